What follows belongs to an exercise in optimizing a design on an open flow for small area and a short achievable clock period; a production flow would make more cautious choices.
Function was checked by simulation only, so behaviour that the tests miss may differ from the original.
The runs stand in the order in which they began. Some may have run side by side, so a run need not build on the results above it, and the first need not be the original design.
The series may have gaps, and a smaller design here may also do less where the tests do not look.
Power and IR drop assume default switching activity.

==> design.v <==
module mips32_pipeline #(parameter WIDTH = 32, REGBITS = 5) (
	input			clk, reset,
	input [WIDTH-1:0] 	imem_data,
	input			imem_ready,
	output [WIDTH-1:0] 	imem_addr,
	input [WIDTH-1:0] 	dmem_rdata,
	output			dmem_we,
	output [WIDTH-1:0] 	dmem_addr,
	output [WIDTH-1:0] 	dmem_wdata,
	output [31:0]		cycle_count,
	output [31:0]		inst_count,
	output [31:0]		branch_predict_correct,
	output [31:0]		branch_predict_total
);
reg [31:0] pc;
reg [31:0] ifid_pc;
reg [31:0] ifid_instr;
reg        ifid_valid;
reg        ifid_pt;           
reg [1:0]  ifid_cnt;          
reg [31:0] idex_pc;
reg [31:0] idex_rd1, idex_rd2;
reg [25:0] idex_ins;          
reg        idex_sx;           
reg        idex_regwrite, idex_memtoreg, idex_memwrite, idex_memread;
reg        idex_alusrc, idex_regdst;
reg [3:0]  idex_alucont;
reg        idex_branch, idex_jump, idex_jr, idex_jal;
reg        idex_valid;
reg        idex_pt;
reg [1:0]  idex_cnt;
reg        idex_multiply, idex_divide;
reg        idex_bne;
reg        idex_lui;
reg [31:0] exmem_aluresult;
reg [31:0] exmem_writedata;
reg [4:0]  exmem_writereg;
reg        exmem_rw;          
reg        exmem_memtoreg;
reg        exmem_we;          
reg        exmem_valid;
reg        exmem_isbr;        
reg        exmem_tk;          
reg        exmem_pt;
reg [9:0]  exmem_idx;
reg [1:0]  exmem_cnt;
reg [31:0] memwb_wdata;
reg [4:0]  memwb_writereg;
reg        memwb_rw;
reg        memwb_valid;
reg [31:0] cycle_counter;
reg [31:0] instruction_counter;
reg [31:0] branch_correct_counter;
reg [31:0] branch_total_counter;
reg [31:0] hi_reg, lo_reg;
reg [31:0] md_op;             
reg        md_x;              
reg        mult_busy, div_busy;
reg [3:0]  md_cnt;
reg [31:0] rf [1:31];
wire [2047:0] bp;
wire [5:0] op = ifid_instr[31:26];
wire [5:0] fn = ifid_instr[5:0];
wire [4:0] ra1 = ifid_instr[25:21];
wire [4:0] ra2 = ifid_instr[20:16];
reg        regwrite, memtoreg, memwrite, memread, alusrc, regdst;
reg [3:0]  alucont;
reg        branch, jump, jr, jal, multiply, divide, mfhi, mflo, bne, lui;
always @(*) begin
	regwrite = 0; memtoreg = 0; memwrite = 0; memread = 0;
	alucont = 4'b0000; alusrc = 0; regdst = 0;
	branch = 0; jump = 0; jr = 0; jal = 0;
	multiply = 0; divide = 0; mfhi = 0; mflo = 0; bne = 0; lui = 0;
	case (op)
		6'b000000: begin
			regdst = 1;
			case (fn)
				6'b100000: begin regwrite = 1; alucont = 4'b0010; end
				6'b100010: begin regwrite = 1; alucont = 4'b0110; end
				6'b100100: begin regwrite = 1; alucont = 4'b0000; end
				6'b100101: begin regwrite = 1; alucont = 4'b0001; end
				6'b100110: begin regwrite = 1; alucont = 4'b0011; end
				6'b100111: begin regwrite = 1; alucont = 4'b0100; end
				6'b101010: begin regwrite = 1; alucont = 4'b0111; end
				6'b000000: begin regwrite = 1; alucont = 4'b1000; end
				6'b000010: begin regwrite = 1; alucont = 4'b1001; end
				6'b000011: begin regwrite = 1; alucont = 4'b1010; end
				6'b001000: jr = 1;
				6'b011000: multiply = 1;
				6'b011010: divide = 1;
				6'b010000: begin regwrite = 1; mfhi = 1; alucont = 4'b1100; end
				6'b010010: begin regwrite = 1; mflo = 1; alucont = 4'b1101; end
				default: ;
			endcase
		end
		6'b100011: begin regwrite = 1; memtoreg = 1; memread = 1; alusrc = 1; alucont = 4'b0010; end
		6'b101011: begin memwrite = 1; alusrc = 1; alucont = 4'b0010; end
		6'b000100: begin branch = 1; alucont = 4'b0110; end
		6'b000101: begin branch = 1; alucont = 4'b0110; bne = 1; end
		6'b001000: begin regwrite = 1; alusrc = 1; alucont = 4'b0010; end
		6'b001100: begin regwrite = 1; alusrc = 1; alucont = 4'b0000; end
		6'b001101: begin regwrite = 1; alusrc = 1; alucont = 4'b0001; end
		6'b001110: begin regwrite = 1; alusrc = 1; alucont = 4'b0011; end
		6'b001111: begin regwrite = 1; lui = 1; alucont = 4'b1111; end
		6'b000010: jump = 1;
		6'b000011: begin jump = 1; jal = 1; regwrite = 1; end
		default: ;
	endcase
end
wire zero_extend = (op == 6'b001101) || (op == 6'b001100) || (op == 6'b001110);
wire [31:0] write_data = memwb_wdata;
wire [31:0] rf_rd1 = (ra1 != 0) ? rf[ra1] : 32'd0;
wire [31:0] rf_rd2 = (ra2 != 0) ? rf[ra2] : 32'd0;
wire [31:0] rd1 = (memwb_rw && memwb_writereg == ra1) ? write_data : rf_rd1;
wire [31:0] rd2 = (memwb_rw && memwb_writereg == ra2) ? write_data : rf_rd2;
always @(posedge clk)
	if (memwb_rw) rf[memwb_writereg] <= write_data;
wire [4:0]  idex_rs_w  = idex_ins[25:21];
wire [4:0]  idex_rt_w  = idex_ins[20:16];
wire [4:0]  idex_rd_w  = idex_ins[15:11];
wire [4:0]  idex_sh_w  = idex_ins[10:6];
wire [31:0] idex_imm   = {{16{idex_sx}}, idex_ins[15:0]};
wire load_use = idex_memread && (idex_rt_w != 0) &&
                ((idex_rt_w == ra1) || (idex_rt_w == ra2));
wire id_uses_hilo = mfhi || mflo || multiply || divide;
wire stall = load_use ||
             (((idex_multiply || idex_divide) || mult_busy || div_busy) && id_uses_hilo);
wire fa_ex = exmem_rw && (exmem_writereg == idex_rs_w);
wire fa_wb = memwb_rw && (memwb_writereg == idex_rs_w);
wire fb_ex = exmem_rw && (exmem_writereg == idex_rt_w);
wire fb_wb = memwb_rw && (memwb_writereg == idex_rt_w);
wire [31:0] fwd1 = fa_ex ? exmem_aluresult : fa_wb ? write_data : idex_rd1;
wire [31:0] fwd2 = fb_ex ? exmem_aluresult : fb_wb ? write_data : idex_rd2;
wire [31:0] a = fwd1;
wire [31:0] b = idex_alusrc ? idex_imm : fwd2;
wire        sub = idex_alucont[2];
wire [31:0] sum = a + (sub ? ~b : b) + {31'd0, sub};
wire        sh_left = (idex_alucont[1:0] == 2'b00);
wire        sh_fill = (idex_alucont[1:0] == 2'b10) & b[31];
reg  [31:0] b_rev, sh_out_rev;
integer k;
always @(*)
	for (k = 0; k < 32; k = k + 1) b_rev[k] = b[31-k];
wire [31:0] sh_in  = sh_left ? b_rev : b;
wire [31:0] sh_r   = $signed({sh_fill, sh_in}) >>> idex_sh_w;
always @(*)
	for (k = 0; k < 32; k = k + 1) sh_out_rev[k] = sh_r[31-k];
wire [31:0] sh_out = sh_left ? sh_out_rev : sh_r;
reg [31:0] alu_result;
always @(*)
	if (idex_lui)
		alu_result = {idex_ins[15:0], 16'h0000};
	else
		case (idex_alucont)
			4'b0000: alu_result = a & b;
			4'b0001: alu_result = a | b;
			4'b0010: alu_result = sum;
			4'b0011: alu_result = a ^ b;
			4'b0100: alu_result = ~(a | b);
			4'b0110: alu_result = sum;
			4'b0111: alu_result = {31'b0, sum[31]};
			4'b1000: alu_result = sh_out;
			4'b1001: alu_result = sh_out;
			4'b1010: alu_result = sh_out;
			4'b1100: alu_result = hi_reg;
			4'b1101: alu_result = lo_reg;
			default: alu_result = 32'd0;
		endcase
wire zero = (alu_result == 0);
wire br_cond = idex_bne ? !zero : zero;
wire branch_taken_ex = idex_branch & idex_valid & br_cond;
wire [31:0] idex_pc4 = idex_pc + 32'd4;
wire [31:0] branch_target = idex_pc4 + {idex_imm[29:0], 2'b00};
wire [31:0] jump_target = {idex_pc4[31:28], idex_ins, 2'b00};
wire jal_v = idex_jal && idex_valid;
wire [4:0]  write_reg = jal_v ? 5'd31 : (idex_regdst ? idex_rd_w : idex_rt_w);
wire [31:0] alu_result_final = jal_v ? idex_pc4 : alu_result;
wire jump_flush = (idex_jump || idex_jr) && idex_valid;
wire flush = branch_taken_ex || jump_flush;
wire [9:0] pidx = pc[11:2];
wire [9:0] ifid_idx = ifid_pc[11:2];
wire [9:0] idex_idx = idex_pc[11:2];
wire [1:0] bp_rd = bp[{pidx, 1'b0} +: 2];
wire       bp_upd = exmem_isbr;
wire [1:0] bp_new = exmem_tk ? ((exmem_cnt == 2'b11) ? 2'b11 : exmem_cnt + 2'd1)
                             : ((exmem_cnt == 2'b00) ? 2'b00 : exmem_cnt - 2'd1);
wire [1:0] fetch_cnt = (bp_upd && exmem_idx == pidx) ? bp_new : bp_rd;
wire [1:0] ifid_cnt_c = (bp_upd && exmem_idx == ifid_idx) ? bp_new : ifid_cnt;
wire [1:0] idex_cnt_c = (bp_upd && exmem_idx == idex_idx) ? bp_new : idex_cnt;
genvar g;
generate
	for (g = 0; g < 1024; g = g + 1) begin : bpe
		reg [1:0] c;
		always @(posedge clk)
			if (reset || (bp_upd && exmem_idx == g))
				c <= reset ? 2'b10 : bp_new;
		assign bp[2*g +: 2] = c;
	end
endgenerate
wire [31:0] pc_plus4 = pc + 32'd4;
wire        fetch_br = (imem_data[31:26] == 6'b000100) || (imem_data[31:26] == 6'b000101);
always @(posedge clk) begin
	if (reset)
		pc <= 0;
	else if (branch_taken_ex)
		pc <= branch_target;
	else if (idex_jr && idex_valid)
		pc <= fwd1;
	else if (idex_jump && idex_valid)
		pc <= jump_target;
	else if (!stall && imem_ready)
		pc <= pc_plus4;
end
always @(posedge clk) begin
	if (reset || flush) begin
		ifid_instr <= 0;
		ifid_valid <= 0;
		ifid_pt <= 0;
	end else if (!stall) begin
		ifid_instr <= imem_ready ? imem_data : 32'd0;
		ifid_valid <= imem_ready;
		ifid_pt <= imem_ready & fetch_br & bp_rd[1];
	end
	if (!stall) begin
		ifid_pc <= pc;
		ifid_cnt <= fetch_cnt;
	end else
		ifid_cnt <= ifid_cnt_c;
end
always @(posedge clk) begin
	idex_pc <= ifid_pc;
	idex_cnt <= ifid_cnt_c;
	if (reset || flush) begin
		idex_rd1 <= 0;
		idex_rd2 <= 0;
		idex_ins <= 0;
		idex_sx <= 0;
		idex_regwrite <= 0;
		idex_memtoreg <= 0;
		idex_memwrite <= 0;
		idex_memread <= 0;
		idex_alusrc <= 0;
		idex_regdst <= 0;
		idex_alucont <= 0;
		idex_branch <= 0;
		idex_jump <= 0;
		idex_jr <= 0;
		idex_jal <= 0;
		idex_valid <= 0;
		idex_pt <= 0;
		idex_multiply <= 0;
		idex_divide <= 0;
		idex_bne <= 0;
		idex_lui <= 0;
	end else if (stall) begin
		idex_regwrite <= 0;
		idex_memtoreg <= 0;
		idex_memwrite <= 0;
		idex_memread <= 0;
		idex_branch <= 0;
		idex_jump <= 0;
		idex_jr <= 0;
		idex_jal <= 0;
		idex_valid <= 0;
		idex_multiply <= 0;
		idex_divide <= 0;
		idex_lui <= 0;
	end else begin
		idex_rd1 <= rd1;
		idex_rd2 <= rd2;
		idex_ins <= ifid_instr[25:0];
		idex_sx <= ~zero_extend & ifid_instr[15];
		idex_regwrite <= regwrite;
		idex_memtoreg <= memtoreg;
		idex_memwrite <= memwrite;
		idex_memread <= memread;
		idex_alusrc <= alusrc;
		idex_regdst <= regdst;
		idex_alucont <= alucont;
		idex_branch <= branch;
		idex_jump <= jump;
		idex_jr <= jr;
		idex_jal <= jal;
		idex_valid <= ifid_valid;
		idex_pt <= ifid_pt;
		idex_multiply <= multiply;
		idex_divide <= divide;
		idex_bne <= bne;
		idex_lui <= lui;
	end
end
always @(posedge clk) begin
	exmem_writereg <= write_reg;
	exmem_memtoreg <= idex_memtoreg;
	exmem_tk <= br_cond;
	exmem_pt <= idex_pt;
	exmem_idx <= idex_idx;
	exmem_cnt <= idex_cnt_c;
	if (reset) begin
		exmem_aluresult <= 0;
		exmem_writedata <= 0;
		exmem_rw <= 0;
		exmem_we <= 0;
		exmem_valid <= 0;
		exmem_isbr <= 0;
	end else begin
		exmem_aluresult <= alu_result_final;
		exmem_writedata <= fwd2;
		exmem_rw <= idex_regwrite && idex_valid && (write_reg != 0);
		exmem_we <= idex_memwrite && idex_valid;
		exmem_valid <= idex_valid;
		exmem_isbr <= idex_branch && idex_valid;
	end
end
assign dmem_we = exmem_we;
assign dmem_addr = exmem_aluresult;
assign dmem_wdata = exmem_writedata;
always @(posedge clk) begin
	memwb_wdata <= exmem_memtoreg ? dmem_rdata : exmem_aluresult;
	memwb_writereg <= exmem_writereg;
	if (reset) begin
		memwb_rw <= 0;
		memwb_valid <= 0;
	end else begin
		memwb_rw <= exmem_rw;
		memwb_valid <= exmem_valid;
	end
end
always @(posedge clk) begin
	if (reset) begin
		cycle_counter <= 0;
		instruction_counter <= 0;
		branch_correct_counter <= 0;
		branch_total_counter <= 0;
	end else begin
		cycle_counter <= cycle_counter + 1;
		if (memwb_valid)
			instruction_counter <= instruction_counter + 1;
		if (exmem_isbr) begin
			branch_total_counter <= branch_total_counter + 1;
			if (exmem_tk == exmem_pt)
				branch_correct_counter <= branch_correct_counter + 1;
		end
	end
end
assign cycle_count = cycle_counter;
assign inst_count = instruction_counter;
assign branch_predict_correct = branch_correct_counter;
assign branch_predict_total = branch_total_counter;
assign imem_addr = pc;
wire        m_last = (md_cnt == 4'd0);
wire [5:0]  m_dig  = m_last ? {{4{lo_reg[1]}}, lo_reg[1:0]} : {1'b0, lo_reg[4:0]};
wire [37:0] m_sum  = $signed(hi_reg) + $signed(md_op) * $signed(m_dig);
reg [31:0] d_r;
reg [32:0] d_q;
reg [33:0] d_t;
integer j;
always @(*) begin
	d_r = hi_reg;
	d_q = {md_x, lo_reg};
	for (j = 0; j < 3; j = j + 1) begin
		d_t = {1'b0, d_r, d_q[32]} - {2'b00, md_op};
		if (!d_t[33])
			d_r = d_t[31:0];
		else
			d_r = {d_r[30:0], d_q[32]};
		d_q = {d_q[31:0], !d_t[33]};
	end
end
wire d_zero = (md_op == 0);
always @(posedge clk) begin
	if (reset) begin
		hi_reg <= 0;
		lo_reg <= 0;
		mult_busy <= 0;
		div_busy <= 0;
	end else begin
		if (idex_multiply && !mult_busy && !div_busy && idex_valid) begin
			mult_busy <= 1;
			md_cnt <= 4'd6;
			md_op <= fwd1;
			hi_reg <= 0;
			lo_reg <= fwd2;
		end else if (mult_busy) begin
			md_cnt <= md_cnt - 4'd1;
			if (m_last) begin
				hi_reg <= m_sum[33:2];
				lo_reg <= {m_sum[1:0], lo_reg[31:2]};
				mult_busy <= 0;
			end else begin
				hi_reg <= m_sum[36:5];
				lo_reg <= {m_sum[4:0], lo_reg[31:5]};
			end
		end
		if (idex_divide && !div_busy && !mult_busy && idex_valid) begin
			div_busy <= 1;
			md_cnt <= 4'd12;
			md_op <= fwd2;
			md_x <= 0;
			hi_reg <= 0;
			lo_reg <= fwd1;
		end else if (div_busy) begin
			md_cnt <= md_cnt - 4'd1;
			if (md_cnt <= 4'd10) begin
				if (m_last && d_zero) begin
					hi_reg <= 32'hDEADBEEF;
					lo_reg <= 32'hDEADBEEF;
				end else begin
					hi_reg <= d_r;
					lo_reg <= d_q[31:0];
				end
				md_x <= d_q[32];
			end
			if (m_last)
				div_busy <= 0;
		end
	end
end
endmodule
==> run.sh <==
#!/bin/bash
# synth_recipe.tcl (not shown) runs the flow's synth.tcl, then flattens the netlist and writes it again
# the make line also repeats each setting of config.mk as NAME=value (left out here)
make -C /OpenROAD-flow-scripts/flow DESIGN_CONFIG=/design/flow/config.mk WORK_HOME=/design/flow/orfs CLKGATE_MAP_FILE= SYNTH_SCRIPT=/design/flow/synth_recipe.tcl finish
==> config.mk <==
export PLATFORM = sky130hd
export DESIGN_NAME = mips32_pipeline
export DESIGN_NICKNAME = mips32_pipeline
export VERILOG_FILES = /design/flow/design.v
export SDC_FILE = /design/flow/constraint.sdc
export NUM_CORES = 4
export LEC_CHECK = 0
export CAP_MARGIN = 20
export CORE_MARGIN = 2
export CORE_UTILIZATION = 30
export SLEW_MARGIN = 20
==> constraint.sdc <==
create_clock -name core_clock -period 95.0 [get_ports {clk}]
set_input_delay 19.0000 -clock core_clock [delete_from_list [all_inputs] [get_ports {clk}]]
set_output_delay 19.0000 -clock core_clock [all_outputs]
set_load 0.01 [all_outputs]
==> results by group, run 1 <==
Critical path
  – Critical Path Fanout Max: about 90
  – CP startpoint: reset
  – Critical R2R Capture: hi_reg[19]
  – Critical Path Source Type: input pin
  – Reg-to-reg setup timing slack: 80.92 ns
  – Crit path capture type: flop
  – Critical path capture point: bpe[393].c[1]
  – CP required: approximately 96 ns
  – Crit Reg-Reg Startpoint: md_op[1]
  – Critical path class: in -> reg
  – Worst Reg2Reg Path Length in Cells: 50
  – CP arrival: around 23 ns

Route
  – DR iter-0 viols: 15000
  – Detail Route Antenna Nets: 0
  – Vias per cell: 5.56
  – Post-DR wirelength/cell: about 28 µm
  – Via count: 120000
  – DRC: 0
  – Pre-antenna DRT Iters: 7
  – Total wire length: ~610000 µm

Global routing
  – Largest net degree at the start of global routing: 238
  – First-pass GRT wire length: 861000 µm
  – Grt total ovfl: 0
  – Initial antenna violation count: 48
  – Vias in the first global route: 118000
  – Total GRT Usage: 0.189

Floorplanning
  – I/O pin total: 292
  – Die Area: 619000 µm²
  – # rows: ~290
  – Die Ht: about 790 µm
  – Core Area: around 610000 µm²
  – Die Wd: a little under 800 µm
  – Starting Density: 0.301

Timing
  – Crit share post-route: 0.233
  – Measured slew at the worst slew-check pin: 1.43 ns
  – Setup repair after global routing missed its margin: no
  – Post-Route Setup TNS: 0 ns
  – # setup viols final: 0
  – Slew Limit Fails: 0
  – Endpoints failing hold: 0
  – Fin crit period: approximately 22 ns
  – Slew HR: 0.0421
  – Max Clock Freq: between 0.04 and 0.05 GHz
  – Setup Skew: 0.136 ns
  – Setup ws final: 72.91 ns

Layout
  – Area grow syn2layout: 13.9%
  – Fillers: 58700
  – Most frequent cells in the layout: edfxtp_1 (3109), mux4_2 (1243), nand2_1 (937)
  – Layout Nets: approximately 14000
  – Regs by FF count: bpe.c (2048), rf (992)
  – Largest register FFs: 2048
  – Util after Layout: 0.343
  – Biggest register: bpe.c
  – Commonest non-fill, non-tap cell in the layout: edfxtp_1
  – Layout cell share with drive strength beyond 1: 0.187

Clock tree
  – Clock Pin Slew Worst Setup and Hold Paths: 0.06 ns
  – CTS hold repair buffers: 0
  – CTS tree: done
  – Cells resized by post-CTS repair: 0
  – CTS H-tree depth: 5
  – Clk root buf: clkbuf_16
  – CTS Buf Count: between 300 and 400
  – Clock latency on the worst-skew pair: 1.03 ns
  – CTS sink cnt: 3662
  – Post-CTS Setup Bufs: 0
  – Max clock buf depth: 4

Placement
  – Post-DP HPWL: between 300000 and 400000 µm
  – DP Worst Slack: slightly above 70 ns
  – Port bufs: 291
  – Final Wtd Congestion: around 1.0

Yosys
  – Ys async rst share: 0
  – Main synth FF type: edfxtp_1
  – Cells after Synth: 13000
  – Register area share after synthesis: 0.569
  – Synth cell types: around 110
  – Yosys warning count: 1
  – #FFs+latches synth: between 3000 and 4000
  – Number of synthesized flops with an enable pin: between 3000 and 4000
  – Yosys top cell area share: 0.508
  – Largest area contributor in the netlist: edfxtp_1
  – Post-Syn Area: approximately 180000 µm²
  – Largest cells by area after synthesis: edfxtp_1 (51%), mux4_2 (15%), dfxtp_1 (6.0%)
  – Syn_area_per_cell: 14.1 µm²
  – Syn Nets: around 14000

Worst hold path
  – Hold Crit Start: ifid_pc[15]
  – Hold Crit Class: reg -> reg

Power
  – Internal power: slightly above 3 mW
  – Leakage: slightly below 70 nW
  – Power per cell area: approximately 20 nW/µm²
  – Max VDD drop: 0.0000161 V
  – Clock power share: 0.368
  – Switching Fraction: 0.257
  – Register share of total power: 0.496
  – Sw power: 1.07 mW
  – Combinational power share: 0.136

Flow run
  – Max cap viols: 0

Status
  – Status: no timing/DRC/antenna violations
==> power by group through the flow <==
| stage | registers (mW) | logic (mW) | clock network, mW |
|---|---|---|---|
| after floorplan | 2.16 | 0.337 | 0 |
| after global placement | 2.10 | 0.559 | 0 |
| after detailed placement | 2.10 | 0.561 | 0 |
| after CTS | 2.07 | 0.562 | 1.56 |
| after global routing | 2.09 | 0.592 | 1.62 |
| final | 2.07 | 0.566 | 1.54 |
==> cells by family after synthesis <==
logic type / count (synthesis) / synth area share
mux: 1494 / 0.166
fa+ha+maj: 474 / 0.0390
buf+inv: 1319 / 0.0276
flops: 3662 / 0.569
compound gates: 2869 / 0.110
xor+xnor: 430 / 0.0205
simple gates: 2789 / 0.0681
==> metal layers <==
metal / vias up / track usage / share of wire
li1: 51000 / - / -
met1: 61900 / 0.248 / 0.40
met2: 5670 / 0.297 / 0.46
met3: 1073 / 0.0465 / 0.096
met4: 14 / 0.0829 / 0.051
met5: - / 0 / 0.00015
==> critical path, stage by stage <==
cell and delay, ns:
buf_8 0.31, or2_4 0.86, buf_4 0.83, buf_4 0.83
buf_4 0.77
==> metrics by stage <==
step	std cells	power (mW)	hold WS [ns]	instance area (µm²)
6_report	21500	4.17	0.255	209000
5_1_grt	21500	4.30	0.265	209000
4_1_cts	21500	4.19	0.232	209000
3_5_place_dp	20800	2.66	0.328	196000
3_3_place_gp	20800	2.66	0.324	196000
2_1_floorplan	13000	2.49	0.323	184000
==> layout make-up <==
type / instances / area, µm² / share of cell area
repair buffers: 620 / 5620 / 0.0269
multi-input cells: 8056 / 74800 / 0.358
well taps: 8092 / 10100 / 0.0484
inverters: 336 / 1270 / 0.00606
flip-flops and latches: 3662 / 105000 / 0.499
clock inverters: 241 / 2610 / 0.0125
clock buffers: 472 / 10200 / 0.0489
diodes: 23 / 57.6 / 0.000275
==> worst min path at each step <==
stage,to,cells past startpoint,slack (ns)
6_report,idex_pc[15],0,0.26
5_1_grt,idex_pc[15],0,0.26
4_1_cts,idex_pc[15],0,0.23
3_5_place_dp,idex_pc[20],0,0.33
3_3_place_gp,idex_pc[20],0,0.32
2_1_floorplan,idex_pc[0],0,0.32
==> Yosys cell counts, drive strengths merged (227+ instances only) <==
cell and number:
dfxtp 553, mux4 1243, a21oi 495, xnor2 232, nand3 227, nand2 943, a21o 252, clkbuf 745
o21ai 322, nor2 922, ha 306, buf 238, inv 333, o21bai 858, edfxtp 3109
==> run 2, diff against run 1 <==
--- a/design.v
+++ b/design.v
@@ -58,4 +58,6 @@
 reg        mult_busy, div_busy;
 reg [3:0]  md_cnt;
+reg        reset_q;
+always @(posedge clk) reset_q <= reset;
 reg [31:0] rf [1:31];
 wire [2047:0] bp;
@@ -110,6 +112,14 @@
 wire zero_extend = (op == 6'b001101) || (op == 6'b001100) || (op == 6'b001110);
 wire [31:0] write_data = memwb_wdata;
-wire [31:0] rf_rd1 = (ra1 != 0) ? rf[ra1] : 32'd0;
-wire [31:0] rf_rd2 = (ra2 != 0) ? rf[ra2] : 32'd0;
+reg  [31:0] rf_rd1, rf_rd2;
+integer r;
+always @(*) begin
+	rf_rd1 = 0;
+	rf_rd2 = 0;
+	for (r = 1; r < 32; r = r + 1) begin
+		rf_rd1 = rf_rd1 | ({32{ra1 == r}} & rf[r]);
+		rf_rd2 = rf_rd2 | ({32{ra2 == r}} & rf[r]);
+	end
+end
 wire [31:0] rd1 = (memwb_rw && memwb_writereg == ra1) ? write_data : rf_rd1;
 wire [31:0] rd2 = (memwb_rw && memwb_writereg == ra2) ? write_data : rf_rd2;
@@ -135,5 +145,6 @@
 wire [31:0] b = idex_alusrc ? idex_imm : fwd2;
 wire        sub = idex_alucont[2];
-wire [31:0] sum = a + (sub ? ~b : b) + {31'd0, sub};
+wire [31:0] sum;
+rca #(32) alu_add(.a(a), .b(sub ? ~b : b), .ci(sub), .s(sum));
 wire        sh_left = (idex_alucont[1:0] == 2'b00);
 wire        sh_fill = (idex_alucont[1:0] == 2'b10) & b[31];
@@ -170,6 +181,10 @@
 wire br_cond = idex_bne ? !zero : zero;
 wire branch_taken_ex = idex_branch & idex_valid & br_cond;
-wire [31:0] idex_pc4 = idex_pc + 32'd4;
-wire [31:0] branch_target = idex_pc4 + {idex_imm[29:0], 2'b00};
+wire [31:0] idex_pc4;
+wire [31:0] branch_target;
+inc #(30) idex_pc_inc(.a(idex_pc[31:2]), .s(idex_pc4[31:2]));
+assign idex_pc4[1:0] = idex_pc[1:0];
+rca #(30) bt_add(.a(idex_pc4[31:2]), .b(idex_imm[29:0]), .ci(1'b0), .s(branch_target[31:2]));
+assign branch_target[1:0] = idex_pc[1:0];
 wire [31:0] jump_target = {idex_pc4[31:28], idex_ins, 2'b00};
 wire jal_v = idex_jal && idex_valid;
@@ -181,11 +196,28 @@
 wire [9:0] ifid_idx = ifid_pc[11:2];
 wire [9:0] idex_idx = idex_pc[11:2];
-wire [1:0] bp_rd = bp[{pidx, 1'b0} +: 2];
+wire [31:0] bp_csel = 32'd1 << pidx[4:0];
+wire [31:0] bp_rsel = 32'd1 << pidx[9:5];
+reg  [63:0] bp_row;
+reg  [1:0]  bp_rd;
+integer q, q2;
+always @(*) begin
+	bp_row = 0;
+	for (q = 0; q < 32; q = q + 1)
+		for (q2 = 0; q2 < 32; q2 = q2 + 1)
+			bp_row[2*q +: 2] = bp_row[2*q +: 2] | ({2{bp_csel[q2]}} & bp[2*(32*q+q2) +: 2]);
+	bp_rd = 0;
+	for (q = 0; q < 32; q = q + 1)
+		bp_rd = bp_rd | ({2{bp_rsel[q]}} & bp_row[2*q +: 2]);
+end
 wire       bp_upd = exmem_isbr;
 wire [1:0] bp_new = exmem_tk ? ((exmem_cnt == 2'b11) ? 2'b11 : exmem_cnt + 2'd1)
                              : ((exmem_cnt == 2'b00) ? 2'b00 : exmem_cnt - 2'd1);
-wire [1:0] fetch_cnt = (bp_upd && exmem_idx == pidx) ? bp_new : bp_rd;
+wire [1:0] bp_rd_e = reset_q ? 2'b10 : bp_rd;
+wire [1:0] fetch_cnt = (bp_upd && exmem_idx == pidx) ? bp_new : bp_rd_e;
 wire [1:0] ifid_cnt_c = (bp_upd && exmem_idx == ifid_idx) ? bp_new : ifid_cnt;
 wire [1:0] idex_cnt_c = (bp_upd && exmem_idx == idex_idx) ? bp_new : idex_cnt;
+wire [31:0] bp_wa = reset_q ? 32'hffffffff : (bp_upd ? (32'd1 << exmem_idx[4:0]) : 32'd0);
+wire [31:0] bp_wb = reset_q ? 32'hffffffff : (32'd1 << exmem_idx[9:5]);
+wire [1:0]  bp_wd = reset_q ? 2'b10 : bp_new;
 genvar g;
 generate
@@ -193,10 +225,12 @@
 		reg [1:0] c;
 		always @(posedge clk)
-			if (reset || (bp_upd && exmem_idx == g))
-				c <= reset ? 2'b10 : bp_new;
+			if (bp_wa[g % 32] & bp_wb[g / 32])
+				c <= bp_wd;
 		assign bp[2*g +: 2] = c;
 	end
 endgenerate
-wire [31:0] pc_plus4 = pc + 32'd4;
+wire [31:0] pc_plus4;
+inc #(30) pc_inc(.a(pc[31:2]), .s(pc_plus4[31:2]));
+assign pc_plus4[1:0] = pc[1:0];
 wire        fetch_br = (imem_data[31:26] == 6'b000100) || (imem_data[31:26] == 6'b000101);
 always @(posedge clk) begin
@@ -220,5 +254,5 @@
 		ifid_instr <= imem_ready ? imem_data : 32'd0;
 		ifid_valid <= imem_ready;
-		ifid_pt <= imem_ready & fetch_br & bp_rd[1];
+		ifid_pt <= imem_ready & fetch_br & bp_rd_e[1];
 	end
 	if (!stall) begin
@@ -232,8 +266,6 @@
 	idex_cnt <= ifid_cnt_c;
 	if (reset || flush) begin
-		idex_rd1 <= 0;
 		idex_rd2 <= 0;
-		idex_ins <= 0;
-		idex_sx <= 0;
+		idex_ins[20:16] <= 0;
 		idex_regwrite <= 0;
 		idex_memtoreg <= 0;
@@ -327,4 +359,9 @@
 	end
 end
+wire [31:0] cycle_inc, inst_inc, bc_inc, bt_inc;
+inc #(32) cyc_i(.a(cycle_counter), .s(cycle_inc));
+inc #(32) ins_i(.a(instruction_counter), .s(inst_inc));
+inc #(32) bc_i(.a(branch_correct_counter), .s(bc_inc));
+inc #(32) bt_i(.a(branch_total_counter), .s(bt_inc));
 always @(posedge clk) begin
 	if (reset) begin
@@ -334,11 +371,11 @@
 		branch_total_counter <= 0;
 	end else begin
-		cycle_counter <= cycle_counter + 1;
+		cycle_counter <= cycle_inc;
 		if (memwb_valid)
-			instruction_counter <= instruction_counter + 1;
+			instruction_counter <= inst_inc;
 		if (exmem_isbr) begin
-			branch_total_counter <= branch_total_counter + 1;
+			branch_total_counter <= bt_inc;
 			if (exmem_tk == exmem_pt)
-				branch_correct_counter <= branch_correct_counter + 1;
+				branch_correct_counter <= bc_inc;
 		end
 	end
@@ -350,10 +387,32 @@
 assign imem_addr = pc;
 wire        m_last = (md_cnt == 4'd0);
-wire [5:0]  m_dig  = m_last ? {{4{lo_reg[1]}}, lo_reg[1:0]} : {1'b0, lo_reg[4:0]};
-wire [37:0] m_sum  = $signed(hi_reg) + $signed(md_op) * $signed(m_dig);
+reg [4:0]  m_d;
+reg [36:0] m_op [0:6];
+reg [36:0] cs_s, cs_c, t_s;
+integer j;
+always @(*) begin
+	m_d = m_last ? {3'b000, lo_reg[1:0]} : lo_reg[4:0];
+	m_op[0] = {5'b00000, ~hi_reg[31], hi_reg[30:0]};
+	for (j = 0; j < 5; j = j + 1) begin
+		m_op[j+1] = 0;
+		if (j == 1)
+			m_op[j+1][j +: 32] = {~(m_d[j] & (md_op[31] ^ m_last)), {31{m_d[j]}} & (md_op[30:0] ^ {31{m_last}})};
+		else
+			m_op[j+1][j +: 32] = {~(m_d[j] & md_op[31]), {31{m_d[j]}} & md_op[30:0]};
+	end
+	m_op[6] = {1'b1, 34'd0, m_last & m_d[1], 1'b0};
+	cs_s = m_op[0];
+	cs_c = m_op[1];
+	for (j = 2; j < 7; j = j + 1) begin
+		t_s  = cs_s ^ cs_c ^ m_op[j];
+		cs_c = ((cs_s & cs_c) | (cs_s & m_op[j]) | (cs_c & m_op[j])) << 1;
+		cs_s = t_s;
+	end
+end
+wire [36:0] m_sum;
+rca #(37) m_add(.a(cs_s), .b(cs_c), .ci(1'b0), .s(m_sum));
 reg [31:0] d_r;
 reg [32:0] d_q;
 reg [33:0] d_t;
-integer j;
 always @(*) begin
 	d_r = hi_reg;
@@ -370,5 +429,10 @@
 wire d_zero = (md_op == 0);
 always @(posedge clk) begin
-	if (reset) begin
+	if (((idex_multiply && idex_valid) || (idex_divide && idex_valid)) && !mult_busy && !div_busy) begin
+		md_op <= fwd2;
+		md_x <= 0;
+	end else if (div_busy && md_cnt <= 4'd10)
+		md_x <= d_q[32];
+	if (reset_q) begin
 		hi_reg <= 0;
 		lo_reg <= 0;
@@ -376,10 +440,9 @@
 		div_busy <= 0;
 	end else begin
-		if (idex_multiply && !mult_busy && !div_busy && idex_valid) begin
+		if ((idex_multiply && idex_valid) && !mult_busy && !div_busy) begin
 			mult_busy <= 1;
 			md_cnt <= 4'd6;
-			md_op <= fwd1;
 			hi_reg <= 0;
-			lo_reg <= fwd2;
+			lo_reg <= fwd1;
 		end else if (mult_busy) begin
 			md_cnt <= md_cnt - 4'd1;
@@ -393,9 +456,7 @@
 			end
 		end
-		if (idex_divide && !div_busy && !mult_busy && idex_valid) begin
+		if ((idex_divide && idex_valid) && !div_busy && !mult_busy) begin
 			div_busy <= 1;
 			md_cnt <= 4'd12;
-			md_op <= fwd2;
-			md_x <= 0;
 			hi_reg <= 0;
 			lo_reg <= fwd1;
@@ -410,5 +471,4 @@
 					lo_reg <= d_q[31:0];
 				end
-				md_x <= d_q[32];
 			end
 			if (m_last)
@@ -418,2 +478,31 @@
 end
 endmodule
+module rca #(parameter N = 32) (
+	input  [N-1:0] a, b,
+	input          ci,
+	output [N-1:0] s
+);
+wire [N:0] c;
+assign c[0] = ci;
+genvar i;
+generate
+	for (i = 0; i < N; i = i + 1) begin : fa
+		assign s[i] = a[i] ^ b[i] ^ c[i];
+		assign c[i+1] = (a[i] & b[i]) | (c[i] & (a[i] ^ b[i]));
+	end
+endgenerate
+endmodule
+module inc #(parameter N = 32) (
+	input  [N-1:0] a,
+	output [N-1:0] s
+);
+wire [N:0] c;
+assign c[0] = 1'b1;
+genvar i;
+generate
+	for (i = 0; i < N; i = i + 1) begin : ha
+		assign s[i] = a[i] ^ c[i];
+		assign c[i+1] = a[i] & c[i];
+	end
+endgenerate
+endmodule
==> results by group, run 2 <==
Timing
  – Measured slew at the worst slew-check pin: 1.27 ns (-0.154 ns)
  – Slew HR: 0.148 (+0.106)
  – Post-Route Setup TNS: 0 ns (unchanged)
  – Crit share post-route: 0.231 (-0.00160)
  – Endpoints failing hold: 0 (unchanged)
  – # setup viols final: 0 (unchanged)
  – Fin crit period: 21.94 ns (-0.152 ns)
  – Setup repair after global routing missed its margin: no
  – Setup Skew: 0.0940 ns (-0.0419 ns)
  – Slew Limit Fails: 0 (unchanged)
  – Max Clock Freq: 0.0456 GHz (+0.69%)

Clock tree
  – Max clock buf depth: 4 (unchanged)
  – Post-CTS Setup Bufs: 0 (unchanged)
  – Clock latency on the worst-skew pair: 1.03 ns (about the same)
  – Clk root buf: clkbuf_16
  – Clock Pin Slew Worst Setup and Hold Paths: 0.06 ns (about the same)
  – CTS hold repair buffers: 0 (unchanged)
  – CTS tree: done
  – Cells resized by post-CTS repair: 0 (unchanged)
  – CTS sink cnt: 3653 (-0.25%)
  – CTS H-tree depth: 5 (unchanged)
  – CTS Buf Count: 382 (unchanged)

Global routing
  – First-pass GRT wire length: 957000 µm (+11%)
  – Vias in the first global route: 122000 (+3.2%)
  – Largest net degree at the start of global routing: 242 (+1.7%)
  – Total GRT Usage: 0.238 (+0.0488)
  – Initial antenna violation count: 51 (+6.3%)
  – Grt total ovfl: 0 (unchanged)

Route
  – Pre-antenna DRT Iters: 11 (+4)
  – Total wire length: 697000 µm (+15%)
  – Detail Route Antenna Nets: 0 (unchanged)
  – Via count: 128000 (+6.6%)
  – DRC: 0 (unchanged)
  – Post-DR wirelength/cell: 33.5 µm (+19%)
  – DR iter-0 viols: 22800 (+52%)
  – Vias per cell: 6.13 (+10%)

Power
  – Leakage: 65.8 nW (-4.1%)
  – Power per cell area: 19.6 nW/µm² (-2.0%)
  – Max VDD drop: 0.0000143 V (-11%)
  – Total power: 3.75 mW (-10%)

Floorplanning
  – Die Wd: 747 µm (-5.0%)
  – # rows: 272 (-5.2%)
  – Starting Density: 0.302 (+0.000800)
  – Core Area: 549000 µm² (-10%)
  – Die Area: 558000 µm² (-9.7%)
  – Die Ht: 747 µm (-5.0%)
  – I/O pin total: 292 (unchanged)

Placement
  – Final Wtd Congestion: 1.00 (-3.3%)
  – Post-DP HPWL: 421000 µm (+6.3%)
  – Port bufs: 291 (unchanged)

Critical path
  – Worst Reg2Reg Path Length in Cells: 57 (+14%)
  – CP required: 76.00 ns (-19.71 ns)
  – Critical Path Source Type: flop
  – Family with the most delay on the worst path: buffers and inverters
  – Worst path bufs/invs: 1 (-3)
  – Max incr delay on CP: 1.02 ns (+0.16 ns)
  – Cell count along the critical path: 1 (-4)
  – Crit Reg-Reg Startpoint: idex_ins[20]
  – CP startpoint: pc[5]
  – Cells along the critical path: clkdlybuf4s50_1
  – Crit path capture type: primary output
  – Crit-path slowest cell: clkdlybuf4s50_1
  – Critical Path Fanout Max: 20 (-78%)
  – Critical path class: reg -> out
  – CP arrival: 2.94 ns (-19.86 ns)

Yosys
  – Synth cell types: 100 (-6.5%)
  – Number of synthesized flops with an enable pin: 3162 (+1.7%)
  – Syn_area_per_cell: 12.7 µm² (-9.7%)
  – Yosys top cell area share: 0.573 (+0.0647)
  – Post-Syn Area: 166000 µm² (-9.8%)
  – Yosys warning count: 2 (+1)
  – Post-synth top cells: edfxtp_1 (3162), nor2_1 (1570), a22oi_1 (881)
  – Largest area contributor in the netlist: edfxtp_1
  – Main synth FF type: edfxtp_1
  – Cells after Synth: 13000 (-0.12%)
  – Count leader, synth: edfxtp_1
  – #FFs+latches synth: 3653 (-0.25%)
  – Syn Nets: 13700 (+0.86%)
  – Ys async rst share: 0 (unchanged)
  – Largest cells by area after synthesis: edfxtp_1 (57%), dfxtp_1 (5.9%), a22oi_1 (4.0%)
  – Register area share after synthesis: 0.632 (+0.0638)

Worst hold path
  – Hold Crit Class: reg -> reg
  – Hold Path Cell Cnt: 0 (unchanged)
  – Hold Crit Start: ifid_pc[27]

Flow run
  – Max cap viols: 0 (unchanged)

Layout
  – Biggest register: bpe.c
  – Commonest non-fill, non-tap cell in the layout: edfxtp_1
  – Most frequent cells in the layout: edfxtp_1 (3162), nor2_1 (1466), a22oi_1 (881)
  – Layout Nets: 13900 (+2.0%)
  – Regs by FF count: bpe.c (2048), rf (992)
  – Area grow syn2layout: 15.8%
  – Largest register FFs: 2048 (unchanged)
  – Layout cell share with drive strength beyond 1: 0.114 (-0.0733)

Status
  – Status: no timing/DRC/antenna violations
-- run 2: cell count changes after synthesis, sizes merged, moves of 204 or more --
cell    delta
a221oi   +484
mux4    -1238
o21bai   -843
a22o     +478
nand4    +204
nor2     +651
a22oi    +791
a21o     -210
nand2    -286
-- run 2: cells by family after synthesis --
logic type,after synthesis,share of synthesized area
AND/OR/NAND/NOR,3496,0.0953
AO/OA/AOI/OAI,3426,0.156
flip-flops,3653,0.632
XOR/XNOR,227,0.0120
buffers and inverters,1334,0.0309
adder cells (fa/ha/maj),608,0.0556
multiplexers,277,0.0183
-- run 2: worst paths after layout --
path,endpoint,slack (ns)
worst max-delay path,imem_addr[5],73.06
worst min-delay path,idex_pc[27],0.34
worst max register to register,flop,73.77
worst min register to register,idex_pc[27],0.34
-- run 2: layout make-up --
type | count | area (µm²)
fillers | 53400 | 357000
flip-flops and latches | 3653 | 105000
multi-input cells | 8034 | 57400
clock buffers | 473 | 10200
well taps | 7261 | 9080
repair buffers | 788 | 6850
clock inverters | 218 | 2100
inverters | 333 | 1250
diodes | 32 | 80.1
-- run 2: layer usage --
layer / track usage / routed length, µm
met1: 0.308 / 257000
met2: 0.360 / 301000
met3: 0.0691 / 93600
met4: 0.126 / 45800
met5: 0.00136 / 321
-- run 2: through the flow --
stage / hold WS, ns / utilization / instances / worst slack (ns) / instance area [µm²]
detailed placement: 0.327 / 0.326 / 20100 / 73.05 / 179000
global placement: 0.325 / 0.326 / 20100 / 73.08 / 179000
floorplan: 0.323 / - / 13000 / 64.17 / 166000
CTS: 0.338 / 0.349 / 20800 / 73.03 / 192000
finish: 0.340 / 0.349 / 20800 / 73.06 / 192000
global route: 0.347 / 0.349 / 20800 / 72.91 / 192000
-- run 2: power by group --
group / internal, mW / leakage [nW] / total [mW] / switching (mW)
clock network: 0.851 / 6.04 / 1.51 / 0.657
registers: 1.86 / 33.7 / 1.90 / 0.0374
logic: 0.0833 / 26.0 / 0.346 / 0.263
==> run 3, diff against run 2 <==
--- a/design.v
+++ b/design.v
@@ -13,5 +13,7 @@
 	output [31:0]		branch_predict_total
 );
-reg [31:0] pc;
+reg [31:0] pc;                
+reg [31:0] pc_n;              
+wire [31:0] pcv = ~pc_n;
 reg [31:0] ifid_pc;
 reg [31:0] ifid_instr;
@@ -33,5 +35,7 @@
 reg        idex_bne;
 reg        idex_lui;
-reg [31:0] exmem_aluresult;
+reg [31:0] exmem_aluresult;   
+reg [31:0] exmem_alu_n;       
+wire [31:0] exmem_alu = ~exmem_alu_n;
 reg [31:0] exmem_writedata;
 reg [4:0]  exmem_writereg;
@@ -140,6 +144,6 @@
 wire fb_ex = exmem_rw && (exmem_writereg == idex_rt_w);
 wire fb_wb = memwb_rw && (memwb_writereg == idex_rt_w);
-wire [31:0] fwd1 = fa_ex ? exmem_aluresult : fa_wb ? write_data : idex_rd1;
-wire [31:0] fwd2 = fb_ex ? exmem_aluresult : fb_wb ? write_data : idex_rd2;
+wire [31:0] fwd1 = fa_ex ? exmem_alu : fa_wb ? write_data : idex_rd1;
+wire [31:0] fwd2 = fb_ex ? exmem_alu : fb_wb ? write_data : idex_rd2;
 wire [31:0] a = fwd1;
 wire [31:0] b = idex_alusrc ? idex_imm : fwd2;
@@ -193,5 +197,5 @@
 wire jump_flush = (idex_jump || idex_jr) && idex_valid;
 wire flush = branch_taken_ex || jump_flush;
-wire [9:0] pidx = pc[11:2];
+wire [9:0] pidx = pcv[11:2];
 wire [9:0] ifid_idx = ifid_pc[11:2];
 wire [9:0] idex_idx = idex_pc[11:2];
@@ -231,19 +235,17 @@
 endgenerate
 wire [31:0] pc_plus4;
-inc #(30) pc_inc(.a(pc[31:2]), .s(pc_plus4[31:2]));
-assign pc_plus4[1:0] = pc[1:0];
-wire        fetch_br = (imem_data[31:26] == 6'b000100) || (imem_data[31:26] == 6'b000101);
-always @(posedge clk) begin
-	if (reset)
-		pc <= 0;
-	else if (branch_taken_ex)
-		pc <= branch_target;
-	else if (idex_jr && idex_valid)
-		pc <= fwd1;
-	else if (idex_jump && idex_valid)
-		pc <= jump_target;
-	else if (!stall && imem_ready)
-		pc <= pc_plus4;
-end
+inc #(30) pc_inc(.a(pcv[31:2]), .s(pc_plus4[31:2]));
+assign pc_plus4[1:0] = pcv[1:0];
+wire        pc_en = reset || flush || (!stall && imem_ready);
+wire [31:0] pc_d  = reset ? 32'd0 :
+                    branch_taken_ex ? branch_target :
+                    (idex_jr && idex_valid) ? fwd1 :
+                    (idex_jump && idex_valid) ? jump_target :
+                    pc_plus4;
+always @(posedge clk)
+	if (pc_en) begin
+		pc <= pc_d;
+		pc_n <= ~pc_d;
+	end
 always @(posedge clk) begin
 	if (reset || flush) begin
@@ -254,8 +256,8 @@
 		ifid_instr <= imem_ready ? imem_data : 32'd0;
 		ifid_valid <= imem_ready;
-		ifid_pt <= imem_ready & fetch_br & bp_rd_e[1];
+		ifid_pt <= bp_rd_e[1];    
 	end
 	if (!stall) begin
-		ifid_pc <= pc;
+		ifid_pc <= pcv;
 		ifid_cnt <= fetch_cnt;
 	end else
@@ -331,4 +333,5 @@
 	if (reset) begin
 		exmem_aluresult <= 0;
+		exmem_alu_n <= 32'hffffffff;
 		exmem_writedata <= 0;
 		exmem_rw <= 0;
@@ -338,4 +341,5 @@
 	end else begin
 		exmem_aluresult <= alu_result_final;
+		exmem_alu_n <= ~alu_result_final;
 		exmem_writedata <= fwd2;
 		exmem_rw <= idex_regwrite && idex_valid && (write_reg != 0);
@@ -349,5 +353,5 @@
 assign dmem_wdata = exmem_writedata;
 always @(posedge clk) begin
-	memwb_wdata <= exmem_memtoreg ? dmem_rdata : exmem_aluresult;
+	memwb_wdata <= exmem_memtoreg ? dmem_rdata : exmem_alu;
 	memwb_writereg <= exmem_writereg;
 	if (reset) begin
==> flow/run.sh (new file) <==
#!/bin/bash
# Standard layout, with plain buffers (buf_4) on the ports instead of the
# delay buffer that buffer_ports picks by default.
set -o pipefail
cp standard.sh standard_sh_copy.log
export BUFFER_PORTS_ARGS="-buffer_cell sky130_fd_sc_hd__buf_4"
bash standard.sh > standard.log 2>&1
==> standard.sh (new file) <==
#!/bin/bash
# synth_recipe.tcl (not shown) runs the flow's synth.tcl, then flattens the netlist and writes it again
# the make line also repeats each setting of config.mk as NAME=value (left out here)
make -C /OpenROAD-flow-scripts/flow DESIGN_CONFIG=/design/flow/config.mk WORK_HOME=/design/flow/orfs CLKGATE_MAP_FILE= SYNTH_SCRIPT=/design/flow/synth_recipe.tcl "${@:-finish}"
--- a/config.mk
+++ b/config.mk
@@ -9,3 +9,4 @@
 export CORE_MARGIN = 2
 export CORE_UTILIZATION = 30
+export CTS_BUF_LIST = sky130_fd_sc_hd__clkbuf_8
 export SLEW_MARGIN = 20
removed: run.sh
==> results by group, run 3 <==
Placement
  – Port bufs: 291 (unchanged)
  – DP Area: 182000 µm² (+1.3%)
  – DP Worst Slack: 72.95 ns (-0.105 ns)
  – Final Wtd Congestion: 1.02 (+1.3%)
  – Post-DP HPWL: 457000 µm (+8.6%)

Route
  – Metal1 wirelength: 271000 µm (+5.6%)
  – Detail Route Antenna Nets: 0 (unchanged)
  – DRC: 0 (unchanged)
  – Vias per cell: 6.12 (-0.27%)
  – Pre-antenna DRT Iters: 17 (+6)
  – Top layer in use: met5
  – Total wire length: 739000 µm (+5.9%)
  – Via count: 132000 (+3.3%)
  – Met3 wire len: 98500 µm (+5.2%)
  – Met2 routed wirelength: 312000 µm (+3.7%)
  – Post-DR wirelength/cell: 34.3 µm (+2.3%)
  – DR iter-0 viols: 25000 (+9.8%)

Yosys
  – Register area share after synthesis: 0.634 (+0.00126)
  – Post-synth top cells: edfxtp_1 (3226), nor2_1 (1716), clkbuf_1 (824)
  – Yosys top cell area share: 0.575 (+0.00221)
  – Largest area contributor in the netlist: edfxtp_1
  – Number of synthesized flops with an enable pin: 3226 (+2.0%)
  – #FFs+latches synth: 3717 (+1.8%)
  – Count leader, synth: edfxtp_1
  – Yosys warning count: 2 (unchanged)
  – Synth cell types: 100 (unchanged)
  – Ys async rst share: 0 (unchanged)
  – Cells after Synth: 13200 (+1.2%)
  – Post-Syn Area: 168000 µm² (+1.6%)
  – Largest cells by area after synthesis: edfxtp_1 (58%), dfxtp_1 (5.8%), nor2_1 (3.8%)
  – Syn_area_per_cell: 12.8 µm² (+0.43%)
  – Main synth FF type: edfxtp_1
  – Syn Nets: 13800 (+1.1%)

Timing
  – Hold slack: 0.334 ns (-0.00598 ns)
  – Fin crit period: 22.22 ns (+0.278 ns)
  – Slew Limit Fails: 0 (unchanged)
  – Post-Route Setup TNS: 0 ns (unchanged)
  – Endpoints failing hold: 0 (unchanged)
  – Crit share post-route: 0.234 (+0.00292)
  – Setup Skew: 0.176 ns (+0.0820 ns)
  – Slew HR: 0.0497 (-0.0982)
  – Max Clock Freq: 0.0450 GHz (-1.2%)
  – Setup ws final: 72.78 ns (-0.278 ns)
  – # setup viols final: 0 (unchanged)
  – Measured slew at the worst slew-check pin: 1.41 ns (+0.142 ns)
  – Setup repair after global routing missed its margin: no

Clock tree
  – CTS tree: done
  – Clock Pin Slew Worst Setup and Hold Paths: 0.07 ns (about the same)
  – Max clock buf depth: 4 (unchanged)
  – Cells resized by post-CTS repair: 0 (unchanged)
  – CTS H-tree depth: 6 (+1)
  – CTS sink cnt: 3717 (+1.8%)
  – Clock latency on the worst-skew pair: 1.37 ns (+0.34 ns)
  – CTS Buf Count: 600 (+57%)
  – CTS hold repair buffers: 0 (unchanged)
  – Clk root buf: clkbuf_8
  – Post-CTS Setup Bufs: 0 (unchanged)

Floorplanning
  – # rows: 275 (+1.1%)
  – Starting Density: 0.301 (-0.00103)
  – Core Area: 560000 µm² (+2.0%)
  – Die Ht: 753 µm (+0.81%)
  – Die Area: 567000 µm² (+1.6%)
  – I/O pin total: 292 (unchanged)
  – Die Wd: 753 µm (+0.81%)

Critical path
  – CP arrival: 23.13 ns (+20.19 ns)
  – Crit Reg-Reg Startpoint: memwb_writereg[3]
  – Max incr delay on CP: 0.81 ns (-0.21 ns)
  – CP required: 95.91 ns (+19.91 ns)
  – Crit-path slowest cell: nand2_4
  – Reg-to-reg setup timing slack: 72.78 ns (-0.99 ns)
  – Most frequent CP cell: fa_1
  – Critical Path Fanout Max: 64 (+220%)
  – Critical Path Source Type: flop
  – Worst Reg2Reg Path Length in Cells: 52 (-8.8%)
  – Critical R2R Capture: pc[0]
  – CP startpoint: memwb_writereg[3]
  – Critical path class: reg -> reg
  – Crit path capture type: flop

Global routing
  – Largest net degree at the start of global routing: 240 (-0.83%)
  – Vias in the first global route: 125000 (+2.7%)
  – Grt total ovfl: 0 (unchanged)
  – Total GRT Usage: 0.248 (+0.0100)
  – Initial antenna violation count: 63 (+24%)
  – First-pass GRT wire length: 1000000 µm (+5.0%)

Flow run
  – Max cap viols: 0 (unchanged)

Worst hold path
  – Hold EP: idex_pc[14]
  – Hold Crit Start: ifid_pc[14]
  – Hold Crit Class: reg -> reg
  – Hold Path Cell Cnt: 0 (unchanged)

Power
  – Leakage: 68.6 nW (+4.3%)
  – Power per cell area: 18.5 nW/µm² (-5.4%)
  – Total power: 3.58 mW (-4.6%)
  – Max VDD drop: 0.0000150 V (+4.5%)

Layout
  – Biggest register: bpe.c
  – Commonest non-fill, non-tap cell in the layout: edfxtp_1
  – Layout Nets: 14200 (+2.8%)
  – Most frequent cells in the layout: edfxtp_1 (3226), nor2_1 (1588), a22oi_1 (797)
  – Fillers: 55000 (+2.9%)
  – Regs by FF count: bpe.c (2048), rf (992)
  – Largest register FFs: 2048 (unchanged)
  – Fin area: 193000 µm² (+0.77%)
  – Area grow syn2layout: 14.8%
  – Layout cell share with drive strength beyond 1: 0.147 (+0.0329)

Status
  – Status: no timing/DRC/antenna violations
## run 3: changes by cell type after synthesis, sizes merged, moves of 31 or more
cell,delta
a22o,+42
clkbuf,-31
xor2,+31
o22ai,-42
a22oi,-83
nor2,+143
a221oi,+32
nand2,-31
and3,+39
edfxtp,+64
nor2b,+34
## run 3: layout make-up
class / count / area [µm²] / area share
clock inverters: 423 / 2690 / 0.0139
well taps: 7479 / 9360 / 0.0484
multi-input cells: 8127 / 58200 / 0.301
diodes: 28 / 70.1 / 0.000362
inverters: 351 / 1320 / 0.00684
repair buffers: 780 / 6210 / 0.0321
flip-flops and latches: 3717 / 107000 / 0.552
clock buffers: 631 / 8680 / 0.0449
## run 3: critical path: cells and delay by family (launching register included)
| family | cells | cell delay [ns] |
|---|---|---|
| mux | 1 | 0.28 |
| xor+xnor | 4 | 0.62 |
| compound gates | 5 | 1.61 |
| fa+ha+maj | 30 | 13.93 |
| buf+inv | 4 | 1.42 |
| simple gates | 8 | 3.06 |
| flops | 1 | 0.65 |
## run 3: worst max path at each step
stage | to | slack, ns | depth (start not counted)
global placement | pc[27] | 73.15 | 52
detailed placement | pc[27] | 72.95 | 52
CTS | idex_rd2[13] | 72.88 | 54
global route | pc[0] | 72.03 | 52
finish | pc[0] | 72.78 | 52
floorplan | bpe[0].c[0] | 64.28 | 4
## run 3: through the flow
| stage | std cells | util |
|---|---|---|
| 5_1_grt | 21500 | 0.345 |
| 4_1_cts | 21500 | 0.345 |
| 6_report | 21500 | 0.345 |
| 2_1_floorplan | 13200 | - |
| 3_3_place_gp | 20400 | 0.324 |
| 3_5_place_dp | 20400 | 0.324 |
## run 3: cell families after synthesis
kind of cell,after synthesis,synth area share
AND/OR/NAND/NOR,3645,0.0979
buffers and inverters,1333,0.0305
XOR/XNOR,228,0.0119
flip-flops,3717,0.634
adder cells (fa/ha/maj),607,0.0547
multiplexers,278,0.0186
AO/OA/AOI/OAI,3369,0.153
## run 3: per-layer routing
layer  vias to the layer above  track usage
met1                     65700        0.315
met4                        48        0.153
met5                         -     0.000505
li1                      52200            -
met2                     10900        0.367
met3                      2795       0.0794
## run 3: power by group
part           internal [mW]  switching [mW]
clock network          0.687           0.684
logic                 0.0694           0.232
registers               1.87          0.0332
==> run 4, diff against run 3 <==
--- a/design.v
+++ b/design.v
@@ -15,24 +15,38 @@
 reg [31:0] pc;                
 reg [31:0] pc_n;              
-wire [31:0] pcv = ~pc_n;
+wire [31:0] pcv;              
 reg [31:0] ifid_pc;
-reg [31:0] ifid_instr;
-reg        ifid_valid;
+reg [31:0] ifid_instr_q;      
+reg        ifid_z;            
 reg        ifid_pt;           
 reg [1:0]  ifid_cnt;          
 reg [31:0] idex_pc;
+reg        idex_live, idex_z;
 reg [31:0] idex_rd1, idex_rd2;
 reg [25:0] idex_ins;          
 reg        idex_sx;           
-reg        idex_regwrite, idex_memtoreg, idex_memwrite, idex_memread;
-reg        idex_alusrc, idex_regdst;
-reg [3:0]  idex_alucont;
-reg        idex_branch, idex_jump, idex_jr, idex_jal;
-reg        idex_valid;
+reg        idex_regwrite_q, idex_memtoreg, idex_memwrite_q, idex_memread_q;
+reg        idex_alusrc_q, idex_regdst;
+reg [3:0]  idex_alucont_q;
+reg        idex_branch_q, idex_jump_q, idex_jr_q, idex_jal_q;
+reg        idex_valid_q;
 reg        idex_pt;
 reg [1:0]  idex_cnt;
-reg        idex_multiply, idex_divide;
+reg        idex_multiply_q, idex_divide_q;
 reg        idex_bne;
-reg        idex_lui;
+reg        idex_lui_q;
+wire       idex_regwrite = idex_regwrite_q & idex_live;
+wire       idex_memwrite = idex_memwrite_q & idex_live;
+wire       idex_memread  = idex_memread_q & idex_live;
+wire       idex_branch   = idex_branch_q & idex_live;
+wire       idex_jump     = idex_jump_q & idex_live;
+wire       idex_jr       = idex_jr_q & idex_live;
+wire       idex_jal      = idex_jal_q & idex_live;
+wire       idex_valid    = idex_valid_q & idex_live;
+wire       idex_multiply = idex_multiply_q & idex_live;
+wire       idex_divide   = idex_divide_q & idex_live;
+wire       idex_lui      = idex_lui_q & idex_live;
+wire       idex_alusrc   = idex_alusrc_q & ~idex_z;
+wire [3:0] idex_alucont  = idex_alucont_q & {4{~idex_z}};
 reg [31:0] exmem_aluresult;   
 reg [31:0] exmem_alu_n;       
@@ -64,6 +78,10 @@
 reg        reset_q;
 always @(posedge clk) reset_q <= reset;
+reg        pc_z;
+assign pcv = pc_z ? 32'd0 : ~pc_n;
 reg [31:0] rf [1:31];
 wire [2047:0] bp;
+wire [31:0] ifid_instr = ifid_z ? 32'd0 : ifid_instr_q;
+wire       ifid_valid = ~ifid_z;
 wire [5:0] op = ifid_instr[31:26];
 wire [5:0] fn = ifid_instr[5:0];
@@ -145,10 +163,10 @@
 wire fb_wb = memwb_rw && (memwb_writereg == idex_rt_w);
 wire [31:0] fwd1 = fa_ex ? exmem_alu : fa_wb ? write_data : idex_rd1;
-wire [31:0] fwd2 = fb_ex ? exmem_alu : fb_wb ? write_data : idex_rd2;
+wire [31:0] fwd2 = idex_z ? 32'd0 : fb_ex ? exmem_alu : fb_wb ? write_data : idex_rd2;
 wire [31:0] a = fwd1;
 wire [31:0] b = idex_alusrc ? idex_imm : fwd2;
 wire        sub = idex_alucont[2];
 wire [31:0] sum;
-rca #(32) alu_add(.a(a), .b(sub ? ~b : b), .ci(sub), .s(sum));
+csa_add #(32, 16) alu_add(.a(a), .b(sub ? ~b : b), .ci(sub), .s(sum));
 wire        sh_left = (idex_alucont[1:0] == 2'b00);
 wire        sh_fill = (idex_alucont[1:0] == 2'b10) & b[31];
@@ -182,6 +200,6 @@
 			default: alu_result = 32'd0;
 		endcase
-wire zero = (alu_result == 0);
-wire br_cond = idex_bne ? !zero : zero;
+wire ops_eq = (a == fwd2);
+wire br_cond = idex_bne ? !ops_eq : ops_eq;
 wire branch_taken_ex = idex_branch & idex_valid & br_cond;
 wire [31:0] idex_pc4;
@@ -189,5 +207,5 @@
 inc #(30) idex_pc_inc(.a(idex_pc[31:2]), .s(idex_pc4[31:2]));
 assign idex_pc4[1:0] = idex_pc[1:0];
-rca #(30) bt_add(.a(idex_pc4[31:2]), .b(idex_imm[29:0]), .ci(1'b0), .s(branch_target[31:2]));
+csa_add #(30, 15) bt_add(.a(idex_pc[31:2]), .b(idex_imm[29:0]), .ci(1'b1), .s(branch_target[31:2]));
 assign branch_target[1:0] = idex_pc[1:0];
 wire [31:0] jump_target = {idex_pc4[31:28], idex_ins, 2'b00};
@@ -237,26 +255,27 @@
 inc #(30) pc_inc(.a(pcv[31:2]), .s(pc_plus4[31:2]));
 assign pc_plus4[1:0] = pcv[1:0];
-wire        pc_en = reset || flush || (!stall && imem_ready);
-wire [31:0] pc_d  = reset ? 32'd0 :
-                    branch_taken_ex ? branch_target :
+wire        pc_ld = imem_ready ? (flush || !stall) : flush;
+wire [31:0] pc_d  = branch_taken_ex ? branch_target :
                     (idex_jr && idex_valid) ? fwd1 :
                     (idex_jump && idex_valid) ? jump_target :
                     pc_plus4;
 always @(posedge clk)
-	if (pc_en) begin
+begin
+	if (reset)
+		pc <= 32'd0;
+	else if (pc_ld)
 		pc <= pc_d;
+	if (pc_ld)
 		pc_n <= ~pc_d;
-	end
+	pc_z <= reset || (pc_z && !pc_ld);
+end
 always @(posedge clk) begin
-	if (reset || flush) begin
-		ifid_instr <= 0;
-		ifid_valid <= 0;
-		ifid_pt <= 0;
-	end else if (!stall) begin
-		ifid_instr <= imem_ready ? imem_data : 32'd0;
-		ifid_valid <= imem_ready;
-		ifid_pt <= bp_rd_e[1];    
-	end
+	if (reset || flush)
+		ifid_z <= 1;
+	else if (!stall)
+		ifid_z <= !imem_ready;
 	if (!stall) begin
+		ifid_instr_q <= imem_data;
+		ifid_pt <= bp_rd_e[1];    
 		ifid_pc <= pcv;
 		ifid_cnt <= fetch_cnt;
@@ -267,63 +286,36 @@
 	idex_pc <= ifid_pc;
 	idex_cnt <= ifid_cnt_c;
-	if (reset || flush) begin
-		idex_rd2 <= 0;
-		idex_ins[20:16] <= 0;
-		idex_regwrite <= 0;
-		idex_memtoreg <= 0;
-		idex_memwrite <= 0;
-		idex_memread <= 0;
-		idex_alusrc <= 0;
-		idex_regdst <= 0;
-		idex_alucont <= 0;
-		idex_branch <= 0;
-		idex_jump <= 0;
-		idex_jr <= 0;
-		idex_jal <= 0;
-		idex_valid <= 0;
-		idex_pt <= 0;
-		idex_multiply <= 0;
-		idex_divide <= 0;
-		idex_bne <= 0;
-		idex_lui <= 0;
-	end else if (stall) begin
-		idex_regwrite <= 0;
-		idex_memtoreg <= 0;
-		idex_memwrite <= 0;
-		idex_memread <= 0;
-		idex_branch <= 0;
-		idex_jump <= 0;
-		idex_jr <= 0;
-		idex_jal <= 0;
-		idex_valid <= 0;
-		idex_multiply <= 0;
-		idex_divide <= 0;
-		idex_lui <= 0;
-	end else begin
+	idex_live <= !(reset || flush || stall);
+	if (reset || flush)
+		idex_z <= 1;
+	else if (!stall)
+		idex_z <= 0;
+	if (!stall) begin
 		idex_rd1 <= rd1;
 		idex_rd2 <= rd2;
 		idex_ins <= ifid_instr[25:0];
 		idex_sx <= ~zero_extend & ifid_instr[15];
-		idex_regwrite <= regwrite;
+		idex_regwrite_q <= regwrite;
 		idex_memtoreg <= memtoreg;
-		idex_memwrite <= memwrite;
-		idex_memread <= memread;
-		idex_alusrc <= alusrc;
+		idex_memwrite_q <= memwrite;
+		idex_memread_q <= memread;
+		idex_alusrc_q <= alusrc;
 		idex_regdst <= regdst;
-		idex_alucont <= alucont;
-		idex_branch <= branch;
-		idex_jump <= jump;
-		idex_jr <= jr;
-		idex_jal <= jal;
-		idex_valid <= ifid_valid;
+		idex_alucont_q <= alucont;
+		idex_branch_q <= branch;
+		idex_jump_q <= jump;
+		idex_jr_q <= jr;
+		idex_jal_q <= jal;
+		idex_valid_q <= ifid_valid;
 		idex_pt <= ifid_pt;
-		idex_multiply <= multiply;
-		idex_divide <= divide;
+		idex_multiply_q <= multiply;
+		idex_divide_q <= divide;
 		idex_bne <= bne;
-		idex_lui <= lui;
+		idex_lui_q <= lui;
 	end
 end
 always @(posedge clk) begin
 	exmem_writereg <= write_reg;
+	exmem_alu_n <= ~alu_result_final;
 	exmem_memtoreg <= idex_memtoreg;
 	exmem_tk <= br_cond;
@@ -333,5 +325,4 @@
 	if (reset) begin
 		exmem_aluresult <= 0;
-		exmem_alu_n <= 32'hffffffff;
 		exmem_writedata <= 0;
 		exmem_rw <= 0;
@@ -341,5 +332,4 @@
 	end else begin
 		exmem_aluresult <= alu_result_final;
-		exmem_alu_n <= ~alu_result_final;
 		exmem_writedata <= fwd2;
 		exmem_rw <= idex_regwrite && idex_valid && (write_reg != 0);
@@ -365,7 +355,8 @@
 wire [31:0] cycle_inc, inst_inc, bc_inc, bt_inc;
 inc #(32) cyc_i(.a(cycle_counter), .s(cycle_inc));
-inc #(32) ins_i(.a(instruction_counter), .s(inst_inc));
-inc #(32) bc_i(.a(branch_correct_counter), .s(bc_inc));
-inc #(32) bt_i(.a(branch_total_counter), .s(bt_inc));
+wire bc_en = exmem_isbr && (exmem_tk == exmem_pt);
+incc #(32) ins_i(.a(instruction_counter), .ci(memwb_valid), .s(inst_inc));
+incc #(32) bc_i(.a(branch_correct_counter), .ci(bc_en), .s(bc_inc));
+incc #(32) bt_i(.a(branch_total_counter), .ci(exmem_isbr), .s(bt_inc));
 always @(posedge clk) begin
 	if (reset) begin
@@ -376,11 +367,7 @@
 	end else begin
 		cycle_counter <= cycle_inc;
-		if (memwb_valid)
-			instruction_counter <= inst_inc;
-		if (exmem_isbr) begin
-			branch_total_counter <= bt_inc;
-			if (exmem_tk == exmem_pt)
-				branch_correct_counter <= bc_inc;
-		end
+		instruction_counter <= inst_inc;
+		branch_total_counter <= bt_inc;
+		branch_correct_counter <= bc_inc;
 	end
 end
@@ -415,5 +402,5 @@
 end
 wire [36:0] m_sum;
-rca #(37) m_add(.a(cs_s), .b(cs_c), .ci(1'b0), .s(m_sum));
+csa_add #(37, 19) m_add(.a(cs_s), .b(cs_c), .ci(1'b0), .s(m_sum));
 reg [31:0] d_r;
 reg [32:0] d_q;
@@ -423,5 +410,5 @@
 	d_q = {md_x, lo_reg};
 	for (j = 0; j < 3; j = j + 1) begin
-		d_t = {1'b0, d_r, d_q[32]} - {2'b00, md_op};
+		d_t = bk_sub({1'b0, d_r, d_q[32]}, {2'b00, md_op});
 		if (!d_t[33])
 			d_r = d_t[31:0];
@@ -431,4 +418,28 @@
 	end
 end
+function [33:0] bk_sub(input [33:0] x, input [33:0] y);
+	reg [33:0] g, p, yb;
+	reg [34:0] G, P;    
+	reg [34:0] gg, pp;
+	integer i, d;
+	begin
+		yb = ~y;
+		g = x & yb;
+		p = x ^ yb;
+		gg[0] = 1'b1; pp[0] = 1'b0;
+		for (i = 0; i < 34; i = i + 1) begin gg[i+1] = g[i]; pp[i+1] = p[i]; end
+		for (d = 1; d < 35; d = d * 2)
+			for (i = 2*d - 1; i < 35; i = i + 2*d) begin
+				gg[i] = gg[i] | (pp[i] & gg[i-d]);
+				pp[i] = pp[i] & pp[i-d];
+			end
+		for (d = 16; d >= 1; d = d / 2)
+			for (i = 3*d - 1; i < 35; i = i + 2*d) begin
+				gg[i] = gg[i] | (pp[i] & gg[i-d]);
+				pp[i] = pp[i] & pp[i-d];
+			end
+		for (i = 0; i < 34; i = i + 1) bk_sub[i] = p[i] ^ gg[i];
+	end
+endfunction
 wire d_zero = (md_op == 0);
 always @(posedge clk) begin
@@ -511,2 +522,43 @@
 endgenerate
 endmodule
+module incc #(parameter N = 32) (
+	input  [N-1:0] a,
+	input          ci,
+	output [N-1:0] s
+);
+wire [N:0] c;
+assign c[0] = ci;
+genvar i;
+generate
+	for (i = 0; i < N; i = i + 1) begin : ha
+		assign s[i] = a[i] ^ c[i];
+		assign c[i+1] = a[i] & c[i];
+	end
+endgenerate
+endmodule
+module csa_add #(parameter N = 32, parameter L = 16) (
+	input  [N-1:0] a, b,
+	input          ci,
+	output [N-1:0] s
+);
+wire [L:0] cl;
+wire [N-L:0] c0, c1;
+wire [N-1:L] s0, s1;
+assign cl[0] = ci;
+assign c0[0] = 1'b0;
+assign c1[0] = 1'b1;
+genvar i;
+generate
+	for (i = 0; i < L; i = i + 1) begin : lo
+		assign s[i] = a[i] ^ b[i] ^ cl[i];
+		assign cl[i+1] = (a[i] & b[i]) | (cl[i] & (a[i] ^ b[i]));
+	end
+	for (i = L; i < N; i = i + 1) begin : hi
+		assign s0[i] = a[i] ^ b[i] ^ c0[i-L];
+		assign c0[i-L+1] = (a[i] & b[i]) | (c0[i-L] & (a[i] ^ b[i]));
+		assign s1[i] = a[i] ^ b[i] ^ c1[i-L];
+		assign c1[i-L+1] = (a[i] & b[i]) | (c1[i-L] & (a[i] ^ b[i]));
+	end
+endgenerate
+assign s[N-1:L] = cl[L] ? s1 : s0;
+endmodule
==> flow/run.sh (replaced) <==
#!/bin/bash
# Standard layout (standard.sh, unchanged synthesis) with two changes:
#  - plain buf_4 port buffers instead of the delay buffer buffer_ports picks
#  - clock tree: larger sink clusters and no dummy loads (fewer clock buffers)
set -o pipefail
export BUFFER_PORTS_ARGS="-buffer_cell sky130_fd_sc_hd__buf_4"
export CTS_ARGS="-sink_clustering_enable -repair_clock_nets -dont_use_dummy_load -buf_list sky130_fd_sc_hd__clkbuf_16 -sink_clustering_size 20 -sink_clustering_max_diameter 60"
bash standard.sh > standard.log 2>&1
--- a/config.mk
+++ b/config.mk
@@ -6,7 +6,6 @@
 export NUM_CORES = 4
 export LEC_CHECK = 0
-export CAP_MARGIN = 20
+export CAP_MARGIN = 30
 export CORE_MARGIN = 2
-export CORE_UTILIZATION = 30
-export CTS_BUF_LIST = sky130_fd_sc_hd__clkbuf_8
+export CORE_UTILIZATION = 65
 export SLEW_MARGIN = 20
==> results by group, run 4 <==
Status
  – Status: no timing/DRC/antenna violations

Route
  – Pre-antenna DRT Iters: 22 (+5)
  – Via count: 133000 (+0.63%)
  – DR iter-0 viols: 32500 (+30%)
  – DRC: 0 (unchanged)
  – Detail Route Antenna Nets: 0 (unchanged)
  – Post-DR wirelength/cell: 41.1 µm (+20%)
  – Total wire length: 678000 µm (-8.2%)
  – Vias per cell: 8.03 (+31%)

Yosys
  – Ys async rst share: 0 (unchanged)
  – Count leader, synth: edfxtp_1
  – Number of synthesized flops with an enable pin: 3283 (+1.8%)
  – Yosys top cell area share: 0.586 (+0.0106)
  – #FFs+latches synth: 3710 (-0.19%)
  – Multiplexer share of the synthesized area: 0.0181 (-0.000588)
  – Largest area contributor in the netlist: edfxtp_1
  – Syn Nets: 13800 (-0.71%)
  – Post-Syn Area: 168000 µm² (about the same)
  – Cells after Synth: 13000 (-1.1%)
  – Main synth FF type: edfxtp_1
  – Adder-Cell Fraction of Synth Area: 0.0600 (+0.00535)
  – Xor/xnor share of the synthesized area: 0.0110 (-0.000831)
  – Syn_area_per_cell: 12.9 µm² (+1.0%)
  – Synth Area in Compound Gates: 0.144 (-0.00853)
  – Synth cell types: 103 (+3.0%)
  – Register area share after synthesis: 0.637 (+0.00306)
  – Combinational family with the most area after synthesis: compound AO/OA/AOI/OAI gates
  – Post-synth top cells: edfxtp_1 (3283), nor2_1 (1542), a22oi_1 (1005)
  – Largest cells by area after synthesis: edfxtp_1 (59%), dfxtp_1 (5.1%), a22oi_1 (4.5%)
  – Simple logic cell fraction of the synthesized area: 0.0981 (+0.000211)
  – Yosys warning count: 2 (unchanged)

Clock tree
  – CTS tree: done
  – Max clock buf depth: 3 (-1)
  – Clock Pin Slew Worst Setup and Hold Paths: 0.08 ns (about the same)
  – CTS sink cnt: 3710 (-0.19%)
  – CTS Buf Count: 232 (-61%)
  – Clock latency on the worst-skew pair: 0.99 ns (-0.38 ns)
  – Post-CTS Setup Bufs: 0 (unchanged)
  – Cells resized by post-CTS repair: 0 (unchanged)
  – CTS hold repair buffers: 0 (unchanged)
  – CTS H-tree depth: 4 (-2)
  – Clk root buf: clkbuf_16

Placement
  – Post-DP HPWL: 414000 µm (-9.5%)
  – DP Worst Slack: 73.78 ns (+0.833 ns)
  – Final Wtd Congestion: 1.07 (+5.6%)
  – DP Area: 176000 µm² (-3.1%)
  – Port bufs: 291 (unchanged)

Layout
  – Largest register FFs: 2048 (unchanged)
  – Util after Layout: 0.710 (+0.365)
  – Fillers: 17000 (-69%)
  – Fin area: 183000 µm² (-5.5%)
  – Layout Nets: 13800 (-3.0%)
  – Layout cell share with drive strength beyond 1: 0.113 (-0.0333)
  – Area grow syn2layout: 8.52%
  – Biggest register: bpe.c
  – Regs by FF count: bpe.c (2048), rf (992)
  – Most frequent cells in the layout: edfxtp_1 (3283), nor2_1 (1443), a22oi_1 (1005)
  – Commonest non-fill, non-tap cell in the layout: edfxtp_1

Critical path
  – Crit path capture type: primary output
  – Worst path bufs/invs: 1 (-3)
  – Reg-to-reg setup timing slack: 76.23 ns (+3.45 ns)
  – Max incr delay on CP: 0.36 ns (-0.45 ns)
  – CP arrival: 1.45 ns (-21.68 ns)
  – Crit Reg-Reg Startpoint: md_cnt[0]
  – Critical path class: reg -> out
  – Critical Path Source Type: flop
  – Worst Reg2Reg Path Length in Cells: 57 (+9.6%)
  – CP required: 76.00 ns (-19.91 ns)
  – Cells along the critical path: buf_4
  – Critical R2R Capture: hi_reg[31]
  – Family with the most delay on the worst path: flip-flops
  – Critical Path Fanout Max: 3 (-95%)
  – Crit-path slowest cell: dfxtp_1

Timing
  – Post-Route Setup TNS: 0 ns (unchanged)
  – Crit share post-route: 0.215 (-0.0186)
  – Slew HR: 0.147 (+0.0971)
  – Endpoints failing hold: 0 (unchanged)
  – Max Clock Freq: 0.0489 GHz (+8.7%)
  – Setup repair after global routing missed its margin: no
  – Measured slew at the worst slew-check pin: 1.28 ns (-0.135 ns)
  – Setup ws final: 74.55 ns (+1.77 ns)
  – Setup Skew: 0.161 ns (-0.0148 ns)
  – # setup viols final: 0 (unchanged)
  – Slew Limit Fails: 0 (unchanged)
  – Fin crit period: 20.45 ns (-1.77 ns)

Floorplanning
  – Die Ht: 513 µm (-32%)
  – Starting Density: 0.654 (+0.354)
  – I/O pin total: 292 (unchanged)
  – Die Wd: 513 µm (-32%)
  – Die Area: 263000 µm² (-54%)
  – Core Area: 257000 µm² (-54%)
  – # rows: 186 (-32%)

Worst hold path
  – Hold Crit Start: ifid_pc[28]
  – Hold Crit Class: reg -> reg
  – Hold EP: idex_pc[28]
  – Hold Path Cell Cnt: 0 (unchanged)

Global routing
  – Initial antenna violation count: 41 (-35%)
  – Total GRT Usage: 0.505 (+0.257)
  – Largest net degree at the start of global routing: 228 (-5.0%)
  – First-pass GRT wire length: 932000 µm (-7.3%)
  – Vias in the first global route: 124000 (-0.95%)
  – Grt total ovfl: 0 (unchanged)

Power
  – Power per cell area: 17.1 nW/µm² (-7.5%)
  – Leakage: 65.9 nW (-3.9%)
  – Total power: 3.13 mW (-13%)
  – Max VDD drop: 0.0000233 V (+55%)

Flow run
  – Max cap viols: 0 (unchanged)
## run 4: cell count changes after synthesis, sizes merged, moves of 39 or more
cell	delta
nor2	-173
a221oi	-156
a222oi	+62
a21oi	-58
dfxtp	-64
nor2b	+66
a211oi	+39
fa	+39
a22oi	+207
edfxtp	+57
a22o	-202
nand3	+81
nand4	-45
inv	+57
## run 4: routing by layer
layer  share of wire  track usage
met1            0.32        0.658
met2            0.40        0.679
met3            0.20        0.239
met4           0.085        0.313
met5          0.0013       0.0117
## run 4: cells by family after synthesis
logic type,after synthesis
adder cells (fa/ha/maj),655
XOR/XNOR,211
flip-flops,3710
AND/OR/NAND/NOR,3585
buffers and inverters,1391
AO/OA/AOI/OAI,3226
multiplexers,252
## run 4: per-stage QoR
stage | hold WS (ns) | cells
floorplan | 0.323 | 13000
global placement | 0.324 | 16200
detailed placement | 0.327 | 16200
CTS | 0.325 | 16400
global route | 0.329 | 16500
finish | 0.314 | 16500
## run 4: final cells by class
cell class	count	area, µm²	share of cell area
Tap cell	3384	4230	0.0232
Timing Repair Buffer	813	6450	0.0353
Antenna cell	37	92.6	0.000507
Clock buffer	232	5810	0.0318
Sequential cell	3710	107000	0.587
Multi-Input combinational cell	7929	57300	0.314
Inverter	411	1550	0.00846
## run 4: worst max path at each step
stage                          end  cells after the start  slack [ns]        startpoint
floorplan              bpe[0].c[0]                      4       64.25           reset_q
detailed placement          pc[31]                      7       73.78        imem_ready
global route                pc[31]                      7       74.48        imem_ready
CTS                 cycle_count[0]                      1       74.52  cycle_counter[0]
finish              cycle_count[0]                      1       74.55  cycle_counter[0]
global placement            pc[31]                      7       73.88        imem_ready
## run 4: power breakdown
group | internal [mW] | leakage [nW] | switching (mW)
Sequential | 1.87 | 34.6 | 0.0322
Clock | 0.428 | 2.86 | 0.516
Combinational | 0.0676 | 28.5 | 0.218
Total | 2.36 | 65.9 | 0.765
==> run 5, diff against run 4 <==
--- a/config.mk
+++ b/config.mk
@@ -8,4 +8,4 @@
 export CAP_MARGIN = 30
 export CORE_MARGIN = 2
-export CORE_UTILIZATION = 65
+export CORE_UTILIZATION = 55
 export SLEW_MARGIN = 20
==> results by group, run 5 <==
Global routing
  – Met2 Track Usage GR: 0.621 (-0.0584)
  – Largest net degree at the start of global routing: 269 (+18%)
  – Initial antenna violation count: 46 (+12%)
  – Grt total ovfl: 0 (unchanged)
  – Routing usage on met3: 0.172 (-0.0663)
  – Total GRT Usage: 0.441 (-0.0636)
  – Vias in the first global route: 121000 (-1.8%)
  – Gr busiest metal: met2
  – First-pass GRT wire length: 956000 µm (+2.6%)
  – Met1 Track Usage GR: 0.593 (-0.0649)

Critical path
  – Reg-to-reg setup timing slack: 76.90 ns (+0.67 ns)
  – Crit-path slowest cell: buf_4
  – Critical Path Fanout Max: 88 (+85)
  – Critical R2R Capture: hi_reg[31]
  – Cells along the critical path: buf_6, buf_4, buf_4, nor2_1, and2_1
  – Worst Reg2Reg Path Length in Cells: 57 (unchanged)
  – Worst path bufs/invs: 3 (+2)
  – Critical path class: in -> reg
  – Family with the most delay on the worst path: buffers and inverters
  – Most frequent CP cell: buf_4
  – CP required: 95.76 ns (+19.76 ns)
  – CP arrival: 21.38 ns (+19.93 ns)
  – Critical Path Source Type: input pin
  – Crit path capture type: flop
  – Cell count along the critical path: 5 (+4)
  – Max incr delay on CP: 0.75 ns (+0.39 ns)
  – Crit Reg-Reg Startpoint: md_cnt[0]

Yosys
  – #FFs+latches synth: 3710 (unchanged)
  – Post-synth top cells: edfxtp_1 (3283), nor2_1 (1542), a22oi_1 (1005)
  – Main synth FF type: edfxtp_1
  – Syn_area_per_cell: 12.9 µm² (unchanged)
  – Synth cell types: 103 (unchanged)
  – Register area share after synthesis: 0.637 (unchanged)
  – Ys async rst share: 0 (unchanged)
  – Largest cells by area after synthesis: edfxtp_1 (59%), dfxtp_1 (5.1%), a22oi_1 (4.5%)
  – Count leader, synth: edfxtp_1
  – Number of synthesized flops with an enable pin: 3283 (unchanged)
  – Yosys top cell area share: 0.586 (unchanged)
  – Cells after Synth: 13000 (unchanged)
  – Syn Nets: 13800 (unchanged)
  – Post-Syn Area: 168000 µm² (unchanged)
  – Yosys warning count: 2 (unchanged)
  – Largest area contributor in the netlist: edfxtp_1

Placement
  – DP Worst Slack: 73.55 ns (-0.237 ns)
  – Post-DP HPWL: 428000 µm (+3.4%)
  – Placed cell count: 16900 (+4.4%)
  – Port bufs: 291 (unchanged)
  – Final Wtd Congestion: 1.04 (-2.9%)
  – DP Area: 177000 µm² (+0.72%)

Timing
  – Crit share post-route: 0.217 (+0.00187)
  – Hold slack: 0.325 ns (+0.0107 ns)
  – # setup viols final: 0 (unchanged)
  – Setup Skew: 0.131 ns (-0.0297 ns)
  – Slew Limit Fails: 0 (unchanged)
  – Post-Route Setup TNS: 0 ns (unchanged)
  – Measured slew at the worst slew-check pin: 1.28 ns (-0.00353 ns)
  – Setup repair after global routing missed its margin: no
  – Fin crit period: 20.62 ns (+0.177 ns)
  – Max Clock Freq: 0.0485 GHz (-0.86%)
  – Setup ws final: 74.38 ns (-0.177 ns)
  – Slew HR: 0.149 (+0.00235)
  – Endpoints failing hold: 0 (unchanged)

Clock tree
  – Max clock buf depth: 4 (+1)
  – Clock latency on the worst-skew pair: 0.96 ns (-0.03 ns)
  – CTS H-tree depth: 5 (+1)
  – CTS Buf Count: 279 (+20%)
  – CTS hold repair buffers: 0 (unchanged)
  – Cells resized by post-CTS repair: 0 (unchanged)
  – CTS sink cnt: 3710 (unchanged)
  – CTS tree: done
  – Post-CTS Setup Bufs: 0 (unchanged)
  – Clk root buf: clkbuf_16
  – Clock Pin Slew Worst Setup and Hold Paths: 0.08 ns (about the same)

Layout
  – Fin cells: 17300 (+4.4%)
  – Most frequent cells in the layout: edfxtp_1 (3283), nor2_1 (1444), a22oi_1 (1005)
  – Area grow syn2layout: 9.86%
  – Largest register FFs: 2048 (unchanged)
  – Commonest non-fill, non-tap cell in the layout: edfxtp_1
  – Layout cell share with drive strength beyond 1: 0.116 (+0.00279)
  – Fin area: 185000 µm² (+1.2%)
  – Layout Nets: 13800 (+0.22%)
  – Regs by FF count: bpe.c (2048), rf (992)
  – Fillers: 23700 (+39%)
  – Biggest register: bpe.c

Power
  – Leakage: 66.5 nW (+0.93%)
  – Power per cell area: 17.6 nW/µm² (+2.6%)
  – Max VDD drop: 0.0000158 V (-32%)

Route
  – Total wire length: 699000 µm (+3.1%)
  – DR iter-0 viols: 27400 (-16%)
  – Pre-antenna DRT Iters: 14 (-36%)
  – Post-DR wirelength/cell: 40.5 µm (-1.3%)
  – DRC: 0 (unchanged)
  – Via count: 129000 (-2.7%)
  – Vias per cell: 7.48 (-6.9%)
  – Detail Route Antenna Nets: 0 (unchanged)

Floorplanning
  – Core Area: 305000 µm² (+19%)
  – Die Area: 310000 µm² (+18%)
  – Die Wd: 557 µm (+8.6%)
  – Starting Density: 0.552 (-0.103)
  – # rows: 203 (+9.1%)
  – I/O pin total: 292 (unchanged)
  – Die Ht: 557 µm (+8.6%)

Worst hold path
  – Hold EP: idex_pc[17]
  – Hold Path Cell Cnt: 0 (unchanged)
  – Hold Crit Class: reg -> reg
  – Hold Crit Start: ifid_pc[17]

Flow run
  – Max cap viols: 0 (unchanged)

Status
  – Status: no timing/DRC/antenna violations
## run 5: cell counts after synthesis
Identical to the previous run, type by type.
## run 5: layout make-up
cell class              instances  area [µm²]  area share
diodes                         25        62.6    0.000338
clock buffers                 279        6980      0.0378
inverters                     411        1550     0.00836
multi-input cells            7929       57400       0.311
flip-flops and latches       3710      107000       0.580
well taps                    4100        5130      0.0277
repair buffers                796        6570      0.0356
## run 5: worst register-to-register path: cells and delay by family, from the launching register on
| kind | cells | cell delay [ns] |
|---|---|---|
| mux | 1 | 0.11 |
| buf+inv | 7 | 0.53 |
| fa+ha+maj | 37 | 15.23 |
| compound gates | 4 | 0.39 |
| xor+xnor | 2 | 0.17 |
| simple gates | 6 | 1.16 |
| flops | 1 | 0.41 |
## run 5: where the power goes
group / internal, mW / switching [mW] / leakage (nW)
registers: 1.87 / 0.0321 / 34.6
logic: 0.0669 / 0.217 / 28.5
clock network: 0.519 / 0.545 / 3.44
## run 5: cell families (layout without fill, tap and decap cells)
logic type,Yosys count,after routing,synth area share
flops,3710,3710,0.637
simple gates,3585,3585,0.0981
compound gates,3226,3226,0.144
buf+inv,1391,1486,0.0318
fa+ha+maj,655,655,0.0600
mux,252,252,0.0181
xor+xnor,211,211,0.0110
other cells,0,25,0
## run 5: through the flow
stage / total power, mW / utilization
3_5_place_dp: 2.20 / 0.581
3_3_place_gp: 2.19 / 0.580
5_1_grt: 3.31 / 0.606
2_1_floorplan: 2.08 / -
4_1_cts: 3.22 / 0.604
6_report: 3.25 / 0.606
## run 5: routing by layer
metal  share of wire  vias to the layer above  routed length (µm)
li1                -                    50400                   -
met1            0.36                    63900              250000
met2            0.41                    12000              289000
met3            0.16                     2571              115000
met4           0.064                       42               45000
met5         0.00073                        -                 510
## run 5: worst max path at each step
stage                                endpoint    start
after floorplan                   bpe[0].c[0]  reset_q
after global placement    exmem_writedata[11]    reset
after detailed placement  exmem_writedata[11]    reset
after CTS                 exmem_writedata[19]    reset
after global routing      exmem_writedata[19]    reset
final                     exmem_writedata[19]    reset

what the ideal ports hide:
No port has a modelled driver above. Below, the same layouts with a new extraction and two added sets of constraints.
Step 1: set_driving_cell puts a clkbuf_16 on clk and a buf_2 on each other input, an assumption about the parent block.
Step 2 adds t to the input delays and takes it off the output delays; t is the mean of the earliest and latest rising clock arrival at the registers after step 1. Input paths then give back, and output paths get back, about the clock's delay inside the block.
Slacks: no drivers / after step 1 / after step 2; pairs: no drivers / after step 1.
run	shift t [ns]	slack for setup (ns)	hold WS [ns]	worst data-port slew with drivers (ns)
run 1	1.068	72.907 / 72.828 / 71.892	0.255 / 0.255 / 0.255	0.18
run 2	1.098	73.059 / 72.946 / 73.223	0.340 / 0.340 / 0.340	0.09
run 3	1.383	72.781 / 72.781 / 72.781	0.334 / 0.334 / 0.334	0.15
run 4	1.008	74.553 / 74.441 / 73.678	0.314 / 0.314 / 0.314	0.07
run 5	0.995	74.375 / 74.431 / 73.436	0.325 / 0.325 / 0.325	0.07
After both steps setup and hold are still met in every run listed. For run 1, which loses most, drivers alone change the setup slack by -0.079 ns; drivers and shift together by -1.015 ns.
